Source: an optimization exercise on an open RTL-to-GDS flow (aim: small area). Production flows keep margins and buffers that such runs may drop.
Function was checked by simulation only, so behaviour that the tests miss may differ from the original.
Order is by start time. A run may have started before the one above it ended, and the first run may already hold edits.
Some runs may be left out. An edit can pass the tests and still lose a function that they never use.
The clock input has no modelled driver; a real chip could not lean on it and would need a root buffer or a full tree.
Power and IR drop assume default switching activity.

===== design/flow/config.mk =====
export PLATFORM = sky130hd
export DESIGN_NAME = top_sp
export DESIGN_NICKNAME = top_sp
export VERILOG_FILES = /design/flow/design.v
export SDC_FILE = /design/flow/constraint.sdc
export NUM_CORES = 4
export LEC_CHECK = 0
export CAP_MARGIN = 20
export CORE_MARGIN = 2
export CORE_UTILIZATION = 40
export PLACE_DENSITY = 0.6
export SLEW_MARGIN = 20

===== design/flow/constraint.sdc =====
create_clock -name core_clock -period 10.0 [get_ports {clk}]
set_input_delay 2.0000 -clock core_clock [delete_from_list [all_inputs] [get_ports {clk}]]
set_output_delay 2.0000 -clock core_clock [all_outputs]
set_load 0.01 [all_outputs]

===== design/flow/design.v =====
module fifo4(clk, rst, clr,  din, we, dout, re, full, empty);
parameter dw = 8;
input		clk, rst;
input		clr;
input   [dw:1]	din;
input		we;
output  [dw:1]	dout;
input		re;
output		full, empty;
reg     [dw:1]	mem[0:3];
reg     [1:0]   wp;
reg     [1:0]   rp;
wire    [1:0]   wp_p1;
wire    [1:0]   wp_p2;
wire    [1:0]   rp_p1;
wire		full, empty;
reg		gb;
always @(posedge clk or negedge rst)
        if(!rst)	wp <= 2'h0;
        else
        if(clr)		wp <= 2'h0;
        else
        if(we)		wp <= wp_p1;
assign wp_p1 = wp + 2'h1;
assign wp_p2 = wp + 2'h2;
always @(posedge clk or negedge rst)
        if(!rst)	rp <= 2'h0;
        else
        if(clr)		rp <= 2'h0;
        else
        if(re)		rp <= rp_p1;
assign rp_p1 = rp + 2'h1;
assign  dout = mem[ rp ];
always @(posedge clk or negedge rst)
        if(!rst) begin
                mem[0] <= {dw{1'b0}};
                mem[1] <= {dw{1'b0}};
                mem[2] <= {dw{1'b0}};
                mem[3] <= {dw{1'b0}};
        end
        else
        if(we)	mem[ wp ] <= din;
assign empty = (wp == rp) & !gb;
assign full  = (wp == rp) &  gb;
always @(posedge clk)
	if(!rst)			gb <= 1'b0;
	else
	if(clr)				gb <= 1'b0;
	else
	if((wp_p1 == rp) & we)		gb <= 1'b1;
	else
	if(re)				gb <= 1'b0;
endmodule
module simple_spi_top(
  input  wire       clk_i,          
  input  wire       rst_i,          
  input  wire       cyc_i,          
  input  wire       stb_i,          
  input  wire [1:0] adr_i,          
  input  wire       we_i,           
  input  wire [7:0] dat_i,          
  output reg  [7:0] dat_o,          
  output reg        ack_o,          
  output reg        inta_o,         
 output reg  [7:0] dat_o_tst,
  output reg        sck_o,          
  output wire       mosi_o,         
  input  wire       miso_i          
);
  reg  [7:0] spcr;        
  wire [7:0] spsr;        
  reg  [7:0] sper;        
  reg  [7:0] treg, rreg;  
  wire [7:0] rfdout;
  reg        wfre, rfwe;
  wire       rfre, rffull, rfempty;
  wire [7:0] wfdout;
  wire       wfwe, wffull, wfempty;
  wire      tirq;      
  wire      wfov;      
  reg [1:0] state;     
  reg [2:0] bcnt;
  wire wb_acc = cyc_i & stb_i;        
  wire wb_wr  = wb_acc & we_i;        
  always @(posedge clk_i or negedge rst_i)
    if (~rst_i)
      begin
          spcr <= 8'h10;   
          sper <= 8'h00;
      end
    else if (wb_wr)
      begin
        if (adr_i == 2'b00)
          spcr <= dat_i | 8'h10;  
        if (adr_i == 2'b11)
          sper <= dat_i;
      end
  assign wfwe = wb_acc & (adr_i == 2'b10) & ack_o &  we_i;
  assign wfov = wfwe & wffull;
  always @(posedge clk_i)
    case(adr_i)
      2'b00: dat_o <= spcr;
      2'b01: dat_o <= spsr;
      2'b10: dat_o <= rfdout;
      2'b11: dat_o <= sper;
    endcase
  assign rfre = wb_acc & (adr_i == 2'b10) & ack_o & ~we_i;
  always @(posedge clk_i or negedge rst_i)
    if (~rst_i)
      ack_o <= 1'b0;
    else
      ack_o <= wb_acc & !ack_o;
  wire       spie = spcr[7];    
  wire       spe  = spcr[6];    
  wire       dwom = spcr[5];    
  wire       mstr = spcr[4];    
  wire       cpol = spcr[3];    
  wire       cpha = spcr[2];    
  wire [1:0] spr  = spcr[1:0];  
  wire [1:0] icnt = sper[7:6];  
  wire [1:0] spre = sper[1:0];  
  wire [3:0] espr = {spre, spr};
  wire wr_spsr = wb_wr & (adr_i == 2'b01);
  reg spif;
  always @(posedge clk_i)
    if (~spe)
      spif <= 1'b0;
    else
      spif <= (tirq | spif) & ~(wr_spsr & dat_i[7]);
  reg wcol;
  always @(posedge clk_i)
    if (~spe)
      wcol <= 1'b0;
    else
      wcol <= (wfov | wcol) & ~(wr_spsr & dat_i[6]);
  assign spsr[7]   = spif;
  assign spsr[6]   = wcol;
  assign spsr[5:4] = 2'b00;
  assign spsr[3]   = wffull;
  assign spsr[2]   = wfempty;
  assign spsr[1]   = rffull;
  assign spsr[0]   = rfempty;
  always @(posedge clk_i )
       if( rfwe)
  dat_o_tst <= treg;
  always @(posedge clk_i)
    inta_o <= spif & spie;
  fifo4 #(8)
  rfifo(
	.clk   ( clk_i   ),
	.rst   ( rst_i   ),
	.clr   ( ~spe    ),
	.din   ( treg    ),
	.we    ( rfwe    ),
	.dout  ( rfdout  ),
	.re    ( rfre    ),
	.full  ( rffull  ),
	.empty ( rfempty )
  ),
  wfifo(
	.clk   ( clk_i   ),
	.rst   ( rst_i   ),
	.clr   ( ~spe    ),
	.din   ( dat_i   ),
	.we    ( wfwe    ),
	.dout  ( wfdout  ),
	.re    ( wfre    ),
	.full  ( wffull  ),
	.empty ( wfempty )
  );
  reg [11:0] clkcnt;
  always @(posedge clk_i)
    if(spe & (|clkcnt & |state))
      clkcnt <= clkcnt - 11'h1;
    else
      case (espr)
        4'b0000: clkcnt <= 12'h0;    
        4'b0001: clkcnt <= 12'h1;    
        4'b0010: clkcnt <= 12'h3;    
        4'b0011: clkcnt <= 12'hf;    
        4'b0100: clkcnt <= 12'h1f;   
        4'b0101: clkcnt <= 12'h7;    
        4'b0110: clkcnt <= 12'h3f;   
        4'b0111: clkcnt <= 12'h7f;   
        4'b1000: clkcnt <= 12'hff;   
        4'b1001: clkcnt <= 12'h1ff;  
        4'b1010: clkcnt <= 12'h3ff;  
        4'b1011: clkcnt <= 12'h7ff;  
      endcase
  wire ena = ~|clkcnt;
  always @(posedge clk_i)
    if (~spe)
      begin
          state <= 2'b00;  
          bcnt  <= 3'h0;
          treg  <= 8'h00;
          wfre  <= 1'b0;
          rfwe  <= 1'b0;
          sck_o <= 1'b0;
      end
    else
      begin
         wfre <= 1'b0;
         rfwe <= 1'b0;
         case (state)
           2'b00:  
              begin
                  bcnt  <= 3'h7;    
                  treg  <= wfdout;  
                  sck_o <= cpol;    
                  if (~wfempty) begin
                    wfre  <= 1'b1;
                    state <= 2'b01;
                    if (cpha) sck_o <= ~sck_o;
                  end
              end
           2'b01:  
              if (ena) begin
                sck_o   <= ~sck_o;
                state   <= 2'b11;
              end
           2'b11:  
              if (ena) begin
                treg <= {treg[6:0], miso_i};
                bcnt <= bcnt -3'h1;
                if (~|bcnt) begin
                  state <= 2'b00;
                  sck_o <= cpol;
                  rfwe  <= 1'b1;
                end else begin
                  state <= 2'b01;
                  sck_o <= ~sck_o;
                end
              end
           2'b10: state <= 2'b00;
         endcase
      end
  assign mosi_o = treg[7];
  reg [1:0] tcnt;  
  always @(posedge clk_i)
    if (~spe)
      tcnt <= icnt;
    else if (rfwe)  
      if (|tcnt)
        tcnt <= tcnt - 2'h1;
      else
        tcnt <= icnt;
  assign tirq = ~|tcnt & rfwe;
endmodule
`timescale 1ns / 1ns
module ip_control (
								input SBCLKi,	 
								input RST, 		 
                                input [7:0] SBDATo,dat_o_tst,
                                input       SBACKo,
								output reg  IPLOAD,
                                output reg  SBWRi,
                                output reg  SBSTBi,
                                output reg [1:0] SBADRi,
                                output reg [7:0] SBDATi,
                                output reg spi_cs,
				     output reg [15:0]ch4_data,
				     output reg [7:0]tx_data,
				     output reg  tx_enb
);		
localparam SLAVE_ADDR_WR = 8'h44 ;  
localparam SLAVE_ADDR_RD = 8'h45 ;  
reg [7:0] 	temp_reg;
reg [7:0] cmd_temp;
reg [5:0]state;
reg [9:0]timer_load;
reg timer_start;
reg wb_sc;
wire timer_done;
reg [15:0]rd_cntr,rd_reg;
reg [5:0]bt_cntr;
reg [3:0]cntr;
wire [7:0] uart_msg [12:0];
parameter  
			idle		    = 6'd0,
            urat_msg        = 6'd1,
			IP_config		= 6'd2,
			IPDONE_check	= 6'd3,
            spi_csr0        = 6'd4,
            spi_csr1        = 6'd5,
            spi_csr2        = 6'd6,
            spi_br          = 6'd7,
            spi_csr         = 6'd8,
            spi_txdr1       = 6'd9,
            spi_sr1         = 6'd10,
            Poll_TRDY_r1    = 6'd11,
            spi_sr2         = 6'd12,
            spi_txdr2       = 6'd13,
            spi_txdr3       = 6'd14,
            spi_txdr4       = 6'd15,
            rd_bt1          = 6'd16,
            rd_bt2          = 6'd17,
            rd_bt3          = 6'd18,
             del          = 6'd19,
stop = 6'd19;
always@(posedge SBCLKi or posedge RST)
begin
	if(RST) begin
		IPLOAD <= 0;
		wb_sc  <= 0;
		SBWRi  <= 0;
		SBSTBi <= 0;
		SBADRi <= 0;
		SBDATi <= 0;
		bt_cntr<=5'b00000;
spi_cs<=1;
		cntr<= 0;
		timer_start <= 0;
		timer_load  <= 0;
		state  <= idle;
		ch4_data <= 16'h0000;
	end
	else case (state)
    idle : begin
    	timer_load  <= 0;
    rd_reg <= 16'h0000;
     rd_cntr<= 16'h0001;
spi_cs<=1;
bt_cntr<=5'b00000;
        	SBSTBi 	<= 0;
			SBWRi 	<= 0;
			SBADRi	<= 8'h00;
			SBDATi	<= 8'h00; 
            tx_enb<= 0;
			wb_sc	<= 0;
            state <= spi_csr0; 
            end
	spi_csr0 : begin
				if(wb_sc == 0) begin
						SBSTBi 	<= 1;
						SBWRi 	<= 1;
						SBADRi	<= 2'b00;  
						SBDATi	<= 8'b0101_0000;  
						wb_sc	<= 1;
						state 	<= spi_csr0;
				end
				else if((SBACKo == 1) && (wb_sc == 1))begin
						SBADRi <= 8'h00;
						SBDATi <= 0;
						SBSTBi <= 0;
						SBWRi  <= 0;
						wb_sc  <= 0;
                            state  <= spi_txdr3;
	            end
	            end
	spi_txdr3 : begin
				if(wb_sc == 0) begin
						SBSTBi 	<= 1;
						SBWRi 	<= 1;
						SBADRi	<= 2'b10;  
						SBDATi	<= 8'b0000_0000;  
						wb_sc	<= 1;
						state 	<= spi_txdr3;
				end
				else if( (SBACKo == 1) &&(wb_sc == 1))begin 
						SBADRi <= 8'h00;
						SBDATi <= 0;
						SBSTBi <= 0;
						SBWRi  <= 0;
						wb_sc  <= 0;
                            state  <= spi_txdr4;
	            end
	            end
	spi_txdr4 : begin
				if(wb_sc == 0) begin
tx_enb<= 0;
						SBSTBi 	<= 1;
						SBWRi 	<= 1;
						SBADRi	<= 2'b11;  
						SBDATi	<= 8'b0000_0000;  
						wb_sc	<= 1;
						state 	<= spi_txdr4;
				end
				else if( (SBACKo == 1) &&(wb_sc == 1))begin 
						SBADRi <= 8'h00;
						SBDATi <= 0;
						SBSTBi <= 0;
						SBWRi  <= 0;
						wb_sc  <= 0;
						if(rd_cntr=='d1)								
				        cmd_temp<=8'b0000_0110;
						else if(rd_cntr=='d2) 
                        cmd_temp<=8'b1100_0000;
						else if(rd_cntr=='d3)								
                        cmd_temp<=8'b0000_0000;
                            state  <= spi_txdr2;
	            end
	            end
	spi_txdr2 : begin
				if(wb_sc == 0) begin
				tx_enb<= 0;
						SBSTBi 	<= 1;
						SBWRi 	<= 0;
						SBADRi	<= 2'b01;  
						wb_sc	<= 1;
						state 	<= spi_txdr2;
				end
				else if( (SBACKo == 1) && (wb_sc == 1))begin 
						SBADRi <= 8'h00;
						SBDATi <= 0;
						SBSTBi <= 0;
						SBWRi  <= 0;
						temp_reg <= SBDATo;
						wb_sc  <= 0;
                            state  <= Poll_TRDY_r1;
	            end
	            end
    Poll_TRDY_r1 : begin
                    if(temp_reg[7] == 1)    
                    begin
                        state <= spi_sr1;
                    end
                    else
                        state <= spi_txdr2; 
    end
	spi_sr1 : begin
				if(wb_sc == 0) begin
						SBSTBi 	<= 1;
						SBWRi 	<= 1;
						SBADRi	<= 2'b01;  
						SBDATi	<= 8'b1000_0000;  
						wb_sc	<= 1;
						state 	<= spi_sr1;
				end
				else if( (SBACKo == 1) && (wb_sc == 1))begin 
						SBADRi <= 8'h00;
						SBDATi <= 0;
						SBSTBi <= 0;
						SBWRi  <= 0;
						wb_sc  <= 0;
                            state  <= spi_csr1; 
	            end
	            end
	spi_csr1 : begin
					if(wb_sc == 0) begin
cntr<= 0;
						spi_cs<=0;
						SBSTBi 	<= 1;
						SBWRi 	<= 1; 
						SBADRi	<= 2'b10;  
						SBDATi	<=cmd_temp; 
						wb_sc	<= 1;
						state 	<= spi_csr1;
				end
				else if((SBACKo == 1) &&(wb_sc == 1))begin  
						SBADRi <= 8'h00;
						SBDATi <= 0;
						SBSTBi <= 0;
						SBWRi  <= 0;	
						temp_reg <= SBDATo;
						wb_sc  <= 0;
						if(rd_cntr == 'd2)  
						begin		
						ch4_data[15:8]<={4'b0000,dat_o_tst[3:0]};
                        tx_enb<= 1; 
						end
						if(rd_cntr == 'd3)  
						begin		
						ch4_data[7:0]<=dat_o_tst;
                        tx_enb<= 1; 
						end
						 if(( rd_cntr ==3) )
						 begin
						 timer_load  <= 0;
						state  <= stop;
						end
						else 
						begin
						rd_cntr<=rd_cntr+1;
					    tx_data<=dat_o_tst;
                        tx_enb<= 1; 
						state  <= spi_txdr4;
						end
				end
	           end	
	stop: begin
	if(timer_load  =='h3fa)
	begin
	timer_load  <= 0;
	state  <=idle;
	end
	else
	begin
		timer_load  <=timer_load +1;
	state  <=stop;
	end
	end
endcase
end
endmodule	
`timescale 1ns / 1ps
module top_sp(
    input reset,clk,
    input spi_miso,
    output spi_mosi,
    output spi_sck,
    output spi_cs,
	    output  [15:0]ch4_data
    );
wire [7:0] dat_o;
wire       stb_i;          
wire [1:0] adr_i;          
wire       we_i;           
wire [7:0] dat_i,dat_o_tst;          
wire        ack_o;       
wire        inta_o;        
wire [7:0]tx_data;
wire  tx_enb,scu_rst_n,scu_rst;
reg [9:0] rst_cnt;
always @(posedge clk) 
begin
if (!reset)
rst_cnt <= 10'h000;
else if(rst_cnt != 10'h25A)
rst_cnt <= rst_cnt+1;
end
assign scu_rst = (rst_cnt == 10'h25A) ;
assign scu_rst_n = scu_rst ; 
     ip_control ip_cntr (
                                    .SBCLKi(clk),     
                                    .RST(~scu_rst_n),          
                                    .SBDATo(dat_o),
                                    .SBACKo(ack_o),
                                    .SBWRi(we_i),
												.IPLOAD(),
                                    .SBSTBi(stb_i),
    .dat_o_tst(dat_o_tst),
                                    .SBADRi(adr_i),
                                    .SBDATi(dat_i),
                                    .spi_cs(spi_cs),
											.ch4_data(ch4_data),
                       .tx_data(tx_data),
                       .tx_enb(tx_enb)
    );    
   simple_spi_top spi_ip(
      .clk_i(clk),          
      .rst_i(scu_rst_n),          
     .cyc_i(1'b1),          
      .stb_i(stb_i),          
      .adr_i(adr_i),          
      .we_i(we_i),           
      .dat_i(dat_i),          
      .dat_o(dat_o),          
      .ack_o(ack_o),          
		.inta_o(),
.dat_o_tst(dat_o_tst),
      .sck_o(spi_sck),          
      .mosi_o(spi_mosi),         
      .miso_i(spi_miso)          
    );
endmodule

===== design/flow/run.sh =====
#!/bin/bash
# synth_recipe.tcl (not shown) runs the flow's synth.tcl, then flattens the netlist and writes it again
# the make line also repeats each setting of config.mk as NAME=value (left out here)
make -C /OpenROAD-flow-scripts/flow DESIGN_CONFIG=/design/flow/config.mk WORK_HOME=/design/flow/orfs CLKGATE_MAP_FILE= SYNTH_SCRIPT=/design/flow/synth_recipe.tcl finish

==> results of run 1 <==
## cells in the mapped netlist (6+ instances only)
| master | number | area share [%] |
|---|---|---|
| a311oi_1 | 10 | 1.0 |
| o2bb2ai_1 | 7 | 0.71 |
| o22ai_1 | 9 | 0.66 |
| nand2b_1 | 11 | 0.80 |
| dfrtp_1 | 95 | 28 |
| dfxtp_1 | 29 | 6.8 |
| nand3_1 | 23 | 1.3 |
| or3_1 | 7 | 0.51 |
| ha_1 | 34 | 5.0 |
| a21oi_1 | 36 | 2.1 |
| mux2i_1 | 7 | 0.82 |
| and2_1 | 18 | 1.3 |
| o211ai_1 | 11 | 0.96 |
| nand2_1 | 69 | 3.0 |
| xor2_1 | 13 | 1.3 |
| mux2_2 | 53 | 7.0 |
| nand4_1 | 12 | 0.87 |
| a222oi_1 | 9 | 1.0 |
| nor3_1 | 17 | 0.99 |
| o21ai_0 | 33 | 1.9 |
| a22o_1 | 6 | 0.61 |
| edfxtp_1 | 41 | 14 |
| and3_1 | 10 | 0.73 |
| nor2_1 | 57 | 2.5 |
| clkbuf_1 | 31 | 1.4 |
| xnor2_1 | 24 | 2.4 |
| nor2b_1 | 12 | 0.87 |
| a31oi_1 | 7 | 0.51 |
| inv_1 | 35 | 1.5 |
## worst paths after layout
path / slack (ns) / end / startpoint
setup reg to reg: 6.84 / ip_cntr.timer_load[7] / ip_cntr.state[2]
max in group asynchronous: 7.70 / ip_cntr.wb_sc / rst_cnt[0]
hold / removal: 0.42 / ip_cntr.temp_reg[7] / spi_ip.dat_o[7]
min in group asynchronous: 1.09 / ip_cntr.SBDATi[1] / rst_cnt[9]
setup / recovery: 6.52 / spi_cs / ip_cntr.spi_cs
hold reg to reg: 0.42 / ip_cntr.temp_reg[7] / spi_ip.dat_o[7]
## per-stage QoR
| step | instance area (um^2) | setup WS (ns) | util, % |
|---|---|---|---|
| after floorplan | 8600 | 6.30 | - |
| after global placement | 8970 | 6.97 | 42.7 |
| after detailed placement | 8970 | 6.93 | 42.7 |
| after CTS | 9580 | 6.50 | 45.6 |
| after global routing | 9580 | 6.44 | 45.6 |
| final | 9580 | 6.52 | 45.6 |
## layer usage
metal / up-vias / global-route usage [%] / routed length, um
li1: 2965 / - / -
met1: 2976 / 24.5 / 8830
met2: 123 / 26.2 / 8250
met3: 22 / 3.64 / 634
met4: 0 / 5.57 / 254
met5: - / 0 / 0
## layout make-up
| type | count | share of cell area, % |
|---|---|---|
| clock inverters | 13 | 1.50 |
| repair buffers | 23 | 2.29 |
| flip-flops and latches | 166 | 44.0 |
| well taps | 275 | 3.59 |
| multi-input cells | 578 | 42.4 |
| clock buffers | 19 | 4.85 |
| inverters | 35 | 1.40 |
## kinds of logic after synthesis
family | count (synthesis)
multiplexers | 62
XOR/XNOR | 37
flip-flops | 166
AND/OR/NAND/NOR | 270
buffers and inverters | 79
other | 1
adder cells (fa/ha/maj) | 34
AO/OA/AOI/OAI | 171
==> results_dict.tcl, run 1 <==
set metrics [dict create \
    cts-buffers-inserted 17 \
    die_h_um 151 \
    crit_path_top_delay_cell "dfstp_2" \
    ys_ff_latch 166 \
    die-area_um2 22700 \
    crit_fanout 2 \
    fin_cells 1109 \
    ys_dominant_reg_cell "dfrtp_1" \
    vias_per_cell 5.49 \
    avgRoutedWirePerCell_um 16.2 \
    cts-resized-gates 0 \
    multi_input_area_um2 4060 \
    overflow 0 \
    grt_pass1_wl_um 30800 \
    drv_slew 0 \
    final-hold-violation-count 0 \
    nets 858 \
    path_cells "clkdlybuf4s50_1" \
    drtIter0Drc 432 \
    ys_types 77 \
    root_buffer "clkbuf_16" \
    grt_usage_pct 17.2 \
    postCtsSetupBuffers 0 \
    dp_hpwl_um 12300 \
    cts.sinks 166 \
    ant_nets 0 \
    synthAdderAreaFrac_pct 4.95 \
    largest_reg_flops 32 \
    synth_xor_area_share_pct 3.77 \
    fmax_mhz 287 \
    synth_top_family_by_area "simple AND/OR/NAND/NOR gates" \
    final.setup_skew_ns 0.00711 \
    endpoint_kind "primary output" \
    cts_tree "yes" \
    clock_path_buffers 2 \
    postSynthAreaPerCell_um2 10.5 \
    grt_max_degree 82 \
    crit_type "register to primary output" \
    largest-register "spi_ip.wfifo.mem" \
    synth_compound_gate_area_share_pct 13.8 \
    final_common_cell "dfrtp_1" \
    cp_data_required_time_ns 8.00 \
    startpoint_type "register" \
    rsz0062_at_grt "no" \
    ctsHoldBuffers 0 \
    status "finished clean" \
    boundaryPins 22 \
    dr.pass1.iters 5 \
    reg_top3 "spi_ip.wfifo.mem x32, ip_cntr.rd_cntr x16" \
    tightest_slew_ns 0.846 \
    portBuffers 17 \
    whs_ns 0.421 \
    relSlewSlack_pct 43.4 \
    post-route-period-util_pct 34.8 \
    cpLargestDelayFamily "flip-flops" \
    rows 53 \
    place.gp.congestion 0.835 \
    area_growth_pct 11.6 \
    cp.depth 1 \
    path_buf_inv 1 \
    cts.clk_slew.worst_paths_ns 0.07 \
    setup_viol 0 \
    drc 0 \
    final_cell_mix "dfrtp_1 (95), nand2_1 (69), nor2_1 (57)" \
    hold_class "register to register" \
    maxCapViolations 0 \
    drive_gt1_share_pct 13.2 \
    nFillCells 1958 \
    antenna_found_initial 0 \
    seq_area_um2 4220 \
    hold_path_depth 0 \
    synth_edf_count 41 \
    coreArea_um2 21000 \
    yosys_warnings 5 \
    tns_ns 0 \
    routed_wl_um 18000 \
    grt_pass1_vias 5931 \
    cpPeakStageDelay_ns 0.53 \
    clock_latency_ns 0.43 \
    synthCells 820 \
    reg2reg_depth 5 \
    min_period_ns 3.48 \
    synth_simple_gate_area_share_pct 16.3 \
    die_w_um 151 \
    diodes 0 \
    cts_htree_levels 4 \
    synth-seq-area-share_pct 49.1 \
    vias 6086 \
    critical_path_arrival_ns 1.48 \
    placed_cells 1077 \
    ys_async_sr_fraction_pct 57.8 \
    start_util_pct 40.8 \
    syn-cell-area_um2 8590 \
    muxShareOfSynthArea_pct 8.20 \
]
Power of run 1 is not shown: the default activity estimate is doubtful for this run.
==> run 2: changes to the inputs <==
==> design/flow/design.v (replaced) <==
module top_sp(
    input reset, clk,
    input spi_miso,
    output spi_mosi,
    output spi_sck,
    output spi_cs,
    output [15:0] ch4_data
    );
reg        rst_q;        
reg [10:0] c;
reg [8:0]  sr;
reg [11:0] ch4;
wire cs_dec = (c >= 11'd998 && c <= 11'd1014) |
    (c >= 11'd1331 && c <= 11'd1965);
wire sck_dec = (c == 11'd1006) |
    (c == 11'd1008) |
    (c == 11'd1010) |
    (c == 11'd1012) |
    (c == 11'd1014) |
    (c == 11'd1016) |
    (c == 11'd1018) |
    (c == 11'd1020) |
    (c == 11'd1023) |
    (c == 11'd1025) |
    (c == 11'd1027) |
    (c == 11'd1029) |
    (c == 11'd1031) |
    (c == 11'd1033) |
    (c == 11'd1035) |
    (c == 11'd1037) |
    (c == 11'd1040) |
    (c == 11'd1042) |
    (c == 11'd1044) |
    (c == 11'd1046) |
    (c == 11'd1048) |
    (c == 11'd1050) |
    (c == 11'd1052) |
    (c == 11'd1054) |
    (c == 11'd1057) |
    (c == 11'd1059) |
    (c == 11'd1061) |
    (c == 11'd1063) |
    (c == 11'd1065) |
    (c == 11'd1067) |
    (c == 11'd1069) |
    (c == 11'd1071) |
    (c == 11'd1941) |
    (c == 11'd1943) |
    (c == 11'd1945) |
    (c == 11'd1947) |
    (c == 11'd1949) |
    (c == 11'd1951) |
    (c == 11'd1953) |
    (c == 11'd1955) |
    (c == 11'd1970) |
    (c == 11'd1972) |
    (c == 11'd1974) |
    (c == 11'd1976) |
    (c == 11'd1978) |
    (c == 11'd1980) |
    (c == 11'd1982) |
    (c == 11'd1984) |
    (c == 11'd1999) |
    (c == 11'd2001) |
    (c == 11'd2003) |
    (c == 11'd2005) |
    (c == 11'd2007) |
    (c == 11'd2009) |
    (c == 11'd2011) |
    (c == 11'd2013) |
    (c == 11'd2028) |
    (c == 11'd2030) |
    (c == 11'd2032) |
    (c == 11'd2034) |
    (c == 11'd2036) |
    (c == 11'd2038) |
    (c == 11'd2040) |
    (c == 11'd2042);
wire mc = (c >= 11'd1032 && c <= 11'd1035) |
    (c >= 11'd1039 && c <= 11'd1042) |
    (c >= 11'd1979 && c <= 11'd1982) |
    (c >= 11'd1998 && c <= 11'd2001);
wire e7 = (c == 11'd1021) |
    (c == 11'd1038) |
    (c == 11'd1956) |
    (c == 11'd1985) |
    (c == 11'd2014);
wire e0 = (c == 11'd1055) |
    (c == 11'd1072) |
    (c == 11'd2043);
wire sh = (c == 11'd1006) |
    (c == 11'd1008) |
    (c == 11'd1010) |
    (c == 11'd1012) |
    (c == 11'd1014) |
    (c == 11'd1016) |
    (c == 11'd1018) |
    (c == 11'd1020) |
    (c == 11'd1023) |
    (c == 11'd1025) |
    (c == 11'd1027) |
    (c == 11'd1029) |
    (c == 11'd1031) |
    (c == 11'd1033) |
    (c == 11'd1035) |
    (c == 11'd1037) |
    (c == 11'd1040) |
    (c == 11'd1057) |
    (c == 11'd1941) |
    (c == 11'd1943) |
    (c == 11'd1945) |
    (c == 11'd1947) |
    (c == 11'd1949) |
    (c == 11'd1951) |
    (c == 11'd1953) |
    (c == 11'd1955) |
    (c == 11'd1970) |
    (c == 11'd1972) |
    (c == 11'd1974) |
    (c == 11'd1976) |
    (c == 11'd1978) |
    (c == 11'd1980) |
    (c == 11'd1982) |
    (c == 11'd1984) |
    (c == 11'd1986) |
    (c == 11'd1988) |
    (c == 11'd1990) |
    (c == 11'd1992) |
    (c == 11'd1994) |
    (c == 11'd1999) |
    (c == 11'd2001) |
    (c == 11'd2003) |
    (c == 11'd2005) |
    (c == 11'd2007) |
    (c == 11'd2009) |
    (c == 11'd2011) |
    (c == 11'd2013) |
    (c == 11'd2015) |
    (c == 11'd2028);
wire cn = (c == 11'd1033) |
    (c == 11'd1996);
wire cb = (c == 11'd1050) |
    (c == 11'd2025);
always @(posedge clk) begin
  rst_q <= ~reset;
  if (rst_q) c <= 11'd1331;
  else if (c == 11'd1072) c <= 11'd0;
  else c <= c + 11'd1;
end
always @(posedge clk)
  if (sh) sr <= {sr[7:0], spi_miso};
always @(posedge clk) begin
  if (!reset) ch4 <= 12'h000;
  else begin
    if (cn && !rst_q) ch4[11:8] <= sr[8:5];
    if (cb && !rst_q) ch4[7:0]  <= sr[8:1];
  end
end
assign spi_cs   = cs_dec | rst_q;
assign spi_sck  = sck_dec;
assign spi_mosi = mc | (e7 & sr[7]) | (e0 & sr[0]);
assign ch4_data = {4'h0, ch4};
endmodule
==> results_dict.tcl, run 2 <==
set metrics [dict create \
    clock_path_buffers 2 \
    clock_latency_ns 0.28 \
    start_util_pct 41.6 \
    cts-resized-gates 0 \
    cpPeakStageDelay_ns 0.86 \
    cp_data_required_time_ns 8.00 \
    diodes 0 \
    reg2reg_depth 8 \
    cts_tree "yes" \
    rows 25 \
    reg_top3 "ch4 x12, c x11, sr x9" \
    final-hold-violation-count 0 \
    final_cell_mix "nor2_1 (27), dfxtp_1 (24), nand2_1 (17), clkdlybuf4s50_1 (17), o21ai_0 (15)" \
    postCtsSetupBuffers 0 \
    routed_wl_um 4620 \
    nets 246 \
    ctsHoldBuffers 0 \
    overflow 0 \
    root_buffer "clkbuf_8" \
    hold_path_depth 0 \
    p_leak_nw 0.790 \
    synth_simple_gate_area_share_pct 26.0 \
    final.setup_skew_ns 0.00679 \
    boundaryPins 22 \
    fmax_mhz 202 \
    endpoint_kind "primary output" \
    relSlewSlack_pct 45.2 \
    synth_xor_area_share_pct 3.98 \
    synth_top_area_share_pct 24.3 \
    hold_class "register to register" \
    crit_fanout 26 \
    ys_dominant_reg_cell "dfxtp_1" \
    die-area_um2 5530 \
    synthCells 232 \
    maxCapViolations 0 \
    grt_usage_pct 18.5 \
    tns_ns 0 \
    drc 0 \
    place.gp.congestion 0.932 \
    largest-register "ch4" \
    postSynthAreaPerCell_um2 8.53 \
    synth-seq-area-share_pct 37.9 \
    path_buf_inv 1 \
    die_h_um 74.3 \
    status "finished clean" \
    antenna_found_initial 0 \
    critical_path_arrival_ns 2.94 \
    yosys-top-cells-count "nor2_1 (27), dfxtp_1 (24), nand2_1 (17)" \
    synth_area_leaders "dfxtp_1 (24%), edfxtp_1 (14%), nor2_1 (5.1%)" \
    post-route-period-util_pct 49.4 \
    syn-cell-area_um2 1980 \
    fin_cells 307 \
    synth_edf_count 9 \
    powerDensity_nw_per_um2 139 \
    setup_viol 0 \
    drtIter0Drc 144 \
    grt_pass1_wl_um 7730 \
    cpLargestDelayFamily "simple AND/OR/NAND/NOR gates" \
    ys_ff_latch 33 \
    die_w_um 74.3 \
    grt_pass1_vias 1523 \
    reg2reg_slack_ns 7.32 \
    ant_nets 0 \
    cp.depth 6 \
    cts.sinks 33 \
    drive_gt1_share_pct 8.33 \
    yosys_warnings 1 \
    grt_max_degree 27 \
    rsz0062_at_grt "no" \
    path_cells "nand2_1 -> or4_1 -> o22ai_1 -> nor2_1 -> o2111ai_1 -> clkdlybuf4s50_1" \
    crit_path_top_delay_cell "dfxtp_1" \
    synth_top_family_by_area "simple AND/OR/NAND/NOR gates" \
    largest_reg_flops 12 \
    cts.clk_slew.worst_paths_ns 0.07 \
    ir_drop_uv 107 \
    vias_per_cell 5.66 \
    final_common_cell "nor2_1" \
    avgRoutedWirePerCell_um 15.1 \
    drv_slew 0 \
    whs_ns 0.451 \
    ys_types 53 \
    min_period_ns 4.94 \
    area_growth_pct 13.4 \
    portBuffers 17 \
    placed_cells 299 \
    coreArea_um2 4750 \
    startpoint_type "register" \
    dr.pass1.iters 4 \
    power.total_w 0.000312 \
    crit_type "register to primary output" \
    cts_htree_levels 2 \
    dp_hpwl_um 3240 \
    synth_compound_gate_area_share_pct 18.0 \
    synth_top_area_cell "dfxtp_1" \
    synthAdderAreaFrac_pct 2.53 \
    synth_most_common_cell "nor2_1" \
    vias 1738 \
    ys_async_sr_fraction_pct 0 \
    cts-buffers-inserted 5 \
    tightest_slew_ns 0.820 \
    muxShareOfSynthArea_pct 5.06 \
]
run 2: cell count changes after synthesis, sizes merged, moves of 18 or more:
cell | previous run | this run
dfrtp | 95 | 0
ha | 34 | 4
inv | 35 | 4
mux2 | 54 | 0
nand2 | 69 | 17
clkbuf | 31 | 10
nor2 | 58 | 30
edfxtp | 41 | 9
a21oi | 36 | 9
o21ai | 34 | 15
xnor2 | 24 | 6
run 2: report_power, final:
group	switching, W	internal, W	leakage (nW)
combinational	0.0000248	0.0000164	0.462
sequential	0.0000101	0.000139	0.276
clock	0.0000483	0.0000733	0.0518
run 2: final timing paths:
kind	from	endpoint
max	c[4]	spi_mosi
min	sr[4]	sr[5]
max reg2reg	c[1]	sr[8]
min reg2reg	sr[4]	sr[5]
run 2: area by class of cell:
class | count | area [um^2]
inverter | 4 | 15.0
multi-input combinational | 178 | 1110
timing repair buffer | 17 | 170
clock buffer | 5 | 68.8
sequential | 33 | 751
fill | 469 | 2510
clock inverter | 3 | 41.3
tap | 67 | 83.8
run 2: worst register-to-register path, cell delays in order (launching register included):
cell and delay, ns:
dfxtp_1 0.49, inv_1 0.15, ha_1 0.36, o21a_1 0.24, a21oi_1 0.11, o22ai_1 0.10, a22oi_1 0.18, nand4_1 0.13
or3_1 0.59
run 2: cells by family (layout without fill, tap and decap cells):
family,after synthesis,in the layout
AND/OR/NAND/NOR,99,99
AO/OA/AOI/OAI,52,52
flip-flops,33,33
buffers and inverters,24,29
multiplexers,10,10
XOR/XNOR,9,9
adder cells (fa/ha/maj),4,4
other,1,4
run 2: per-stage QoR:
stage,setup slack [ns],cell area (um^2),utilization [%]
after floorplan,6.21,1990,-
after detailed placement,5.39,2130,44.9
after global placement,5.39,2130,44.9
after global routing,4.79,2240,47.2
after CTS,5.08,2240,47.2
final,5.06,2240,47.2
run 2: routing by layer:
metal  routed length (um)  global-route usage, %  vias to the layer above
met3                  366                   4.61                       12
met2                 1930                   24.2                       95
li1                     -                      -                      836
met1                 2220                   28.1                      795
met5                    0                      0                        -
met4                  106                   8.53                        0
==> run 3: changes to the inputs <==
==> design/flow/design.v (replaced) <==
module top_sp(
    input reset, clk,
    input spi_miso,
    output spi_mosi,
    output spi_sck,
    output spi_cs,
    output [15:0] ch4_data
    );
reg        rst_q;       
reg        first;
reg  [5:0] hi;
reg  [4:0] lo;
reg  [8:0] sr;          
reg [11:0] ch4;
wire       infr = (hi[5:2] == 4'd0);     
wire [1:0] k    = hi[1:0];               
wire       act  = infr & ~lo[4];         
wire       fin  = infr & (lo == 5'd16);  
wire last_blk = first ? (lo == ((infr && k == 2'd3) ? 5'd20 : 5'd28))
                      : (lo == 5'd16 || (hi == 6'd32 && lo == 5'd1));
always @(posedge clk) begin
  rst_q <= ~reset;
  if (rst_q) begin
    first <= 1'b1;
    hi    <= 6'd43;
    lo    <= 5'd0;
  end else if (last_blk) begin
    lo <= 5'd0;
    hi <= hi + 6'd1;
    if (infr && k == 2'd3) first <= 1'b0;
  end else
    lo <= lo + 5'd1;
end
wire sh = infr & lo[0] & (
            (act & (~k[1] | (first & ~k[0]))) |
            (lo == 5'd1) |
            (first & k == 2'd1 & lo >= 5'd17 & lo <= 5'd25) |
            (first & k == 2'd2 & lo == 5'd17));
always @(posedge clk)
  if (sh) sr <= {sr[7:0], spi_miso};
wire cn = ~rst_q & infr & (k == 2'd1) & (lo == {first, 4'd11});
wire cb = ~rst_q & infr & (k == 2'd2) & (lo == {first, 4'd11});
always @(posedge clk) begin
  if (!reset) ch4 <= 12'h000;
  else begin
    if (cn) ch4[11:8] <= sr[8:5];
    if (cb) ch4[7:0]  <= sr[8:1];
  end
end
wire mc = act & ((k == 2'd1 & (lo[3:1] == 3'd5 | lo[3:1] == 3'd6)) |
                 (k == 2'd2 & lo[3:2] == 2'd0));
wire sel7 = ~k[1] | (first & ~k[0]);
assign spi_sck  = act & lo[0];
assign spi_mosi = mc | (fin & (sel7 ? sr[7] : sr[0]));
assign spi_cs   = rst_q | (first & ~infr) |
                  (hi == 6'd63 & lo >= 5'd10) |
                  (hi == 6'd0 & (lo <= 5'd9 | (first & lo <= 5'd25)));
assign ch4_data = {4'h0, ch4};
endmodule
==> results_dict.tcl, run 3 <==
set metrics [dict create \
    synth_top_area_cell "dfxtp_1" \
    diodes 0 \
    dp_hpwl_um 2410 \
    area_growth_pct 20.5 \
    cts-resized-gates 0 \
    synth_top_area_share_pct 30.1 \
    drive_gt1_share_pct 9.73 \
    powerDensity_nw_per_um2 156 \
    ys_ff_latch 34 \
    status "finished clean" \
    cts-buffers-inserted 5 \
    die-area_um2 4690 \
    ys_types 40 \
    rows 23 \
    postCtsSetupBuffers 0 \
    vias 1227 \
    portBuffers 17 \
    cts_htree_levels 2 \
    root_buffer "clkbuf_8" \
    drv_slew 0 \
    final_util_pct 50.1 \
    p_leak_nw 0.864 \
    fmax_mhz 230 \
    dr.pass1.iters 4 \
    ir_drop_uv 90.2 \
    synth_most_common_cell "dfxtp_1" \
    r2r_start "lo[0]" \
    routed_wl_um 3270 \
    crit_path_top_delay_cell "clkdlybuf4s50_1" \
    critical_path_arrival_ns 2.34 \
    hold_path_depth 0 \
    worstReg2RegEnd "hi[4]" \
    reg2reg_slack_ns 7.78 \
    ys_dominant_reg_cell "dfxtp_1" \
    largest_reg_flops 12 \
    synth_edf_count 9 \
    maxCapViolations 0 \
    reg_top3 "ch4 x12, sr x9, hi x6" \
    clock_path_buffers 2 \
    largest-register "ch4" \
    cpPeakStageDelay_ns 0.50 \
    crit_top_cell "a21oi_1" \
    startpoint_type "register" \
    grt_max_degree 16 \
    drc 0 \
    ctsHoldBuffers 0 \
    final-hold-violation-count 0 \
    die_w_um 68.5 \
    crit_fanout 7 \
    syn-cell-area_um2 1660 \
    final_common_cell "dfxtp_1" \
    antenna_found_initial 0 \
    place.gp.congestion 0.841 \
    grt_pass1_vias 1104 \
    tns_ns 0 \
    setup_viol 0 \
    synthCells 165 \
    min_to "sr[1]" \
    boundaryPins 22 \
    yosys_warnings 1 \
    relSlewSlack_pct 65.8 \
    avgRoutedWirePerCell_um 13.9 \
    start_util_pct 41.6 \
    cts.clk_slew.worst_paths_ns 0.07 \
    grt_pass1_wl_um 5310 \
    reg2reg_depth 6 \
    postSynthAreaPerCell_um2 10.1 \
    ant_nets 0 \
    endpoint_kind "primary output" \
    nFillCells 377 \
    hold_class "register to register" \
    final.setup_skew_ns 0.00494 \
    overflow 0 \
    final_cell_mix "dfxtp_1 (25), nor2_1 (20), clkdlybuf4s50_1 (17)" \
    crit_type "register to primary output" \
    cts.sinks 34 \
    nets 195 \
    cp_data_required_time_ns 8.00 \
    grt_usage_pct 15.8 \
    rsz0062_at_grt "no" \
    tightest_slew_ns 0.512 \
    ys_async_sr_fraction_pct 0 \
    hp-start "sr[0]" \
    coreArea_um2 4000 \
    cts_tree "yes" \
    post-route-period-util_pct 43.4 \
    die_h_um 68.5 \
    synth_area_leaders "dfxtp_1 (30%), edfxtp_1 (16%), mux2i_1 (8.4%)" \
    clock_latency_ns 0.28 \
    min_period_ns 4.34 \
    path_cells "inv_1 -> ha_1 -> o21bai_1 -> a21oi_1 -> a21oi_1 -> o21ai_0 -> o2111ai_1 -> clkdlybuf4s50_1" \
    vias_per_cell 5.22 \
    yosys-top-cells-count "dfxtp_1 (25), nor2_1 (20), mux2i_1 (14)" \
    synth-seq-area-share_pct 46.3 \
    drtIter0Drc 39 \
]
==> run 3: changes by cell type after synthesis, moves of 6 or more <==
cell	change
nor2_1	-7
nand2_1	-15
nand3_1	-9
inv_1	+6
clkbuf_1	-6
o21ai_0	-9
==> run 3: worst max-delay path by stage <==
stage / start / end / slack, ns / depth (start not counted)
2_1_floorplan: lo[1] / spi_cs / 6.57 / 7
3_3_place_gp: lo[1] / spi_cs / 6.01 / 8
3_5_place_dp: lo[1] / spi_cs / 5.99 / 8
4_1_cts: lo[1] / spi_cs / 5.65 / 8
5_1_grt: lo[1] / spi_cs / 5.46 / 8
6_report: lo[1] / spi_cs / 5.66 / 8
==> run 3: cell type report <==
cell class / count / area [um^2] / share of cell area (%)
multi-input combinational: 117 / 826 / 41.2
sequential: 34 / 771 / 38.4
timing repair buffer: 17 / 170 / 8.48
clock buffer: 6 / 82.6 / 4.12
tap: 50 / 62.6 / 3.12
clock inverter: 2 / 60.1 / 2.99
inverter: 9 / 33.8 / 1.68
==> run 3: cell families (layout without fill, tap and decap cells) <==
logic type	after synthesis	after routing	synth area share (%)
buffers and inverters	17	34	4.74
DFF	34	34	46.3
adders and majority gates	8	8	6.02
xor gates and xnor gates	5	5	2.63
and+or+nand+nor	55	55	18.5
other	1	4	0.225
AOI/OAI and AO/OA	28	28	11.1
muxes	17	17	10.5
==> run 3: layer usage <==
layer,vias to the layer above,global-route usage (%),part of all wire (%)
li1,625,-,-
met1,579,21.4,49
met2,19,23.8,47
met3,4,5.36,2.9
met4,0,4.50,0.76
met5,-,0,0
==> run 3: critical path: cells and delay by family (launching register included) <==
kind	cells	cell delay (ns)
AO/OA/AOI/OAI	5	0.77
buffers and inverters	2	0.59
flip-flops	1	0.45
adder cells (fa/ha/maj)	1	0.25
==> run 3: where the power goes <==
part,leakage [nW],internal (W),switching [W]
clock,0.0714,0.000106,0.0000508
sequential,0.283,0.000142,0.00000319
combinational,0.509,0.00000409,0.00000577
==> run 3: per-stage QoR <==
step / instances / total power, W / instance area [um^2] / setup WS, ns / hold WS [ns]
global route: 235 / 0.000323 / 2010 / 5.46 / 0.460
finish: 235 / 0.000312 / 2010 / 5.66 / 0.453
floorplan: 168 / 0.000156 / 1680 / 6.57 / 0.420
detailed placement: 227 / 0.000158 / 1860 / 5.99 / 0.440
global placement: 227 / 0.000157 / 1860 / 6.01 / 0.430
CTS: 235 / 0.000316 / 2010 / 5.65 / 0.452
==> run 4: changes to the inputs <==
--- a/design/flow/config.mk
+++ b/design/flow/config.mk
@@ -10,2 +10,5 @@
 export CORE_UTILIZATION = 40
+export CTS_BUF_LIST = sky130_fd_sc_hd__clkbuf_4
+export CTS_CLUSTER_DIAMETER = 100
+export CTS_CLUSTER_SIZE = 20
 export PLACE_DENSITY = 0.6
==> results_dict.tcl, run 4 <==
set metrics [dict create \
    grt_usage_pct 16.0 \
    yosys_warnings 1 \
    grt_max_degree 16 \
    rows 23 \
    p_sw_w 0.0000567 \
    die-area_um2 4690 \
    reg2reg_depth 6 \
    cp_data_required_time_ns 8.00 \
    intPower_w 0.000223 \
    start_util_pct 41.6 \
    ys_async_sr_fraction_pct 0 \
    fin_cells 235 \
    grt_pass1_vias 1120 \
    avgRoutedWirePerCell_um 13.9 \
    diodes 0 \
    reg2reg_slack_ns 7.78 \
    largest-register "ch4" \
    r2r_start "lo[0]" \
    relSlewSlack_pct 65.0 \
    cts.sinks 34 \
    worstReg2RegEnd "hi[4]" \
    die_h_um 68.5 \
    final_common_cell "dfxtp_1" \
    seq_area_um2 771 \
    dp_hpwl_um 2410 \
    ir_drop_uv 90.9 \
    overflow 0 \
    crit_path_top_delay_cell "clkdlybuf4s50_1" \
    syn-cell-area_um2 1660 \
    ys_dominant_reg_cell "dfxtp_1" \
    endpoint "spi_cs" \
    portBuffers 17 \
    post-route-period-util_pct 44.0 \
    drc 0 \
    root_buffer "clkbuf_4" \
    setup_viol 0 \
    endpoint_kind "primary output" \
    drv_slew 0 \
    vias 1236 \
    final-hold-violation-count 0 \
    tightest_slew_ns 0.524 \
    nFillCells 377 \
    path_cells "inv_1 -> ha_1 -> o21bai_1 -> a21oi_1 -> a21oi_1 -> o21ai_0 -> o2111ai_1 -> clkdlybuf4s50_1" \
    synth-seq-area-share_pct 46.3 \
    synthCells 165 \
    synth_most_common_cell "dfxtp_1" \
    powerDensity_nw_per_um2 142 \
    critical_path_arrival_ns 2.40 \
    worst_slack_ns 5.60 \
    yosys-top-cells-count "dfxtp_1 (25), nor2_1 (20), mux2i_1 (14)" \
    crit_fanout 7 \
    cts-buffers-inserted 5 \
    cts_tree "yes" \
    postCtsSetupBuffers 0 \
    crit_top_cell "a21oi_1" \
    ctsHoldBuffers 0 \
    cts_htree_levels 2 \
    tns_ns 0 \
    maxCapViolations 0 \
    vias_per_cell 5.26 \
    largest_reg_flops 12 \
    clock_latency_ns 0.34 \
    nets 195 \
    cts-resized-gates 0 \
    whs_ns 0.462 \
    routed_wl_um 3280 \
    drive_gt1_share_pct 9.19 \
    synth_top_area_cell "dfxtp_1" \
    pwr-share-clk_pct 44.6 \
    synth_area_leaders "dfxtp_1 (30%), edfxtp_1 (16%), mux2i_1 (8.4%)" \
    synth_edf_count 9 \
    final.setup_skew_ns 0.00919 \
    cpPeakStageDelay_ns 0.50 \
    die_w_um 68.5 \
    final_cell_mix "dfxtp_1 (25), nor2_1 (20), clkdlybuf4s50_1 (17)" \
    placed_cells 227 \
    met3_usage_pct 4.87 \
    grt.busiest_layer "met2" \
    hold_class "register to register" \
    dr.pass1.iters 4 \
    boundaryPins 22 \
    place.gp.congestion 0.841 \
    antenna_found_initial 0 \
    coreArea_um2 4000 \
    synth_top_area_share_pct 30.1 \
    ys_types 40 \
    crit_path_start "lo[1]" \
    seq_power_share_pct 51.8 \
    power.total_w 0.000279 \
    clock_path_buffers 2 \
    grt_pass1_wl_um 5400 \
    ant_nets 0 \
    startpoint_type "register" \
    min_period_ns 4.40 \
    drtIter0Drc 48 \
    postSynthAreaPerCell_um2 10.1 \
    reg_top3 "ch4 x12, sr x9, hi x6" \
    area_growth_pct 18.0 \
    fmax_mhz 227 \
    p_leak_nw 0.846 \
    status "finished clean" \
    met2_usage_pct 23.8 \
    combPwrFrac_pct 3.5 \
    p_sw_share_pct 20.3 \
    ys_ff_latch 34 \
    cts.clk_slew.worst_paths_ns 0.11 \
    rsz0062_at_grt "no" \
    crit_type "register to primary output" \
    grt_use_met1_pct 21.7 \
    place_ws_ns 5.99 \
    multi_input_area_um2 826 \
]
## run 4: logic make-up (layout without fill, tap and decap cells)
kind of cell / Yosys count / count (layout) / synth area share (%)
compound gates: 28 / 28 / 11.1
xor+xnor: 5 / 5 / 2.63
fa+ha+maj: 8 / 8 / 6.02
buf+inv: 17 / 34 / 4.74
flops: 34 / 34 / 46.3
mux: 17 / 17 / 10.5
other cells: 1 / 4 / 0.225
simple gates: 55 / 55 / 18.5
## run 4: per-layer routing
layer / wire length (um) / vias up / share of wire, %
met3: 152 / 5 / 4.6
met4: 46 / 0 / 1.4
li1: - / 623 / -
met1: 1540 / 579 / 47
met5: 0 / - / 0
met2: 1530 / 29 / 47
## run 4: per-stage QoR
| step | area, um^2 | utilization [%] |
|---|---|---|
| after floorplan | 1680 | - |
| after global placement | 1860 | 46.6 |
| after detailed placement | 1860 | 46.6 |
| after CTS | 1960 | 49.1 |
| after global routing | 1960 | 49.1 |
| final | 1960 | 49.1 |
## run 4: how the worst min path moves through the flow
stage                     endpoint  start  depth (start not counted)
final                        sr[1]  sr[0]                          0
after global routing         sr[1]  sr[0]                          0
after CTS                    sr[1]  sr[0]                          0
after detailed placement     sr[1]  sr[0]                          0
after global placement       sr[5]  sr[4]                          0
after floorplan              sr[1]  sr[0]                          0
## run 4: worst max-delay path: cells and delay by family (launching register included)
kind | cells | cell delay (ns)
compound gates | 5 | 0.77
fa+ha+maj | 1 | 0.25
buf+inv | 2 | 0.59
flops | 1 | 0.46
## run 4: area by class of cell
| class | instances | share of cell area, % |
|---|---|---|
| Multi-Input combinational cell | 117 | 42.0 |
| Sequential cell | 34 | 39.2 |
| Timing Repair Buffer | 17 | 8.66 |
| Clock inverter | 3 | 3.25 |
| Tap cell | 50 | 3.18 |
| Clock buffer | 5 | 1.91 |
| Inverter | 9 | 1.72 |
## run 4: power by group through the flow
stage / combinational [W] / clock [W] / sequential (W)
global placement: 0.00000944 / 0 / 0.000148
floorplan: 0.00000956 / 0 / 0.000146
finish: 0.00000982 / 0.000125 / 0.000145
global route: 0.0000114 / 0.000134 / 0.000146
CTS: 0.00000992 / 0.000128 / 0.000145
detailed placement: 0.00000987 / 0 / 0.000148
==> run 5: changes to the inputs <==
==> design/flow/flow/run.sh (new file) <==
#!/bin/bash
# Standard layout, with two changes: the port buffers are the smallest
# buffer (buf_1), and clock tree synthesis inserts no dummy loads.
set -o pipefail
export BUFFER_PORTS_ARGS="-buffer_cell sky130_fd_sc_hd__buf_1"
export CTS_ARGS="-sink_clustering_enable -repair_clock_nets -dont_use_dummy_load -buf_list sky130_fd_sc_hd__clkbuf_4 -sink_clustering_size 20 -sink_clustering_max_diameter 100"
bash standard.sh > standard.log 2>&1
==> design/flow/standard.sh (new file) <==
#!/bin/bash
# synth_recipe.tcl (not shown) runs the flow's synth.tcl, then flattens the netlist and writes it again
# the make line also repeats each setting of config.mk as NAME=value (left out here)
make -C /OpenROAD-flow-scripts/flow DESIGN_CONFIG=/design/flow/config.mk WORK_HOME=/design/flow/orfs CLKGATE_MAP_FILE= SYNTH_SCRIPT=/design/flow/synth_recipe.tcl "${@:-finish}"
--- a/design/flow/config.mk
+++ b/design/flow/config.mk
@@ -10,5 +10,2 @@
 export CORE_UTILIZATION = 40
-export CTS_BUF_LIST = sky130_fd_sc_hd__clkbuf_4
-export CTS_CLUSTER_DIAMETER = 100
-export CTS_CLUSTER_SIZE = 20
 export PLACE_DENSITY = 0.6
removed: design/flow/run.sh
==> results_dict.tcl, run 5 <==
set metrics [dict create \
    synth-seq-area-share_pct 46.3 \
    dr_wl_met3_um 157 \
    cpPeakStageDelay_ns 0.47 \
    ir_drop_uv 63.3 \
    reg2reg_slack_ns 7.77 \
    tns_ns 0 \
    drtIter0Drc 45 \
    synth_top_area_cell "dfxtp_1" \
    ant_nets 0 \
    clock_path_buffers 2 \
    maxUsedRoutingLayer "met4" \
    power.total_w 0.000220 \
    routed_wl_um 3350 \
    dr.pass1.iters 4 \
    r2r_start "lo[0]" \
    hp-start "sr[0]" \
    yosys-top-cells-count "dfxtp_1 (25), nor2_1 (20), mux2i_1 (14)" \
    path_buf_inv 2 \
    ys_async_sr_fraction_pct 0 \
    vias 1283 \
    tightest_slew_ns 0.510 \
    reg_top3 "ch4 x12, sr x9, hi x6" \
    nFillCells 387 \
    crit_top_cell "a21oi_1" \
    boundaryPins 22 \
    worstReg2RegEnd "hi[4]" \
    die_w_um 68.5 \
    final-hold-violation-count 0 \
    fmax_mhz 244 \
    rows 23 \
    largest_reg_flops 12 \
    startpoint_type "register" \
    path_cells "inv_1 -> ha_1 -> o21bai_1 -> a21oi_1 -> a21oi_1 -> o21ai_0 -> o2111ai_1 -> buf_1" \
    crit_fanout 7 \
    hold_path_depth 0 \
    start_util_pct 41.6 \
    wl_met2_um 1600 \
    final.setup_skew_ns 0.0119 \
    crit_path_top_delay_cell "dfxtp_1" \
    ctsHoldBuffers 0 \
    cts_htree_levels 2 \
    vias_per_cell 5.53 \
    ys_types 40 \
    drv_slew 0 \
    cp_data_required_time_ns 8.00 \
    portBuffers 17 \
    grt_pass1_wl_um 5550 \
    cts.sinks 34 \
    ys_dominant_reg_cell "dfxtp_1" \
    grt_max_degree 16 \
    coreArea_um2 4000 \
    relSlewSlack_pct 66.0 \
    drive_gt1_share_pct 8.24 \
    critical_path_arrival_ns 2.10 \
    synth_edf_count 9 \
    powerDensity_nw_per_um2 123 \
    reg2reg_depth 6 \
    grt_pass1_vias 1206 \
    fin_area_um2 1790 \
    post-route-period-util_pct 41.0 \
    yosys_warnings 1 \
    setup_viol 0 \
    final_common_cell "dfxtp_1" \
    final_cell_mix "dfxtp_1 (25), nor2_1 (20), buf_1 (17)" \
    status "finished clean" \
    synth_top_area_share_pct 30.1 \
    drc 0 \
    cts-resized-gates 0 \
    place.gp.congestion 0.909 \
    synth_area_leaders "dfxtp_1 (30%), edfxtp_1 (16%), mux2i_1 (8.4%)" \
    area_growth_pct 7.82 \
    die_h_um 68.5 \
    diodes 0 \
    synth_most_common_cell "dfxtp_1" \
    rsz0062_at_grt "no" \
    min_to "sr[1]" \
    hold_class "register to register" \
    postSynthAreaPerCell_um2 10.1 \
    overflow 0 \
    ys_ff_latch 34 \
    cts-buffers-inserted 5 \
    antenna_found_initial 0 \
    syn-cell-area_um2 1660 \
    postCtsSetupBuffers 0 \
    drt-met1-wl_um 1520 \
    min_period_ns 4.10 \
    cpLargestDelayFamily "compound AO/OA/AOI/OAI gates" \
    clock_latency_ns 0.33 \
    crit_type "register to primary output" \
    cts_tree "yes" \
    dp_hpwl_um 2470 \
    endpoint_kind "primary output" \
    p_leak_nw 0.776 \
    cts.clk_slew.worst_paths_ns 0.10 \
    die-area_um2 4690 \
    placed_area_um2 1760 \
    grt_usage_pct 16.1 \
    synthCells 165 \
    largest-register "ch4" \
    root_buffer "clkbuf_4" \
    nets 195 \
    avgRoutedWirePerCell_um 14.4 \
    maxCapViolations 0 \
]
==> run 5: changes by cell type in the layout (fill, tap and decap cells not counted) <==
cell             delta
clkdlybuf4s50_1    -17
buf_1              +17
clkinv_1            -1
bufinv_16           -2
==> run 5: report_power, final <==
part / leakage, nW / total (W) / internal [W] / switching [W]
Clock: 0.0230 / 0.0000659 / 0.0000235 / 0.0000424
Sequential: 0.283 / 0.000145 / 0.000142 / 0.00000340
Combinational: 0.470 / 0.00000927 / 0.00000354 / 0.00000573
==> run 5: logic make-up after synthesis <==
family          count (synthesis)  synth area share [%]
simple gates                   55                  18.5
buf+inv                        17                  4.74
flops                          34                  46.3
other cells                     1                 0.225
fa+ha+maj                       8                  6.02
mux                            17                  10.5
compound gates                 28                  11.1
xor+xnor                        5                  2.63
==> run 5: worst max-delay path by stage <==
| stage | from | end | slack, ns | cells past startpoint |
|---|---|---|---|---|
| finish | lo[1] | spi_cs | 5.90 | 8 |
| global route | lo[1] | spi_cs | 5.67 | 8 |
| floorplan | lo[1] | spi_cs | 6.57 | 7 |
| global placement | lo[1] | spi_cs | 6.37 | 8 |
| detailed placement | lo[1] | spi_cs | 6.30 | 8 |
| CTS | lo[1] | spi_cs | 5.94 | 8 |
==> run 5: per-stage QoR <==
stage	utilization (%)	setup slack [ns]	hold WS [ns]	instances
floorplan	-	6.57	0.420	168
global placement	43.9	6.37	0.433	227
detailed placement	43.9	6.30	0.439	227
CTS	44.9	5.94	0.444	232
global route	44.9	5.67	0.460	232
finish	44.9	5.90	0.455	232
==> run 5: worst reg2reg max path: stages, from the launching register on <==
cell     delay (ns)
dfxtp_1        0.49
ha_1           0.29
and4b_1        0.21
a22oi_1        0.08
or4_1          0.53
a21oi_1        0.19
mux2_2         0.34
==> run 5: routing by layer <==
metal  global-route usage, %  vias to the layer above
met2                    26.3                       41
met4                    6.75                        0
li1                        -                      619
met5                       0                        -
met1                    20.4                      613
met3                    3.57                       10
==> run 5: cell type report <==
type	instances	area, um^2	share of cell area (%)
Multi-Input combinational cell	117	826	46.0
Inverter	9	33.8	1.88
Sequential cell	34	771	43.0
Clock buffer	5	37.5	2.09
Timing Repair Buffer	17	63.8	3.56
Tap cell	50	62.6	3.49
==> run 6: changes to the inputs <==
==> design/flow/flow/run.sh (replaced) <==
#!/bin/bash
# Layout flow: the standard flow (standard.sh), with three changes:
#  1. after the standard synthesis, the combinational logic between the
#     flip-flops is mapped again by ABC with an area script (reopt.tcl);
#     the flip-flops keep their instances, names and cell types;
#  2. the port buffers are the smallest buffer (buf_1);
#  3. clock tree synthesis inserts no dummy loads.
# Each tool's output goes to a log file of its own in this folder.
set -euo pipefail
export BUFFER_PORTS_ARGS="-buffer_cell sky130_fd_sc_hd__buf_1"
export CTS_ARGS="${CTS_ARGS_OVERRIDE:--sink_clustering_enable -repair_clock_nets -dont_use_dummy_load -buf_list sky130_fd_sc_hd__clkbuf_4 -sink_clustering_size 20 -sink_clustering_max_diameter 100}"
here=$PWD
res=$here/orfs/results/$FLOW_PLATFORM/top_sp/base

bash standard.sh synth > synth.log 2>&1

YOSYS=yosys
[ -x "$FLOW_HOME/../tools/install/yosys/bin/yosys" ] && YOSYS="$FLOW_HOME/../tools/install/yosys/bin/yosys"
cp "$res/1_2_yosys.v" "$here/standard_synth.v"
LIB="$FLOW_HOME/platforms/$FLOW_PLATFORM/lib/sky130_fd_sc_hd__tt_025C_1v80.lib" \
IN="$here/standard_synth.v" OUT="$here/reopt.v" ABCSCR="$here/flow/area.scr" \
DONTUSE="$(sed -n '/DONT_USE_CELLS/,/^#/p' "$FLOW_HOME/platforms/$FLOW_PLATFORM/config.mk" | grep -o 'sky130_fd_sc_hd__\w*' | tr '\n' ' ')" \
  "$YOSYS" -c "$here/flow/reopt.tcl" > reopt.log 2>&1
cp "$here/reopt.v" "$res/1_2_yosys.v"
rm -f "$res/1_synth.odb" "$res/1_synth.sdc"

bash standard.sh > standard.log 2>&1
==> design/flow/flow/area.scr (new file) <==
strash; &get -n; &deepsyn -T 20; &put; dch -f; map -a; topo
==> design/flow/flow/reopt.tcl (new file) <==
# Re-map the combinational logic of the standard synthesis netlist for area.
# Flip-flops stay as they are: same instances, names and cell types.
yosys -import
set lib $::env(LIB)
read_liberty -ignore_miss_func $lib
read_verilog $::env(IN)
hierarchy -top top_sp
set seq {}
foreach c [lsort -unique [regexp -all -inline {sky130_fd_sc_hd__\w+} [read [open $::env(IN)]]]] {
  if {[regexp {__(df|edf|sdf|dl|sedf)} $c]} { lappend seq $c }
}
foreach c $seq { setattr -mod -set keep_hierarchy 1 $c }
flatten
opt -purge
set du {}
foreach c $::env(DONTUSE) { lappend du -dont_use $c }
abc -liberty $lib {*}$du -script $::env(ABCSCR)
opt_clean -purge
hilomap -singleton -hicell sky130_fd_sc_hd__conb_1 HI -locell sky130_fd_sc_hd__conb_1 LO
splitnets
opt_clean -purge
yosys rename -enumerate -pattern _ro%_ w:$*
yosys rename -enumerate -pattern _rc%_ c:$*
blackbox sky130_fd_sc_hd__*
tee -o $::env(OUT).stat stat -liberty $lib
write_verilog -noattr -nohex -nodec $::env(OUT)
==> results_dict.tcl, run 6 <==
set metrics [dict create \
    setup_viol 0 \
    grt_pass1_vias 1012 \
    cts.sinks 34 \
    grt_max_degree 17 \
    grt_pass1_wl_um 4600 \
    drc 0 \
    largest_reg_flops 12 \
    min_period_ns 3.93 \
    hold_class "register to register" \
    final_cell_mix "clkinv_1 (29), o21ai_0 (26), dfxtp_1 (25)" \
    rows 21 \
    antenna_found_initial 0 \
    ctsHoldBuffers 0 \
    powerDensity_nw_per_um2 139 \
    grt_usage_pct 14.9 \
    dp_hpwl_um 1930 \
    nets 191 \
    fmax_mhz 254 \
    area_growth_pct 12.6 \
    met2_usage_pct 22.6 \
    largest-register "ch4" \
    overflow 0 \
    start_util_pct 41.2 \
    relSlewSlack_pct 49.5 \
    cp_data_required_time_ns 8.00 \
    worst_slack_ns 6.07 \
    drive_gt1_share_pct 2.69 \
    crit_path_start "lo[2]" \
    die_w_um 62.2 \
    cts-buffers-inserted 5 \
    root_buffer "clkbuf_4" \
    status "finished clean" \
    reg_top3 "ch4 x12, sr x9, hi x6" \
    crit_type "register to primary output" \
    syn-cell-area_um2 1350 \
    nFillCells 339 \
    endpoint_kind "primary output" \
    die-area_um2 3870 \
    synthCells 161 \
    whs_ns 0.452 \
    portBuffers 17 \
    tightest_slew_ns 0.752 \
    coreArea_um2 3280 \
    routed_wl_um 2570 \
    startpoint_type "register" \
    clock_latency_ns 0.34 \
    cts.clk_slew.worst_paths_ns 0.10 \
    drtIter0Drc 44 \
    r2r_start "hi[3]" \
    cts-resized-gates 0 \
    cts_tree "yes" \
    p_leak_nw 0.494 \
    maxCapViolations 0 \
    placed_cells 227 \
    drv_slew 0 \
    grt.busiest_layer "met2" \
    tns_ns 0 \
    final_common_cell "clkinv_1" \
    clock_path_buffers 2 \
    critical_path_arrival_ns 1.93 \
    diodes 0 \
    met3_usage_pct 6.34 \
    ir_drop_uv 52.8 \
    crit_fanout 5 \
    ant_nets 0 \
    die_h_um 62.2 \
    postCtsSetupBuffers 0 \
    boundaryPins 22 \
    place.gp.congestion 0.894 \
    grt_use_met1_pct 19.2 \
    postSynthAreaPerCell_um2 8.41 \
    hp-start "sr[6]" \
    post-route-period-util_pct 39.3 \
    vias 1129 \
    vias_per_cell 4.87 \
    place_ws_ns 6.21 \
    avgRoutedWirePerCell_um 11.1 \
    power.total_w 0.000213 \
    final-hold-violation-count 0 \
    cts_htree_levels 2 \
    rsz0062_at_grt "no" \
    final.setup_skew_ns 0.0245 \
    dr.pass1.iters 4 \
    fin_cells 232 \
    yosys_warnings 1 \
]
-- run 6: power breakdown --
group	switching, W	internal [W]
registers	0.00000164	0.000141
clock network	0.0000404	0.0000235
logic	0.00000419	0.00000141
total	0.0000462	0.000166
-- run 6: critical path, cell delays in order, from the launching register on --
cell	delay [ns]
dfxtp_1	0.41
clkinv_1	0.15
a21oi_1	0.27
o21ai_0	0.21
a311oi_1	0.31
o22ai_1	0.12
buf_1	0.14
-- run 6: layer usage --
layer	up-vias	wire length (um)
met3	5	171
li1	589	-
met4	0	40
met2	34	1120
met1	501	1240
met5	-	0
-- run 6: final cells by class --
class                      instances  area [um^2]  area share, %
clock buffer                       5         37.5           2.46
inverter                          29          109           7.14
multi-input combinational        101          485           31.9
sequential                        34          771           50.6
tap                               46         57.6           3.78
timing repair buffer              17         63.8           4.19
-- run 6: through the flow --
| stage | utilization [%] | area, um^2 |
|---|---|---|
| after CTS | 46.4 | 1520 |
| after global routing | 46.4 | 1520 |
| after detailed placement | 45.3 | 1490 |
| final | 46.4 | 1520 |
| after floorplan | - | 1370 |
| after global placement | 45.3 | 1490 |
-- run 6: worst paths after layout --
path / endpoint / slack (ns) / cells after the start
setup / recovery: spi_cs / 6.07 / 6
hold / removal: sr[7] / 0.45 / 0
setup reg to reg: hi[4] / 7.62 / 13
hold reg to reg: sr[7] / 0.45 / 0
==> run 7: changes to the inputs <==
--- a/design/flow/flow/run.sh
+++ b/design/flow/flow/run.sh
@@ -7,2 +7,3 @@
 #  3. clock tree synthesis inserts no dummy loads.
+# reopt.v is used only if yosys proves it equivalent to the standard netlist.
 # Each tool's output goes to a log file of its own in this folder.
@@ -23,3 +24,9 @@
   "$YOSYS" -c "$here/flow/reopt.tcl" > reopt.log 2>&1
-cp "$here/reopt.v" "$res/1_2_yosys.v"
+# keep the re-mapped netlist only if yosys proves it equivalent to the standard one
+ln -sf "$FLOW_HOME/platforms/$FLOW_PLATFORM/lib/sky130_fd_sc_hd__tt_025C_1v80.lib" "$here/lib.lib"
+if "$YOSYS" -s "$here/flow/equiv.ys" > equiv.log 2>&1; then
+  cp "$here/reopt.v" "$res/1_2_yosys.v"
+else
+  echo "re-mapped netlist not proven equivalent; keeping the standard one" >> equiv.log
+fi
 rm -f "$res/1_synth.odb" "$res/1_synth.sdc"
==> design/flow/flow/area.scr (replaced) <==
strash; &get -n; &deepsyn -T 20; &put; dch -f; amap; topo
==> design/flow/flow/equiv.ys (new file) <==
# Proves reopt.v equivalent to the standard synthesis netlist (same registers).
read_liberty -ignore_miss_func lib.lib
read_verilog standard_synth.v
rename top_sp gold
read_verilog reopt.v
rename top_sp gate
flatten
opt_clean
equiv_make gold gate equiv
hierarchy -top equiv
equiv_simple -seq 2
equiv_induct
equiv_status -assert
==> results_dict.tcl, run 7 <==
set metrics [dict create \
    status "finished clean" \
    cts_tree "yes" \
    cts-resized-gates 0 \
    worst_slack_ns 6.08 \
    nets 170 \
    die_h_um 61.5 \
    coreArea_um2 3100 \
    multi_input_area_um2 488 \
    setup_viol 0 \
    placed_area_um2 1460 \
    crit_path_top_delay_cell "dfxtp_1" \
    reg_top3 "ch4 x12, sr x9, hi x6" \
    fmax_mhz 255 \
    cts-buffers-inserted 5 \
    avgRoutedWirePerCell_um 12.8 \
    rows 20 \
    p_leak_nw 0.488 \
    largest-register "ch4" \
    path_buf_inv 3 \
    cts.sinks 34 \
    die-area_um2 3780 \
    final.setup_skew_ns 0.0287 \
    grt_pass1_vias 1086 \
    post-route-period-util_pct 39.2 \
    startpoint_type "register" \
    endpoint_kind "primary output" \
    vias_per_cell 5.27 \
    cpPeakStageDelay_ns 0.31 \
    nFillCells 337 \
    cts.clk_slew.worst_paths_ns 0.11 \
    crit_fanout 5 \
    cts_htree_levels 2 \
    routed_wl_um 2670 \
    clock_path_buffers 2 \
    p_sw_share_pct 21.2 \
    power.total_w 0.000211 \
    final_common_cell "nor2_1" \
    vias 1102 \
    dr.pass1.iters 4 \
    ir_drop_uv 63.8 \
    yosys_warnings 1 \
    portBuffers 17 \
    place.gp.congestion 0.831 \
    pwr-share-clk_pct 29.7 \
    seq_power_share_pct 67.7 \
    crit_top_cell "clkinv_1" \
    grt_pass1_wl_um 4710 \
    tns_ns 0 \
    intPower_w 0.000166 \
    ctsHoldBuffers 0 \
    dp_hpwl_um 2040 \
    area_growth_pct 13.2 \
    drtIter0Drc 48 \
    min_period_ns 3.92 \
    overflow 0 \
    grt_max_degree 15 \
    largest_reg_flops 12 \
    rsz0062_at_grt "no" \
    postSynthAreaPerCell_um2 9.51 \
    tightest_slew_ns 0.578 \
    syn-cell-area_um2 1320 \
    drc 0 \
    crit_type "register to primary output" \
    fin_area_um2 1500 \
    ant_nets 0 \
    seq_area_um2 771 \
    path_cells "clkinv_1 -> nand3_1 -> nor2_1 -> clkinv_1 -> or2_0 -> a31oi_1 -> a31o_1 -> buf_1" \
    hold_class "register to register" \
    relSlewSlack_pct 61.1 \
    clock_latency_ns 0.34 \
    start_util_pct 42.6 \
    drv_slew 0 \
    final-hold-violation-count 0 \
    die_w_um 61.5 \
    postCtsSetupBuffers 0 \
    final_cell_mix "nor2_1 (26), dfxtp_1 (25), clkinv_1 (20)" \
    diodes 0 \
    p_sw_w 0.0000449 \
    powerDensity_nw_per_um2 141 \
    drive_gt1_share_pct 3.64 \
    cpLargestDelayFamily "simple AND/OR/NAND/NOR gates" \
    maxCapViolations 0 \
    place_ws_ns 5.96 \
    grt_usage_pct 17.1 \
    antenna_found_initial 0 \
    critical_path_arrival_ns 1.92 \
    root_buffer "clkbuf_4" \
    cp_data_required_time_ns 8.00 \
    combPwrFrac_pct 2.6 \
    boundaryPins 22 \
    synthCells 139 \
]
==> run 7: cell type report <==
type	instances	area share (%)
inverter	20	5.01
clock buffer	5	2.51
multi-input combinational	88	32.6
sequential	34	51.5
timing repair buffer	18	4.76
tap	44	3.68
==> run 7: metal layers <==
metal / GRT usage (%) / vias to the layer above / share of wire (%)
li1: - / 549 / -
met1: 22.0 / 517 / 46
met2: 26.8 / 29 / 47
met3: 4.41 / 7 / 4.8
met4: 8.21 / 0 / 2.0
met5: 0 / - / 0
==> run 7: worst paths after layout <==
path	slack [ns]	cells past startpoint	to	startpoint
hold / removal	0.44	0	sr[4]	sr[3]
setup / recovery	6.08	8	spi_cs	hi[2]
setup reg to reg	7.12	10	ch4[0]	hi[2]
hold reg to reg	0.44	0	sr[4]	sr[3]
==> run 7: per-stage QoR <==
| step | hold WS (ns) | cells | utilization (%) |
|---|---|---|---|
| after floorplan | 0.427 | 142 | - |
| after global placement | 0.441 | 204 | 47.1 |
| after detailed placement | 0.446 | 204 | 47.1 |
| after CTS | 0.442 | 209 | 48.3 |
| after global routing | 0.457 | 209 | 48.3 |
| final | 0.435 | 209 | 48.3 |
==> run 7: worst reg2reg max path, stage by stage (launching register included) <==
cell	delay, ns
dfxtp_1	0.31
clkinv_1	0.09
nand3_1	0.11
nor2_1	0.19
clkinv_1	0.16
or2_0	0.28
nor2_1	0.23
o2111ai_1	0.19
nor2_1	0.48
clkinv_1	0.40
a32o_1	0.34
==> run 7: power by group through the flow <==
stage / logic, W / registers (W) / clock network, W
6_report: 0.00000554 / 0.000143 / 0.0000627
5_1_grt: 0.00000633 / 0.000143 / 0.0000732
4_1_cts: 0.00000552 / 0.000143 / 0.0000656
3_5_place_dp: 0.00000548 / 0.000146 / 0
3_3_place_gp: 0.00000532 / 0.000146 / 0
2_1_floorplan: 0.00000368 / 0.000146 / 0
==> run 8: changes to the inputs <==
--- a/design/flow/flow/run.sh
+++ b/design/flow/flow/run.sh
@@ -11,3 +11,3 @@
 export BUFFER_PORTS_ARGS="-buffer_cell sky130_fd_sc_hd__buf_1"
-export CTS_ARGS="${CTS_ARGS_OVERRIDE:--sink_clustering_enable -repair_clock_nets -dont_use_dummy_load -buf_list sky130_fd_sc_hd__clkbuf_4 -sink_clustering_size 20 -sink_clustering_max_diameter 100}"
+export CTS_ARGS="${CTS_ARGS_OVERRIDE:--sink_clustering_enable -repair_clock_nets -dont_use_dummy_load -buf_list sky130_fd_sc_hd__clkbuf_8 -sink_clustering_size 40 -sink_clustering_max_diameter 200}"
 here=$PWD
==> results_dict.tcl, run 8 <==
set metrics [dict create \
    post-route-period-util_pct 38.6 \
    combPwrFrac_pct 2.4 \
    dr.pass1.iters 4 \
    whs_ns 0.441 \
    largest_reg_flops 12 \
    maxCapViolations 0 \
    crit_fanout 5 \
    overflow 0 \
    cp_data_required_time_ns 8.00 \
    routed_wl_um 2680 \
    cts-buffers-inserted 5 \
    fmax_mhz 259 \
    coreArea_um2 3100 \
    place.gp.congestion 0.831 \
    p_leak_nw 0.501 \
    drc 0 \
    avgRoutedWirePerCell_um 12.8 \
    die-area_um2 3780 \
    reg_top3 "ch4 x12, sr x9, hi x6" \
    postSynthAreaPerCell_um2 9.51 \
    clock_path_buffers 2 \
    cts.sinks 34 \
    final_cell_mix "nor2_1 (26), dfxtp_1 (25), clkinv_1 (20)" \
    final-hold-violation-count 0 \
    setup_viol 0 \
    rsz0062_at_grt "no" \
    cts_tree "yes" \
    p_sw_share_pct 19.8 \
    antenna_found_initial 0 \
    ant_nets 0 \
    cts_htree_levels 2 \
    syn-cell-area_um2 1320 \
    yosys_warnings 1 \
    portBuffers 17 \
    drv_slew 0 \
    final_common_cell "nor2_1" \
    tns_ns 0 \
    crit_type "register to primary output" \
    grt_max_degree 15 \
    synthCells 139 \
    ctsHoldBuffers 0 \
    powerDensity_nw_per_um2 153 \
    drtIter0Drc 41 \
    p_sw_w 0.0000463 \
    die_w_um 61.5 \
    nets 170 \
    startpoint_type "register" \
    grt_usage_pct 17.3 \
    cts.clk_slew.worst_paths_ns 0.07 \
    diodes 0 \
    min_period_ns 3.86 \
    tightest_slew_ns 0.579 \
    seq_power_share_pct 61.2 \
    rows 20 \
    critical_path_arrival_ns 1.86 \
    boundaryPins 22 \
    vias 1093 \
    largest-register "ch4" \
    postCtsSetupBuffers 0 \
    intPower_w 0.000188 \
    endpoint_kind "primary output" \
    area_growth_pct 15.6 \
    clock_latency_ns 0.28 \
    hold_class "register to register" \
    start_util_pct 42.6 \
    pwr-share-clk_pct 36.5 \
    grt_pass1_wl_um 4660 \
    status "finished clean" \
    die_h_um 61.5 \
    vias_per_cell 5.23 \
    drive_gt1_share_pct 3.64 \
    cts-resized-gates 0 \
    root_buffer "clkbuf_8" \
    grt_pass1_vias 1064 \
    dp_hpwl_um 2040 \
    ir_drop_uv 68.2 \
    final.setup_skew_ns 0.0189 \
    relSlewSlack_pct 61.0 \
]
[run 8: area by class of cell]
type                    count  area, um^2
inverters                  20        75.1
multi-input cells          88         488
fillers                   330        1570
repair buffers             18        71.3
flip-flops and latches     34         771
clock buffers               5        68.8
well taps                  44        55.1
[run 8: critical path, cell delays in order (launching register included)]
cell	delay [ns]
dfxtp_1	0.30
clkinv_1	0.09
nand3_1	0.11
nor2_1	0.19
clkinv_1	0.16
or2_0	0.28
a31oi_1	0.20
a31o_1	0.12
buf_1	0.15
[run 8: metrics by stage]
step           power (W)  area, um^2  util, %  std cells  setup slack (ns)
6_report        0.000234        1530     49.3        209              6.14
5_1_grt         0.000246        1530     49.3        209              6.00
2_1_floorplan   0.000149        1330        -        142              6.76
3_3_place_gp    0.000151        1460     47.1        204              6.17
3_5_place_dp    0.000152        1460     47.1        204              5.96
4_1_cts         0.000238        1530     49.3        209              6.12
[run 8: final timing paths]
path / from / endpoint / slack, ns / cells past startpoint
worst max-delay path: hi[2] / spi_cs / 6.14 / 8
worst min-delay path: sr[3] / sr[4] / 0.44 / 0
worst max register to register: hi[2] / ch4[0] / 7.15 / 10
worst min register to register: sr[3] / sr[4] / 0.44 / 0
[run 8: power by group through the flow]
stage	logic [W]	clock network (W)	registers (W)
floorplan	0.00000368	0	0.000146
global placement	0.00000532	0	0.000146
detailed placement	0.00000548	0	0.000146
CTS	0.00000552	0.0000898	0.000143
global route	0.00000633	0.0000969	0.000143
finish	0.00000550	0.0000854	0.000143
[run 8: per-layer routing]
layer	GRT usage, %	wire, um
met1	21.7	1220
met5	0	0
met3	6.30	146
met2	26.9	1260
met4	7.29	49
==> run 9: changes to the inputs <==
--- a/design/flow/flow/run.sh
+++ b/design/flow/flow/run.sh
@@ -11,3 +11,3 @@
 export BUFFER_PORTS_ARGS="-buffer_cell sky130_fd_sc_hd__buf_1"
-export CTS_ARGS="${CTS_ARGS_OVERRIDE:--sink_clustering_enable -repair_clock_nets -dont_use_dummy_load -buf_list sky130_fd_sc_hd__clkbuf_8 -sink_clustering_size 40 -sink_clustering_max_diameter 200}"
+export CTS_ARGS="-sink_clustering_enable -repair_clock_nets -dont_use_dummy_load -buf_list {sky130_fd_sc_hd__clkbuf_2 sky130_fd_sc_hd__clkbuf_4 sky130_fd_sc_hd__clkbuf_8} -sink_clustering_size 40 -sink_clustering_max_diameter 200"
 here=$PWD
==> results_dict.tcl, run 9 <==
set metrics [dict create \
    rsz0062_at_grt "no" \
    coreArea_um2 3100 \
    post-route-period-util_pct 39.2 \
    avgRoutedWirePerCell_um 12.8 \
    clock_latency_ns 0.34 \
    setup_viol 0 \
    reg2reg_slack_ns 7.12 \
    place.gp.congestion 0.831 \
    clock_path_buffers 2 \
    p_leak_nw 0.488 \
    postCtsSetupBuffers 0 \
    whs_ns 0.435 \
    hold_path_depth 0 \
    postSynthAreaPerCell_um2 9.51 \
    cts.clk_slew.worst_paths_ns 0.11 \
    largest_reg_flops 12 \
    vias_per_cell 5.27 \
    root_buffer "clkbuf_4" \
    start_util_pct 42.6 \
    cp_data_required_time_ns 8.00 \
    reg_top3 "ch4 x12, sr x9, hi x6" \
    ant_nets 0 \
    final.setup_skew_ns 0.0287 \
    die_w_um 61.5 \
    drv_slew 0 \
    die-area_um2 3780 \
    power.total_w 0.000211 \
    antenna_found_initial 0 \
    dp_hpwl_um 2040 \
    ir_drop_uv 63.8 \
    fmax_mhz 255 \
    fin_cells 209 \
    synthCells 139 \
    diodes 0 \
    endpoint_kind "primary output" \
    hold_class "register to register" \
    crit_fanout 5 \
    cts.sinks 34 \
    overflow 0 \
    met3_usage_pct 4.41 \
    powerDensity_nw_per_um2 141 \
    nets 170 \
    rows 20 \
    vias 1102 \
    critical_path_arrival_ns 1.92 \
    cts-resized-gates 0 \
    drc 0 \
    min_period_ns 3.92 \
    grt_pass1_vias 1086 \
    largest-register "ch4" \
    cts-buffers-inserted 5 \
    final-hold-violation-count 0 \
    die_h_um 61.5 \
    drive_gt1_share_pct 3.64 \
    grt_max_degree 15 \
    grt_use_met1_pct 22.0 \
    placed_cells 204 \
    status "finished clean" \
    crit_type "register to primary output" \
    grt_usage_pct 17.1 \
    final_common_cell "nor2_1" \
    area_growth_pct 13.2 \
    relSlewSlack_pct 61.1 \
    boundaryPins 22 \
    syn-cell-area_um2 1320 \
    drtIter0Drc 48 \
    cts_htree_levels 2 \
    tns_ns 0 \
    reg2reg_depth 10 \
    tightest_slew_ns 0.578 \
    dr.pass1.iters 4 \
    maxCapViolations 0 \
    startpoint_type "register" \
    grt.busiest_layer "met2" \
    ctsHoldBuffers 0 \
    yosys_warnings 1 \
    met2_usage_pct 26.8 \
    portBuffers 17 \
    grt_pass1_wl_um 4710 \
    cts_tree "yes" \
    final_cell_mix "nor2_1 (26), dfxtp_1 (25), clkinv_1 (20)" \
    routed_wl_um 2670 \
]
run 9: cell types whose count changed in the layout (fill, tap and decap cells not counted):
cell	previous run	this run
clkbuf_4	0	5
clkbuf_8	5	0
run 9: layer usage:
metal,part of all wire [%],routed length (um)
met5,0,0
met4,2.0,53
met3,4.8,129
met2,47,1260
met1,46,1230
run 9: cell type report:
| class | instances | area [um^2] |
|---|---|---|
| clock buffers | 5 | 37.5 |
| fillers | 337 | 1610 |
| inverters | 20 | 75.1 |
| multi-input cells | 88 | 488 |
| flip-flops and latches | 34 | 771 |
| well taps | 44 | 55.1 |
| repair buffers | 18 | 71.3 |
run 9: where the power goes:
group / internal (W) / leakage (nW) / switching, W
clock network: 0.0000235 / 0.0230 / 0.0000392
logic: 0.00000145 / 0.181 / 0.00000409
registers: 0.000141 / 0.283 / 0.00000153
run 9: stage by stage:
step           area [um^2]  setup WS, ns  utilization [%]
2_1_floorplan         1330          6.76                -
3_3_place_gp          1460          6.17             47.1
3_5_place_dp          1460          5.96             47.1
5_1_grt               1500          5.93             48.3
6_report              1500          6.08             48.3
4_1_cts               1500          6.06             48.3
run 9: path summary, 6_finish.rpt:
| path | startpoint | end |
|---|---|---|
| hold / removal | sr[3] | sr[4] |
| hold reg to reg | sr[3] | sr[4] |
| setup reg to reg | hi[2] | ch4[0] |
| setup / recovery | hi[2] | spi_cs |
run 9: critical path, cell delays in order (launching register included):
cell      delay (ns)
dfxtp_1         0.31
clkinv_1        0.09
nand3_1         0.11
nor2_1          0.19
clkinv_1        0.16
or2_0           0.28
a31oi_1         0.20
a31o_1          0.12
buf_1           0.15
==> run 10: changes to the inputs <==
==> design/flow/flow/run.sh (replaced) <==
#!/bin/bash
# Layout flow: the standard flow (standard.sh), with these changes:
#  1. after the standard synthesis, the combinational logic between the
#     flip-flops is mapped again by ABC with area scripts (reopt.tcl, one run
#     per script abc*.scr); the flip-flops keep their instances, names and
#     cell types.  A result is used only if yosys proves it equivalent to the
#     standard netlist (equiv.ys); the smallest such result is kept;
#  2. the port buffers are the smallest buffer (buf_1);
#  3. clock tree synthesis inserts no dummy loads, and post_cts.tcl then
#     lets the clock port drive the leaf clock buffers directly and merges
#     the tie cells of the constant outputs.
# Each tool's output goes to a log file of its own in this folder.
set -uo pipefail
export BUFFER_PORTS_ARGS="-buffer_cell sky130_fd_sc_hd__buf_1"
export CTS_ARGS="-sink_clustering_enable -repair_clock_nets -dont_use_dummy_load -buf_list sky130_fd_sc_hd__clkbuf_4 -sink_clustering_size 20 -sink_clustering_max_diameter 100"
here=$PWD
export POST_CTS_TCL="$here/flow/post_cts.tcl"
res=$here/orfs/results/$FLOW_PLATFORM/top_sp/base

bash standard.sh synth > synth.log 2>&1 || exit 1

YOSYS=yosys
[ -x "$FLOW_HOME/../tools/install/yosys/bin/yosys" ] && YOSYS="$FLOW_HOME/../tools/install/yosys/bin/yosys"
cp "$res/1_2_yosys.v" "$here/standard_synth.v"
cp "$FLOW_HOME/platforms/$FLOW_PLATFORM/lib/sky130_fd_sc_hd__tt_025C_1v80.lib" "$here/lib.lib"
export LIB="$here/lib.lib" IN="$here/standard_synth.v"
export DONTUSE="$(sed -n '/DONT_USE_CELLS/,/^#/p' "$FLOW_HOME/platforms/$FLOW_PLATFORM/config.mk" | grep -o 'sky130_fd_sc_hd__\w*' | tr '\n' ' ')"
for scr in "$here"/flow/abc*.scr; do
  n=$(basename "$scr" .scr)
  ( OUT="$here/reopt_$n.v" ABCSCR="$scr" timeout 600 "$YOSYS" -c "$here/flow/reopt.tcl" > "reopt_$n.log" 2>&1
    sed "s/reopt.v/reopt_$n.v/" "$here/flow/equiv.ys" > "$here/equiv_$n.ys"
    if timeout 600 "$YOSYS" -s "$here/equiv_$n.ys" > "equiv_$n.log" 2>&1; then
      grep 'Chip area' "$here/reopt_$n.v.stat" | awk -v f="$here/reopt_$n.v" '{print $NF, f}' > "$here/area_$n.txt"
    fi ) &
  while [ "$(jobs -rp | wc -l)" -ge 4 ]; do sleep 1; done
done
wait
best=$(cat "$here"/area_*.txt 2>/dev/null | sort -g | head -n 1 | awk '{print $2}')
if [ -n "$best" ]; then
  echo "using $best" > reopt_choice.log
  cat "$here"/area_*.txt >> reopt_choice.log
  cp "$best" "$res/1_2_yosys.v"
else
  echo "no re-mapped netlist proven equivalent; keeping the standard one" > reopt_choice.log
fi
rm -f "$res/1_synth.odb" "$res/1_synth.sdc"

bash standard.sh > standard.log 2>&1
==> design/flow/flow/abc1.scr (new file) <==
strash; &get -n; &deepsyn -T 25 -S 1; &put; dch -f; amap; topo
==> design/flow/flow/abc2.scr (new file) <==
strash; &get -n; &deepsyn -T 25 -S 2; &put; dch -f; amap; topo
==> design/flow/flow/abc3.scr (new file) <==
strash; &get -n; &deepsyn -T 25 -S 3; &put; dch -f; amap; topo
==> design/flow/flow/abc4.scr (new file) <==
strash; &get -n; &deepsyn -T 25 -S 4; &put; dch -f; amap; topo
==> design/flow/flow/abc5.scr (new file) <==
strash; &get -n; &deepsyn -T 25 -S 5; &put; dch -f; amap; topo
==> design/flow/flow/abc6.scr (new file) <==
strash; &get -n; &deepsyn -T 25 -S 6; &put; dch -f; amap; topo
==> design/flow/flow/abc7.scr (new file) <==
strash; &get -n; &deepsyn -T 25 -S 7; &put; dch -f; amap; topo
==> design/flow/flow/abc8.scr (new file) <==
strash; &get -n; &deepsyn -T 25 -S 8; &put; dch -f; amap; topo
==> design/flow/flow/post_cts.tcl (new file) <==
# Run after clock tree synthesis (POST_CTS_TCL).
# 2. The constant outputs each got a tie cell of their own; they share one.
set block [ord::get_db_block]
proc out_net {inst} {
  foreach o [$inst getITerms] {
    if {[$o isOutputSignal] && [$o getNet] ne "NULL"} { return [$o getNet] }
  }
  return ""
}
set clknet [$block findNet clk]
set roots {}
foreach it [$clknet getITerms] { lappend roots [$it getInst] }
if {[llength $roots] == 1} {
  set root [lindex $roots 0]
  set rootout [out_net $root]
  set leaves {}
  set ok 1
  foreach it [$rootout getITerms] {
    set inst [$it getInst]
    if {$inst == $root} { continue }
    if {[string match "sky130_fd_sc_hd__clkbuf_*" [[$inst getMaster] getName]]} {
      lappend leaves $it
    } else { set ok 0 }
  }
  if {$ok && [llength $leaves] >= 1 && [llength $leaves] <= 4} {
    foreach it $leaves { $it disconnect; $it connect $clknet }
    foreach it [$root getITerms] { if {[$it getNet] ne "NULL"} { $it disconnect } }
    odb::dbInst_destroy $root
    odb::dbNet_destroy $rootout
    puts "post_cts: clock port drives [llength $leaves] leaf buffers"
  }
}
set ties {}
foreach inst [$block getInsts] {
  if {[[$inst getMaster] getName] eq "sky130_fd_sc_hd__conb_1"} {
    set n [out_net $inst]
    set only_ports [expr {$n ne "" && [llength [$n getITerms]] == 1 && [llength [$n getBTerms]] >= 1}]
    # a tie cell whose output drives only ports, through its LO pin
    set lo [$inst findITerm LO]
    if {$only_ports && [$lo getNet] == $n} { lappend ties $inst }
  }
}
if {[llength $ties] > 1} {
  set keep [lindex $ties 0]
  set knet [out_net $keep]
  foreach t [lrange $ties 1 end] {
    set n [out_net $t]
    foreach b [$n getBTerms] { $b connect $knet }
    foreach it [$t getITerms] { if {[$it getNet] ne "NULL"} { $it disconnect } }
    odb::dbInst_destroy $t
    odb::dbNet_destroy $n
  }
  puts "post_cts: [llength $ties] constant-output tie cells merged into one"
}
detailed_placement
estimate_parasitics -placement
removed: design/flow/flow/area.scr
==> results_dict.tcl, run 10 <==
set metrics [dict create \
    grt_pass1_wl_um 4150 \
    drc 0 \
    grt_usage_pct 15.5 \
    combPwrFrac_pct 2.9 \
    fmax_mhz 251 \
    syn-cell-area_um2 1310 \
    vias_per_cell 5.34 \
    grt_max_degree 15 \
    ant_nets 0 \
    hp-start "sr[4]" \
    cpPeakStageDelay_ns 0.38 \
    placed_area_um2 1450 \
    post-route-period-util_pct 39.8 \
    die_w_um 61.2 \
    path_buf_inv 1 \
    status "finished clean" \
    setup_viol 0 \
    reg2reg_depth 9 \
    dr.pass1.iters 4 \
    path_cells "or3_1 -> or3_1 -> nor4_1 -> o21ai_0 -> nor2_1 -> a21oi_1 -> nor2_1 -> buf_1" \
    final.setup_skew_ns 0.0219 \
    boundaryPins 22 \
    cts.clk_slew.worst_paths_ns 0.11 \
    cp_data_required_time_ns 8.00 \
    crit_type "register to primary output" \
    relSlewSlack_pct 57.3 \
    grt_pass1_vias 947 \
    start_util_pct 42.5 \
    clock_latency_ns 0.17 \
    crit_path_top_delay_cell "or3_1" \
    final_common_cell "dfxtp_1" \
    largest-register "ch4" \
    critical_path_arrival_ns 1.98 \
    routed_wl_um 2680 \
    p_sw_w 0.0000391 \
    final_cell_mix "dfxtp_1 (25), nor2_1 (21), clkinv_1 (19)" \
    synthCells 134 \
    yosys_warnings 1 \
    antenna_found_initial 0 \
    tightest_slew_ns 0.640 \
    area_growth_pct 12.0 \
    ir_drop_uv 71.6 \
    crit_fanout 4 \
    final-hold-violation-count 0 \
    hold_class "register to register" \
    intPower_w 0.000162 \
    powerDensity_nw_per_um2 137 \
    reg_top3 "ch4 x12, sr x9, hi x6" \
    coreArea_um2 3080 \
    drive_gt1_share_pct 3.21 \
    dp_hpwl_um 1930 \
    avgRoutedWirePerCell_um 13.4 \
    reg2reg_slack_ns 7.06 \
    die_h_um 61.2 \
    fin_area_um2 1470 \
    overflow 0 \
    cpLargestDelayFamily "simple AND/OR/NAND/NOR gates" \
    die-area_um2 3750 \
    drtIter0Drc 41 \
    p_sw_share_pct 19.4 \
    p_leak_nw 0.475 \
    rsz0062_at_grt "no" \
    min_period_ns 3.98 \
    endpoint_kind "primary output" \
    pwr-share-clk_pct 26.3 \
    drv_slew 0 \
    largest_reg_flops 12 \
    min_to "sr[5]" \
    maxCapViolations 0 \
    seq_power_share_pct 70.8 \
    tns_ns 0 \
    postSynthAreaPerCell_um2 9.77 \
    diodes 0 \
    startpoint_type "register" \
    hold_path_depth 0 \
    portBuffers 17 \
    nets 161 \
    cts.sinks 34 \
    place.gp.congestion 0.962 \
    worstReg2RegEnd "ch4[2]" \
    rows 20 \
    r2r_start "hi[2]" \
    vias 1068 \
]
-- run 10: final cells by class --
type | instances | area [um^2]
multi-input combinational | 81 | 467
timing repair buffer | 18 | 71.3
clock buffer | 4 | 30.0
sequential | 34 | 771
tap | 44 | 55.1
inverter | 19 | 71.3
fill | 318 | 1610
-- run 10: how the worst max path moves through the flow --
stage | startpoint | endpoint | cells after the start
floorplan | hi[2] | spi_mosi | 7
global placement | reset | ch4[6] | 5
detailed placement | reset | ch4[2] | 5
global route | hi[2] | spi_mosi | 8
finish | hi[2] | spi_mosi | 8
-- run 10: power groups by stage --
stage                     clock (W)  combinational, W  sequential (W)
after global placement            0        0.00000557        0.000146
after detailed placement          0        0.00000571        0.000146
final                     0.0000529        0.00000583        0.000143
after global routing      0.0000598        0.00000670        0.000143
after floorplan                   0        0.00000387        0.000145
-- run 10: metal layers --
layer  GRT usage [%]  routed length, um
met1            20.7               1270
met2            21.6               1170
met3            7.56                207
met4            6.21                 27
met5               0                  0
-- run 10: per-stage QoR --
| stage | power, W | hold WS, ns | cells | utilization (%) | worst slack (ns) |
|---|---|---|---|---|---|
| 6_report | 0.000201 | 0.447 | 200 | 47.6 | 6.02 |
| 5_1_grt | 0.000209 | 0.462 | 200 | 47.6 | 5.90 |
| 3_5_place_dp | 0.000151 | 0.439 | 199 | 47.0 | 5.97 |
| 3_3_place_gp | 0.000151 | 0.429 | 199 | 47.0 | 6.18 |
| 2_1_floorplan | 0.000149 | 0.417 | 137 | - | 6.41 |
==> run 11: changes to the inputs <==
==> design/flow/flow/abcn1.scr (new file) <==
strash; &get -n; &deepsyn -T 25 -S 1; &dch -f; &nf -R 1000 -a; &put; topo
==> design/flow/flow/abcn2.scr (new file) <==
strash; &get -n; &deepsyn -T 25 -S 2; &dch -f; &nf -R 1000 -a; &put; topo
==> design/flow/flow/abcn3.scr (new file) <==
strash; &get -n; &deepsyn -T 25 -S 3; &dch -f; &nf -R 1000 -a; &put; topo
==> design/flow/flow/abcn4.scr (new file) <==
strash; &get -n; &deepsyn -T 25 -S 4; &dch -f; &nf -R 1000 -a; &put; topo
==> design/flow/flow/abcn5.scr (new file) <==
strash; &get -n; &deepsyn -T 25 -S 5; &dch -f; &nf -R 1000 -a; &put; topo
==> design/flow/flow/abcn6.scr (new file) <==
strash; &get -n; &deepsyn -T 25 -S 6; &dch -f; &nf -R 1000 -a; &put; topo
==> design/flow/flow/abcn7.scr (new file) <==
strash; &get -n; &deepsyn -T 25 -S 7; &dch -f; &nf -R 1000 -a; &put; topo
==> design/flow/flow/abcn8.scr (new file) <==
strash; &get -n; &deepsyn -T 25 -S 8; &dch -f; &nf -R 1000 -a; &put; topo
--- a/design/flow/config.mk
+++ b/design/flow/config.mk
@@ -10,2 +10,3 @@
 export CORE_UTILIZATION = 40
+export GPL_TIMING_DRIVEN = 0
 export PLACE_DENSITY = 0.6
==> results_dict.tcl, run 11 <==
set metrics [dict create \
    drive_gt1_share_pct 2.80 \
    crit_type "register to primary output" \
    post-route-period-util_pct 37.6 \
    final-hold-violation-count 0 \
    p_leak_nw 0.488 \
    tns_ns 0 \
    postSynthAreaPerCell_um2 10.5 \
    crit_fanout 5 \
    die_h_um 60.7 \
    met2_usage_pct 23.2 \
    rows 20 \
    status "finished clean" \
    area_growth_pct 11.6 \
    final_common_cell "dfxtp_1" \
    routed_wl_um 2590 \
    cpPeakStageDelay_ns 0.63 \
    die-area_um2 3690 \
    min_period_ns 3.76 \
    start_util_pct 42.1 \
    grt_use_met1_pct 23.9 \
    path_cells "or4_1 -> a21oi_1 -> nand2_1 -> o211ai_1 -> buf_1" \
    dp_hpwl_um 1820 \
    boundaryPins 22 \
    cp_data_required_time_ns 8.00 \
    ant_nets 0 \
    largest_reg_flops 12 \
    largest-register "ch4" \
    vias_per_cell 5.28 \
    grt_pass1_wl_um 4450 \
    rsz0062_at_grt "no" \
    portBuffers 17 \
    syn-cell-area_um2 1290 \
    grt_usage_pct 16.6 \
    powerDensity_nw_per_um2 139 \
    drc 0 \
    place.gp.congestion 0.829 \
    clock_latency_ns 0.16 \
    whs_ns 0.463 \
    dr.pass1.iters 4 \
    reg_top3 "ch4 x12, sr x9, hi x6" \
    nets 148 \
    cts.sinks 34 \
    endpoint_kind "primary output" \
    grt.busiest_layer "met1" \
    crit_path_top_delay_cell "or4_1" \
    cts.clk_slew.worst_paths_ns 0.08 \
    startpoint_type "register" \
    drtIter0Drc 39 \
    maxCapViolations 0 \
    diodes 0 \
    tightest_slew_ns 0.803 \
    avgRoutedWirePerCell_um 13.8 \
    drv_slew 0 \
    setup_viol 0 \
    critical_path_arrival_ns 1.76 \
    antenna_found_initial 0 \
    grt_max_degree 11 \
    ir_drop_uv 79.5 \
    met3_usage_pct 6.61 \
    die_w_um 60.7 \
    final.setup_skew_ns 0.0131 \
    relSlewSlack_pct 46.1 \
    vias 988 \
    overflow 0 \
    synthCells 122 \
    fmax_mhz 266 \
    coreArea_um2 3050 \
    final_cell_mix "dfxtp_1 (25), buf_1 (17), nor2_1 (15)" \
    yosys_warnings 1 \
    hold_class "register to register" \
    grt_pass1_vias 946 \
    power.total_w 0.000200 \
]
## run 11: power breakdown
group | switching, W | internal [W] | total, W
clock network | 0.0000324 | 0.0000191 | 0.0000515
logic | 0.00000341 | 0.00000178 | 0.00000519
registers | 0.00000191 | 0.000141 | 0.000143
total | 0.0000377 | 0.000162 | 0.000200
## run 11: final cells by class
type / count / area, um^2
fillers: 316 / 1620
flip-flops and latches: 34 / 771
multi-input cells: 83 / 497
repair buffers: 17 / 63.8
well taps: 44 / 55.1
clock buffers: 4 / 30.0
inverters: 5 / 18.8
## run 11: per-stage QoR
| stage | util (%) | area (um^2) | instances | worst slack (ns) |
|---|---|---|---|---|
| after global routing | 47.0 | 1440 | 187 | 6.11 |
| after floorplan | - | 1300 | 125 | 6.62 |
| after global placement | 46.4 | 1420 | 186 | 6.25 |
| after detailed placement | 46.4 | 1420 | 186 | 6.21 |
| final | 47.0 | 1440 | 187 | 6.24 |
## run 11: critical path: cells and delay by family, from the launching register on
kind | cells | cell delay (ns)
AO/OA/AOI/OAI | 2 | 0.39
buffers and inverters | 1 | 0.17
flip-flops | 1 | 0.34
AND/OR/NAND/NOR | 2 | 0.70
## run 11: final timing paths
check	to	startpoint	cells after the start	slack (ns)
hold reg to reg	sr[1]	sr[0]	0	0.46
setup / recovery	spi_cs	hi[5]	5	6.24
setup reg to reg	ch4[0]	hi[5]	7	7.06
hold / removal	sr[1]	sr[0]	0	0.46
## run 11: metal layers
metal,share of wire (%),up-vias
met1,47,463
met3,7.7,4
met4,1.2,0
met2,44,31
li1,-,490
met5,0,-

[port drivers added, routing unchanged]
No port has a modelled driver above. Below, the same layouts with a new extraction and two added sets of constraints.
Step 1 assumes that a clkbuf_16 drives the clock port and a buf_2 every other input.
Step 2, shift: input delay + t, output delay - t, t = (earliest + latest rising clock arrival at the registers) / 2. This alone moves slack from input paths to output paths.
Three values: no drivers, after step 1, after step 2; two values: the first two.
run	t, ns	slack for setup (ns)	worst register clock-pin slew, ns	cell pins on the clock port's net
run 1	0.468	6.521 / 6.476 / 6.841	0.07 / 0.07	1
run 2	0.302	5.058 / 5.035 / 5.337	0.07 / 0.07	1
run 3	0.303	5.657 / 5.634 / 5.937	0.07 / 0.07	1
run 4	0.357	5.595 / 5.571 / 5.928	0.11 / 0.11	1
run 5	0.351	5.902 / 5.878 / 6.229	0.10 / 0.10	1
run 6	0.344	6.070 / 6.049 / 6.209	0.10 / 0.10	1
run 7	0.343	6.081 / 6.060 / 5.971	0.11 / 0.11	1
run 8	0.298	6.136 / 6.111 / 5.982	0.07 / 0.07	1
run 9	0.343	6.081 / 6.060 / 5.971	0.11 / 0.11	1
run 10	0.197	6.019 / 5.978 / 5.924	0.11 / 0.11	4
run 11	0.192	6.242 / 6.202 / 6.213	0.10 / 0.10	4
After both steps every run listed still meets setup and hold. For run 8, which loses most, drivers alone change the setup slack by -0.025 ns; drivers and shift together by -0.154 ns.
